From an optimization exercise on the open Yosys and OpenROAD flow, aimed at small area and a short achievable clock period; shortcuts taken in it are not production practice.
Function was checked by simulation only, so behaviour that the tests miss may differ from the original.
The runs stand in the order in which they began. Some may have run side by side, so a run need not build on the results above it, and the first need not be the original design.
Not every run is shown, and edits may drop behaviour that the tests do not exercise.
No activity file was given, so power comes from the tool's default toggle rates. The clock port is modelled as an ideal driver; clocking choices that lean on that would not hold on a real chip.

[constraint.sdc]
create_clock -name core_clock -period 32.0 [get_ports {clk}]
set_input_delay 6.4000 -clock core_clock [delete_from_list [all_inputs] [get_ports {clk}]]
set_output_delay 6.4000 -clock core_clock [all_outputs]
set_load 0.01 [all_outputs]
[run.sh]
#!/bin/bash
# synth_recipe.tcl (not shown) runs the flow's synth.tcl, then flattens the netlist and writes it again
# the make line also repeats each setting of config.mk as NAME=value (left out here)
make -C /OpenROAD-flow-scripts/flow DESIGN_CONFIG=/design/flow/config.mk WORK_HOME=/design/flow/orfs CLKGATE_MAP_FILE= SYNTH_SCRIPT=/design/flow/synth_recipe.tcl finish
[config.mk]
export PLATFORM = sky130hd
export DESIGN_NAME = finall
export DESIGN_NICKNAME = finall
export VERILOG_FILES = /design/flow/design.v
export SDC_FILE = /design/flow/constraint.sdc
export NUM_CORES = 8
export LEC_CHECK = 0
export CAP_MARGIN = 20
export CORE_MARGIN = 2
export CORE_UTILIZATION = 40
export SETUP_SLACK_MARGIN = 2.0
export SLEW_MARGIN = 20
[design.v]
module signextend(input [15:0] in, output [31:0] out);
    assign out = {{16{in[15]}}, in};
endmodule
module d_flip_flop (
    input wire d,
    input wire clk,
    input wire rst,
    output reg q
);
    always @(posedge clk or posedge rst) begin
        if (rst) q <= 1'b0;
        else q <= d;
    end
endmodule
module register32 (
    input wire [31:0] d,
    input wire clk,
    input wire rst,
    output wire [31:0] q
);
    genvar i;
    generate
        for (i = 0; i < 32; i = i + 1) begin : gen_reg
            d_flip_flop dff (
                .d(d[i]),
                .clk(clk),
                .rst(rst),
                .q(q[i])
            );
        end
    endgenerate
endmodule
module instruction_memory (
    input wire load_memory,
    input wire [31:0] instr_mem_input,
    input wire [7:0] mem_addr_select,
    input wire [7:0] pc_output,
    input wire clk,
    input wire inst_reset,
    output wire [31:0] instr
);
    reg [31:0] instr_mem_q [63:0];
    integer i;
    always @(posedge clk or posedge inst_reset) begin
        if (inst_reset) begin
            for (i = 0; i < 64; i = i + 1)
                instr_mem_q[i] <= 32'b0;
        end
        else if (load_memory) begin
            instr_mem_q[mem_addr_select[5:0]] <= instr_mem_input;
        end
    end
    assign instr = instr_mem_q[pc_output[5:0]];
endmodule
module data_memory (
    input wire load_memory,
    input wire [31:0] data_mem_input,
    input wire [7:0] mem_addr_select,
    input wire [31:0] ALUresult,
    input wire [31:0] write_data,
    input wire clk,
    input wire data_reset,
    output wire [31:0] data,
    input wire Memwrite,
    input wire Memread
);
    reg [31:0] data_mem_q [63:0];
    integer i;
    always @(posedge clk or posedge data_reset) begin
        if (data_reset) begin
            for (i = 0; i < 64; i = i + 1)
                data_mem_q[i] <= 32'b0;
        end
        else if (load_memory) begin
            data_mem_q[mem_addr_select[5:0]] <= data_mem_input;
        end
        else if (Memwrite) begin
            data_mem_q[ALUresult[5:0]] <= write_data;
        end
    end
    assign data = Memread ? data_mem_q[ALUresult[5:0]] : 32'b0;
endmodule
module register_file (
    input wire reg_write,
    input wire [4:0] read_reg_no_1,
    input wire [4:0] read_reg_no_2,
    input wire [4:0] write_reg_no,
    input wire [31:0] write_data,
    output wire [31:0] read_data_1,
    output wire [31:0] read_data_2,
    input wire clk,
    input wire jal,
    input wire [7:0] pc_output,
    input wire reg_file_reset
);
    wire [31:0] reg_q [31:0];
    assign reg_q[0] = 32'b0;  
    genvar i;
    generate
        for (i = 1; i < 32; i = i + 1) begin : reg_file_gen 
            wire [31:0] d_in;
            assign d_in = (i==5'b11111)&&(jal==1'b1) ? pc_output : (reg_file_reset)          ? 32'b0 :
                         (reg_write && (write_reg_no == i)) ? write_data : reg_q[i];
            register32 reg32 (
                .d(d_in),
                .clk(clk),
                .rst(reg_file_reset),
                .q(reg_q[i])
            );
        end
    endgenerate
    assign read_data_1 = (read_reg_no_1 == 0) ? 32'b0 : reg_q[read_reg_no_1];
    assign read_data_2 = (read_reg_no_2 == 0) ? 32'b0 : reg_q[read_reg_no_2];
endmodule
module alu_i (
    input wire a,
    input wire b,
    input wire less,     
    input wire [3:0] alu_control_out,
    input wire carry_in,
    output wire result,
    output wire carry_out
);
    wire b_invert, sum, and_out, or_out;
    assign b_invert = (alu_control_out == 4'b0110 || alu_control_out == 4'b0111);  
    wire b_mux = b_invert ? ~b : b;
    assign and_out = a & b;
    assign or_out = a | b;
    assign sum = a ^ b_mux ^ carry_in;
    assign carry_out = (a & b_mux) | (a & carry_in) | (b_mux & carry_in);
    assign result = (alu_control_out == 4'b0000) ? and_out :
                    (alu_control_out == 4'b0001) ? or_out  :
                    (alu_control_out == 4'b0010 || alu_control_out == 4'b0110) ? sum :
                    (alu_control_out == 4'b0111) ? less :
                    (alu_control_out == 4'b1100) ? ~(a | b) :
                    1'b0;
endmodule
module alu_msb (
    input wire a,
    input wire b,
    input wire [3:0] alu_control_out,
    input wire carry_in,
    input wire less,          
    output wire result,
    output wire carry_out,
    output wire set,          
    output wire overflow
);
    wire b_invert = (alu_control_out == 4'b0110 || alu_control_out == 4'b0111);
    wire b_mux = b_invert ? ~b : b;
    wire sum = a ^ b_mux ^ carry_in;
    assign carry_out = (a & b_mux) | (a & carry_in) | (b_mux & carry_in);
    assign overflow = carry_in ^ carry_out;
    assign set = sum;
    assign result = (alu_control_out == 4'b0000) ? (a & b) :
                    (alu_control_out == 4'b0001) ? (a | b) :
                    (alu_control_out == 4'b0010 || alu_control_out == 4'b0110) ? sum :
                    (alu_control_out == 4'b0111) ? less :
                    (alu_control_out == 4'b1100) ? ~(a | b) :
                    1'b0;
endmodule
module alu (
    input wire [31:0] a,
    input wire [31:0] b,
    input wire [3:0] alu_control_out,
    output wire zero,
    output wire [31:0] result,
    output wire overflow
);
    wire [31:0] carry;
    wire [31:0] r;
    wire set;
    genvar i;
    generate
        for (i = 0; i < 31; i = i + 1) begin : alu_bits
            if (i == 0) begin
                alu_i alu_bit (
                    .a(a[i]),
                    .b(b[i]),
                    .less(set), 
                    .alu_control_out(alu_control_out),
                    .carry_in((alu_control_out == 4'b0110 || alu_control_out == 4'b0111) ? 1'b1 : (alu_control_out == 4'b0010) ? 1'b0 : 1'b0),
                    .result(r[i]),
                    .carry_out(carry[i])
                );
            end else begin
                alu_i alu_bit (
                    .a(a[i]),
                    .b(b[i]),
                    .less(1'b0),
                    .alu_control_out(alu_control_out),
                    .carry_in(carry[i-1]),
                    .result(r[i]),
                    .carry_out(carry[i])
                );
            end
        end
    endgenerate
    alu_msb alu_bit31 (
        .a(a[31]),
        .b(b[31]),
        .alu_control_out(alu_control_out),
        .carry_in(carry[30]),
        .less(1'b0),
        .result(r[31]),
        .carry_out(),
        .set(set),
        .overflow(overflow)
    );
    assign result = r;
    assign zero = ~|result; 
endmodule
module control(
    input wire [5:0] opcode,
    output wire RegDst,
    output wire ALUSrc,
    output wire MemtoReg,
    output wire reg_write,
    output wire Memread,
    output wire Memwrite,
    output wire branch,
    output wire [1:0] ALUop,
    output wire Jump,
    output wire jal
);
    assign RegDst   = (opcode == 6'b000000) ? 1'b1 : 1'b0;
    assign ALUSrc   = (opcode == 6'b100011 || opcode == 6'b101011) ? 1'b1 : 1'b0;
    assign MemtoReg = (opcode == 6'b100011) ? 1'b1 : 1'b0;
    assign reg_write= (opcode == 6'b000000 || opcode == 6'b100011) ? 1'b1 : 1'b0;
    assign Memread  = (opcode == 6'b100011) ? 1'b1 : 1'b0;
    assign Memwrite = (opcode == 6'b101011) ? 1'b1 : 1'b0;
    assign branch   = (opcode == 6'b000100) ? 1'b1 : 1'b0;
    assign ALUop    = (opcode == 6'b000000) ? 2'b10 :
                      (opcode == 6'b000100) ? 2'b01 :
                      2'b00;
    assign Jump=(opcode == 6'b000010) ? 1'b1 : 1'b0;
    assign jal=(opcode==6'b000011) ? 1'b1 :1'b0;
endmodule
module alucontrol(
    input wire [5:0] instr_last_6,
    input wire [1:0] ALUop,
    output wire [3:0] alu_control_out
);
    assign alu_control_out = (ALUop == 2'b00) ? 4'b0010 :
                             (ALUop == 2'b01) ? 4'b0110 :
                             (instr_last_6 == 6'b100000) ? 4'b0010 :  
                             (instr_last_6 == 6'b100010) ? 4'b0110 :  
                             (instr_last_6 == 6'b100100) ? 4'b0000 :  
                             (instr_last_6 == 6'b100101) ? 4'b0001 :  
                             (instr_last_6 == 6'b101010) ? 4'b0111 :  
                             4'b0000; 
endmodule
module program_counter(
    input wire pc_select_line,
    input wire [7:0] pc_input_0,
    input wire [7:0] pc_input_1,
    input wire Jump,
    input wire jal,
    input wire [7:0] pc_input_2,
    input wire clk,
    input wire rst,
    output reg [7:0] pc_output
);
    always @(posedge clk or posedge rst) begin
        if (rst) begin
            pc_output <= 8'b0;  
        end
        else begin
            pc_output <= (Jump | jal ) ? pc_input_2 : pc_select_line ? pc_input_1 : pc_input_0;
        end
    end
endmodule
module full_adder_8bit (
    input  [7:0] a,
    input  [7:0] b,
    input  cin,
    output [7:0] sum,
    output  cout
);
    wire [7:0] carry;
    assign sum[0]   = a[0] ^ b[0] ^ cin;
    assign carry[0] = (a[0] & b[0]) | (a[0] & cin) | (b[0] & cin);
    genvar i;
    generate
        for (i = 1; i < 8; i = i + 1) begin : adder_bits
            assign sum[i]   = a[i] ^ b[i] ^ carry[i-1];
            assign carry[i] = (a[i] & b[i]) | (a[i] & carry[i-1]) | (b[i] & carry[i-1]);
        end
    endgenerate
    assign cout = carry[7];
endmodule
module finall (
    input wire load_memory,
    input wire [31:0] instr_mem_input,
    input wire [31:0] data_mem_input,
    input wire [7:0] mem_addr_select_instr,
    input wire [7:0] mem_addr_select_data,
    input wire clk,
    input wire reset,
    input wire rst,
    output wire [7:0] pc_out,
    output wire rf_we,
    output wire [4:0] rf_waddr,
    output wire [31:0] rf_wdata,
    output wire dm_we,
    output wire [7:0] dm_addr,
    output wire [31:0] dm_wdata
);
    wire [31:0] instr;
    wire [7:0] pc_input,pc_output;
    instruction_memory im (
        .load_memory(load_memory),
        .instr_mem_input(instr_mem_input),
        .mem_addr_select(mem_addr_select_instr),
        .pc_output(pc_output),
        .clk(clk),
        .inst_reset(reset),
        .instr(instr)
    );
    wire zeroo;
    wire RegDst,ALUSrc,MemtoReg,reg_write,Memread,Memwrite,branch;
    wire pc_select_line;
    and and_gate(pc_select_line,branch,zeroo);
    wire [7:0] pc_input_0,pc_input_1;
    wire carr_out_idc,carr_out_idc2;
    wire [1:0] ALUop;
    wire Jump;
    wire jal;
  control c(.opcode(instr[31:26]),.RegDst(RegDst),.ALUSrc(ALUSrc),.MemtoReg(MemtoReg),.reg_write(reg_write),.Memread(Memread),.Memwrite(Memwrite),.branch(branch),.ALUop(ALUop),.Jump(Jump),.jal(jal));
    full_adder_8bit add1(.a(pc_output),.b(8'b00000001),.cin(1'b0),.sum(pc_input_0),.cout(carr_out_idc));
    program_counter pc(.pc_select_line(pc_select_line),.pc_input_0(pc_input_0),.pc_input_1(pc_input_1),.Jump(Jump),.jal(jal),.pc_input_2(instr[7:0]),.clk(clk),.rst(rst),.pc_output(pc_output));
    wire [31:0] read_data_1,read_data_2;
     wire [31:0] data_mem_out;
      wire [31:0] sign_ext_out;
    signextend sextend(.in(instr[15:0]),.out(sign_ext_out));
  full_adder_8bit add2(.a(pc_input_0),.b(sign_ext_out[7:0]),.cin(1'b0),.sum(pc_input_1),.cout(carr_out_idc2));
    wire [3:0] alu_control_out;
    wire [31:0] alu_result;
    wire overflow;
    alu alu_main(.a(read_data_1),.b(ALUSrc?sign_ext_out:read_data_2),.alu_control_out(alu_control_out),.zero(zeroo),.result(alu_result),.overflow(overflow));
    alucontrol a_c(.instr_last_6(instr[5:0]),.ALUop(ALUop),.alu_control_out(alu_control_out));
    register_file rf(
        .reg_write(reg_write),
        .read_reg_no_1(instr[25:21]),
        .read_reg_no_2(instr[20:16]),
        .write_reg_no(RegDst ? instr[15:11] : instr[20:16]),
        .write_data(MemtoReg?data_mem_out:alu_result),
        .read_data_1(read_data_1),
        .read_data_2(read_data_2),
        .clk(clk),
        .jal(jal),
        .pc_output(pc_output),
        .reg_file_reset(rst)
    );
    assign pc_out   = pc_output;
    assign rf_we    = jal | (reg_write & ((RegDst ? instr[15:11] : instr[20:16]) != 5'd0));
    assign rf_waddr = jal ? 5'd31 : (RegDst ? instr[15:11] : instr[20:16]);
    assign rf_wdata = jal ? {24'b0, pc_output} : (MemtoReg ? data_mem_out : alu_result);
    assign dm_we    = Memwrite & ~load_memory;
    assign dm_addr  = alu_result[7:0];
    assign dm_wdata = read_data_2;
    data_memory datam(.load_memory(load_memory),.data_mem_input(data_mem_input),.mem_addr_select(mem_addr_select_data),.ALUresult(alu_result),.write_data(read_data_2),.clk(clk),.data_reset(reset),.data(data_mem_out),.Memwrite(Memwrite),.Memread(Memread));
endmodule
==> results.txt, run 1 <==
* Outcome: timing/DRC/antenna clean
* Most frequent cells in the layout: 5,091 x dfrtp_1, 2,481 x a21oi_1, 2,275 x nor2_1, 2,084 x mux2_2, 1,466 x nand2_1
* Core ar. at 577,000 sq um
* DIE HEIGHT at 765 microns
* Initial antenna violation count at 146
* Peak Freq at 33.5 MHz
* RSZ-0062 raised after global routing: no
* Horiz. Die Dim at 765 microns
* # nets final at 22,100
* Most frequent cell on the critical path: fa_2
* Share of cells above drive strength 1 at 23.4%
* GRT Total Usage at 41.1%
* Ys flop type: dfrtp_1
* DRT iter0 DRCs at 35,100
* I/O pin count at 171
* Post-Layout Cell Count at 30,300
* Most common cell after layout, fill and taps aside: dfrtp_1
* Ys async rst share at 100%
* Post-synth design cell area at 232,000 sq um
* Synth area leaders: dfrtp_1 55%, mux2_2 10%, a21oi_1 5.4%
* CP arrival at 23,470 ps
* Fin crit period at 29,870 ps
* First-pass GRT wire length at 1670 mm
* Hold_buf cts at 0
* Mean number of vias per cell at 6.92
* Clock Path Buffers at 4
* Slowest CP cell: a222oi_1
* Final setup vio count at 0
* DRC violations left at 0
* Worst Path Max Fanout at 12
* Initial Util at 40.1%
* Drt pass-1 iters at 17
* CTS Sinks at 5,096
* EDFF count, synth at 0
* Number of max-cap violations at 0
* Slew headroom at 10.1%
* Vias in the first global route at 194,000
* Sequential cell area fraction in the yosys report at 55.0%
* Antenna Nets Post-Route at 0
* Delay-heaviest family, CP: adder cells
* Root Buffer: clkbuf_16
* Worst reg-to-reg setup slack at 9380 ps
* Routed len/inst at 41.0 microns
* Yosys top cell area share at 55.0%
* Gpl congestion at 1.05
* Syn_nets at 22,000
* Placed cells at 29,000
* Largest net degree at the start of global routing at 186
* Mapped Cells at 21,900
* Synth unique cells at 128
* Max-slew violations at 0
* Crit path kind: flip-flop to primary output
* Worst skew pair latency at 1170 ps
* Number of buffers and inverters on the critical path at 12
* Number of synthesized register bits at 5,096
* CTS tree: built
* Nature of the critical path endpoint: primary output
* Final setup margin at 2130 ps
* Buffers on Ports at 166
* Clock slew seen by the registers of the worst setup and hold paths at 60 ps
* Mean post-synth cell area at 10.6 sq um
* Crit start category: flip-flop
* Dpl ws at -234 ps
* Final Hold Viols at 0
* Vias at 209,000
* Worst path max stage delay at 890 ps
* Final wirelength at 1240 mm
* # H-tree levels at 6
* CP required at 25,600 ps
* Worst slew pin tran at 1350 ps
* Final Cycle Share at 93.4%
* Die area at 585,000 sq um
* Final clock skew at 151 ps
* # rows at 279
* Yosys top cell by area: dfrtp_1
* Fill count at 53,000
* Num CTS Buffers at 569
* Layout area overhead at 16.9%
* YS warnings at 7
* GRT overflow at 0
* Worst min path class: flip-flop to flip-flop
* DP HPWL at 765 mm
==> cell type report <==
cell class	instances	area, sq um	share of cell area (%)
Antenna cell	129	323	0.119
Sequential cell	5096	128000	47.1
Inverter	75	308	0.114
Tap cell	7727	9670	3.57
Clock buffer	853	17000	6.26
Timing Repair Buffer	1638	14500	5.34
Clock inverter	144	2000	0.737
Multi-Input combinational cell	14600	99600	36.8
==> routing by layer <==
layer  share of wire (%)  wire length [microns]  vias to the layer above  track usage (%)
li1                    -                      -                    80300                -
met3                  15                 185000                     5258             17.1
met4                 8.8                 110000                       83             29.1
met5                0.12                   1430                        -            0.674
met1                  36                 452000                   106000             52.4
met2                  40                 491000                    17900             55.9
==> flip-flops by register name, indices dropped and copies added, names as in the netlist <==
signal and cells:
pc.pc_output 8, im.instr_mem_q 2048, rf.reg_file_gen.reg32.gen.dff.q 992, datam.data_mem_q 2048
==> cells in the mapped netlist, types with 287 or more instances <==
cell      count
a21oi_1    2507
a221oi_1    311
a22o_1      368
a22oi_1    1387
and3_1      386
buf_2       287
clkbuf_1   1513
dfrtp_1    5096
mux2_2     2084
nand2_1    1559
nand3_1     505
nand4_1     386
nor2_1     2433
o21ai_0     542
==> logic make-up after synthesis <==
family,count (synthesis),synth area share (%)
AOI/OAI and AO/OA,6281,17.8
buffers and inverters,2212,3.95
DFF,5096,55.0
muxes,2277,11.0
xor gates and xnor gates,35,0.139
adders and majority gates,67,0.458
and+or+nand+nor,5938,11.6
==> worst paths after layout <==
kind	depth (start not counted)	start	to
worst max-delay path	61	pc.pc_output[5]$_DFF_PP0_	rf_wdata[4]
worst min-delay path	1	im.instr_mem_q[6][0]$_DFFE_PP0P_	im.instr_mem_q[6][0]$_DFFE_PP0P_
worst max register to register	61	pc.pc_output[5]$_DFF_PP0_	rf.reg_file_gen[30].reg32.gen_reg[4].dff.q$_DFFE_PP0P_
worst min register to register	1	im.instr_mem_q[6][0]$_DFFE_PP0P_	im.instr_mem_q[6][0]$_DFFE_PP0P_
max in group asynchronous	10	reset	datam.data_mem_q[22][22]$_DFFE_PP0P_
min in group asynchronous	2	rst	rf.reg_file_gen[30].reg32.gen_reg[23].dff.q$_DFFE_PP0P_
==> worst reg2reg max path: cells and delay by family, from the launching register on <==
family / cells / cell delay (ps)
xor gates and xnor gates: 2 / 360
DFF: 1 / 620
and+or+nand+nor: 11 / 3330
buffers and inverters: 11 / 2460
adders and majority gates: 30 / 12970
AOI/OAI and AO/OA: 7 / 2720
==> stage by stage <==
stage / TNS [ps] / instance area (sq um) / hold WS, ps / util [%]
after floorplan: - / 232000 / 450 / -
after global placement: -571 / 249000 / 475 / 43.1
after detailed placement: -684 / 249000 / 484 / 43.2
after CTS: 0 / 270000 / 497 / 46.8
after global routing: 0 / 271000 / 501 / 46.9
final: 0 / 271000 / 496 / 46.9
==> what timing repair did <==
action                     in CTS  in global routing
setup endpoints to repair      33                 32
pin swaps                      54                 36
resized for setup             246                 83
gates cloned                    2                  0
buffers inserted               78                 20
Power of run 1 is not shown: default switching activity piles up to over one toggle a cycle in this logic, so the estimate is an artifact.
==> inputs of run 2 (changes only) <==
==> design.v (replaced) <==
module finall (
    input wire load_memory,
    input wire [31:0] instr_mem_input,
    input wire [31:0] data_mem_input,
    input wire [7:0] mem_addr_select_instr,
    input wire [7:0] mem_addr_select_data,
    input wire clk,
    input wire reset,
    input wire rst,
    output wire [7:0] pc_out,
    output wire rf_we,
    output wire [4:0] rf_waddr,
    output wire [31:0] rf_wdata,
    output wire dm_we,
    output wire [7:0] dm_addr,
    output wire [31:0] dm_wdata
);
    localparam [2:0] C_NOP = 3'd0, C_R = 3'd1, C_LW = 3'd2, C_SW = 3'd3,
                     C_BEQ = 3'd4, C_J = 3'd5, C_JAL = 3'd6;
    localparam [2:0] OP_AND = 3'd0, OP_OR = 3'd1, OP_ADD = 3'd2, OP_SUB = 3'd3,
                     OP_SLT = 3'd4;
    wire [5:0] in_op = instr_mem_input[31:26];
    wire [5:0] in_fn = instr_mem_input[5:0];
    reg  [2:0] in_cls;
    reg  [2:0] in_rop;
    always @* begin
        case (in_fn)
            6'b100000: in_rop = OP_ADD;
            6'b100010: in_rop = OP_SUB;
            6'b100101: in_rop = OP_OR;
            6'b101010: in_rop = OP_SLT;
            default:   in_rop = OP_AND;
        endcase
        case (in_op)
            6'b000000: in_cls = (instr_mem_input[15:11] != 5'd0) ? C_R : C_NOP;
            6'b100011: in_cls = (instr_mem_input[20:16] != 5'd0) ? C_LW : C_NOP;
            6'b101011: in_cls = C_SW;
            6'b000100: in_cls = C_BEQ;
            6'b000010: in_cls = C_J;
            6'b000011: in_cls = C_JAL;
            default:   in_cls = C_NOP;
        endcase
    end
    wire [7:0]  in_f    = (in_op == 6'b000000) ? {in_rop, instr_mem_input[15:11]}
                                               : instr_mem_input[7:0];
    wire [20:0] in_word = {in_cls, instr_mem_input[25:16], in_f};
    wire [5:0] im_la = mem_addr_select_instr[5:0];
    reg  [20:0] im_q [0:63];
    reg  [63:0] im_v;
    integer k;
    always @(posedge clk) begin
        for (k = 0; k < 64; k = k + 1)
            if (load_memory && im_la == k) im_q[k] <= in_word;
    end
    always @(posedge clk or posedge reset) begin
        if (reset) im_v <= 64'b0;
        else if (load_memory) im_v[im_la] <= 1'b1;
    end
    reg  [7:0]  pc;
    reg  [20:0] ir;         
    reg         rst_seen;   
    wire [20:0] im0 = im_v[0] ? im_q[0] : 21'b0;
    wire [20:0] ins = rst_seen ? im0 : ir;
    wire [2:0] cls = ins[20:18];
    wire [4:0] rs  = ins[17:13];
    wire [4:0] rt  = ins[12:8];
    wire [7:0] f   = ins[7:0];
    wire [2:0] rop = f[7:5];
    wire is_r   = (cls == C_R);
    wire is_lw  = (cls == C_LW);
    wire is_sw  = (cls == C_SW);
    wire is_beq = (cls == C_BEQ);
    wire is_j   = (cls == C_J);
    wire is_jal = (cls == C_JAL);
    reg [31:0] rf_q [1:31];
    reg [31:1] rf_v;
    reg [31:0] a, b;
    always @* begin
        a = 32'b0;
        b = 32'b0;
        for (k = 1; k < 32; k = k + 1) begin
            a = a | ({32{rf_v[k] && rs == k}} & rf_q[k]);
            b = b | ({32{rf_v[k] && rt == k}} & rf_q[k]);
        end
    end
    wire        sub  = (rop == OP_SUB) || (rop == OP_SLT);
    wire [31:0] sum  = a + (sub ? ~b : b) + {31'b0, sub};
    reg  [31:0] alu;
    always @* begin
        case (rop)
            OP_OR:          alu = a | b;
            OP_ADD, OP_SUB: alu = sum;
            OP_SLT:         alu = {31'b0, sum[31]};
            default:        alu = a & b;
        endcase
    end
    wire [7:0] maddr = a[7:0] + f;
    wire [5:0]  dm_la = mem_addr_select_data[5:0];
    reg  [31:0] dm_q [0:63];
    reg  [63:0] dm_v;
    wire        st    = is_sw && !load_memory;
    wire [5:0]  dm_wa = load_memory ? dm_la : maddr[5:0];
    wire [31:0] dm_wd = load_memory ? data_mem_input : b;
    wire        dm_wr = load_memory || st;
    always @(posedge clk) begin
        for (k = 0; k < 64; k = k + 1)
            if (dm_wr && dm_wa == k) dm_q[k] <= dm_wd;
    end
    always @(posedge clk or posedge reset) begin
        if (reset) dm_v <= 64'b0;
        else if (dm_wr) dm_v[dm_wa] <= 1'b1;
    end
    reg [31:0] dm_rd;
    always @* begin
        dm_rd = 32'b0;
        for (k = 0; k < 64; k = k + 1)
            dm_rd = dm_rd | ({32{dm_v[k] && maddr[5:0] == k}} & dm_q[k]);
    end
    wire        wr_en   = is_r || is_lw || is_jal;
    wire [4:0]  wr_addr = is_jal ? 5'd31 : is_r ? f[4:0] : rt;
    wire [31:0] wr_data = is_jal ? {24'b0, pc} : is_lw ? dm_rd : alu;
    always @(posedge clk) begin
        for (k = 1; k < 32; k = k + 1)
            if (wr_en && wr_addr == k) rf_q[k] <= wr_data;
    end
    always @(posedge clk or posedge rst) begin
        if (rst) rf_v <= 31'b0;
        else
            for (k = 1; k < 32; k = k + 1)
                if (wr_en && wr_addr == k) rf_v[k] <= 1'b1;
    end
    wire [7:0] pc_inc  = pc + 8'd1;
    wire       taken   = is_beq && (a == b);
    wire [7:0] pc_next = (is_j || is_jal) ? f : taken ? pc_inc + f : pc_inc;
    always @(posedge clk or posedge rst) begin
        if (rst) pc <= 8'b0;
        else     pc <= pc_next;
    end
    always @(posedge clk or posedge rst) begin
        if (rst) rst_seen <= 1'b1;
        else     rst_seen <= 1'b0;
    end
    wire [5:0] fa = rst ? 6'd0 : pc_next[5:0];
    reg [20:0] im_rd;
    always @* begin
        im_rd = 21'b0;
        for (k = 0; k < 64; k = k + 1)
            im_rd = im_rd | ({21{im_v[k] && fa == k}} & im_q[k]);
    end
    always @(posedge clk or posedge reset) begin
        if (reset) ir <= 21'b0;
        else if (load_memory && im_la == fa) ir <= in_word;
        else ir <= im_rd;
    end
    assign pc_out   = pc;
    assign rf_we    = wr_en;
    assign rf_waddr = wr_addr;
    assign rf_wdata = wr_data;
    assign dm_we    = st;
    assign dm_addr  = maddr;
    assign dm_wdata = b;
endmodule
==> run 2 against run 1 <==
  * First-iteration DRC count is 21% lower
  * Critical path depth is 33 lower
  * Hold slack worse by 45 ps
  * Clock skew is 10 ps lower
  * Largest cell class unchanged
==> results.txt, run 2 <==
* Outcome: timing/DRC/antenna clean
* Largest regs: dm_q (2048), im_q (1344), rf_q (992)
* Worst path max stage delay at 890 ps
* Clock slew seen by the registers of the worst setup and hold paths at 70 ps
* Final wirelength at 786 mm
* Fill count at 37,500
* Final Cycle Share at 57.7%
* Worst slew pin tran at 1320 ps
* Post-CTS Setup Inserts at 0
* Synth unique cells at 88
* Final core utilization at 46.2%
* Finished layout cell area at 204,000 sq um
* Num CTS Buffers at 453
* Horiz. Die Dim at 669 microns
* Number of max-cap violations at 0
* Vias at 125,000
* DRT iter0 DRCs at 27,700
* CP required at 25,600 ps
* Dpl ws at 15,140 ps
* Top reg by flops: dm_q
* Hold_ws at 452 ps
* Slew headroom at 10.9%
* Most frequent cells in the layout: 4,384 x edfxtp_1, 1,166 x a22oi_1, 584 x a22o_1, 572 x a221oi_1, 526 x buf_4
* Peak Freq at 54.2 MHz
* Sequential cell area fraction in the yosys report at 77.1%
* Number of synthesized register bits at 4,573
* EDFF count, synth at 4,384
* DRC violations left at 0
* Max-slew violations at 0
* Share of cells above drive strength 1 at 14.4%
* Synth area leaders: edfxtp_1 74%, a22oi_1 5.0%, a22o_1 2.9%
* Layout area overhead at 15.2%
* Crit start category: flip-flop
* Static leakage at 66.1 nW
* RSZ-0062 raised after global routing: no
* Die area at 447,000 sq um
* Worst min path class: flip-flop to flip-flop
* Mean number of vias per cell at 7.17
* Initial Util at 40.1%
* Hold_buf cts at 0
* Slowest CP cell: nor4_1
* Root Buffer: clkbuf_16
* I/O pin count at 171
* GRT Total Usage at 34.1%
* # H-tree levels at 5
* Vias in the first global route at 115,000
* Most common cell in the netlist: edfxtp_1
* GRT overflow at 0
* # rows at 244
* Yosys top cell by area: edfxtp_1
* Crit path kind: flip-flop to primary output
* YS warnings at 4
* CP arrival at 12,060 ps
* Gpl congestion at 0.955
* Final setup vio count at 0
* Hold_sp: dm_v[50]$_DFFE_PP0P_
* Post-synth design cell area at 177,000 sq um
* Final setup margin at 13,540 ps
* Yosys top cell area share at 74.5%
* RR Startpoint: rst_seen$_DFF_PP1_
* Fin crit period at 18,460 ps
* CTS resizes at 0
* Syn_nets at 10,700
* Placed cell area at 189,000 sq um
* Routed len/inst at 45.3 microns
* CTS tree: built
* Setup TNS at 0 ps
* Worst skew pair latency at 1070 ps
* Largest net degree at the start of global routing at 85
* Ys async rst share at 4.13%
* Most common cell after layout, fill and taps aside: edfxtp_1
* Most frequent cell on the critical path: buf_4
* Drt pass-1 iters at 14
* Pwr dens at 69.9 nW/um^2
* First-pass GRT wire length at 1030 mm
* DIE HEIGHT at 669 microns
* Leading cell types by count after synthesis: 4,384 x edfxtp_1, 1,166 x a22oi_1, 584 x a22o_1
* Core ar. at 441,000 sq um
* Initial antenna violation count at 53
* Nature of the critical path endpoint: primary output
* # nets final at 11,300
* Final Hold Viols at 0
* Mean post-synth cell area at 16.8 sq um
* Final clock skew at 141 ps
* DP HPWL at 433 mm
* Worst Setup SP: rst_seen$_DFF_PP1_
* Clock Path Buffers at 4
* Max VDD drop at 0.0599 mV
* CTS Sinks at 4,573
* Max reg flops at 2,048
* Buffers on Ports at 163
* Antenna Nets Post-Route at 0
* Mapped Cells at 10,500
* Ys flop type: edfxtp_1
* Worst Path Max Fanout at 55
==> run 2: kinds of logic (layout without fill, tap and decap cells) <==
logic type / count (synthesis) / in the layout / synth area share [%]
AOI/OAI and AO/OA: 3102 / 3102 / 14.2
xor gates and xnor gates: 82 / 82 / 0.414
adders and majority gates: 121 / 121 / 0.869
buffers and inverters: 741 / 1650 / 1.66
DFF: 4573 / 4573 / 77.1
muxes: 55 / 55 / 0.340
other: 1 / 29 / 0.00212
and+or+nand+nor: 1853 / 1853 / 5.39
==> run 2: metal layers <==
metal | track usage, % | vias to the layer above | wire length [microns]
met4 | 21.6 | 40 | 63600
met3 | 11.4 | 2897 | 130000
met2 | 48.9 | 13100 | 327000
met1 | 44.5 | 63000 | 265000
met5 | 0.0760 | - | 328
li1 | - | 45500 | -
==> run 2: area by class of cell <==
class | instances | area [sq um] | share of cell area (%)
Antenna cell | 28 | 70.1 | 0.0344
Timing Repair Buffer | 702 | 5730 | 2.81
Tap cell | 5904 | 7390 | 3.63
Multi-Input combinational cell | 5214 | 39300 | 19.3
Clock buffer | 552 | 11800 | 5.79
Sequential cell | 4573 | 136000 | 67.0
Clock inverter | 283 | 2560 | 1.26
Inverter | 113 | 429 | 0.211
==> run 2: path summary, 6_finish.rpt <==
kind	cells past startpoint	slack, ps	end
setup / recovery	28	13540	rf_wdata[22]
hold / removal	1	450	dm_v[50]$_DFFE_PP0P_
setup reg to reg	23	19440	ir[17]$_DFF_PP0_
hold reg to reg	1	450	dm_v[50]$_DFFE_PP0P_
max in group asynchronous	3	24510	im_v[28]$_DFFE_PP0P_
min in group asynchronous	2	6130	dm_v[63]$_DFFE_PP0P_
==> run 2: power by group <==
part	internal, mW	switching (mW)	total, mW	leakage (nW)
Clock	2.92	2.34	5.26	6.99
Combinational	0.484	1.46	1.95	17.2
Sequential	6.92	0.106	7.03	42.0
Total	10.3	3.91	14.2	66.1
==> run 2: critical path, delay by kind of cell, from the launching register on <==
kind                     cells  cell delay [ps]
XOR/XNOR                     1              140
AND/OR/NAND/NOR             15             5560
flip-flops                   1              530
AO/OA/AOI/OAI                4              900
adder cells (fa/ha/maj)      1              390
buffers and inverters        7             3310
==> run 2: through the flow <==
step / instances / total power [mW]
2_1_floorplan: 10500 / 7.97
3_3_place_gp: 16500 / 8.95
3_5_place_dp: 16500 / 8.99
4_1_cts: 17300 / 14.1
5_1_grt: 17300 / 14.5
6_report: 17400 / 14.2
==> inputs of run 3 (changes only) <==
==> design.v (replaced) <==
module finall (
    input wire load_memory,
    input wire [31:0] instr_mem_input,
    input wire [31:0] data_mem_input,
    input wire [7:0] mem_addr_select_instr,
    input wire [7:0] mem_addr_select_data,
    input wire clk,
    input wire reset,
    input wire rst,
    output wire [7:0] pc_out,
    output wire rf_we,
    output wire [4:0] rf_waddr,
    output wire [31:0] rf_wdata,
    output wire dm_we,
    output wire [7:0] dm_addr,
    output wire [31:0] dm_wdata
);
    localparam [1:0] C_OTHER = 2'd0, C_R = 2'd1, C_SW = 2'd2, C_BEQ = 2'd3;
    localparam [1:0] S_NOP = 2'd0, S_LW = 2'd1, S_J = 2'd2, S_JAL = 2'd3;
    localparam [2:0] OP_AND = 3'd0, OP_OR = 3'd1, OP_ADD = 3'd2, OP_SUB = 3'd3,
                     OP_SLT = 3'd4;
    wire [5:0] in_op = instr_mem_input[31:26];
    wire [5:0] in_fn = instr_mem_input[5:0];
    reg  [1:0] in_cls;
    reg  [1:0] in_sub;
    reg  [2:0] in_rop;
    always @* begin
        case (in_fn)
            6'b100000: in_rop = OP_ADD;
            6'b100010: in_rop = OP_SUB;
            6'b100101: in_rop = OP_OR;
            6'b101010: in_rop = OP_SLT;
            default:   in_rop = OP_AND;
        endcase
        in_sub = S_NOP;
        case (in_op)
            6'b000000: in_cls = (instr_mem_input[15:11] != 5'd0) ? C_R : C_OTHER;
            6'b101011: in_cls = C_SW;
            6'b000100: in_cls = C_BEQ;
            default: begin
                in_cls = C_OTHER;
                if (in_op == 6'b100011 && instr_mem_input[20:16] != 5'd0) in_sub = S_LW;
                if (in_op == 6'b000010) in_sub = S_J;
                if (in_op == 6'b000011) in_sub = S_JAL;
            end
        endcase
    end
    wire [4:0]  in_rt   = (in_op[1] && !in_op[5]) ? {3'b000, instr_mem_input[7:6]}
                                                 : instr_mem_input[20:16];
    wire [7:0]  in_f    = (in_cls == C_R) ? {in_rop, instr_mem_input[15:11]} :
                          (in_cls == C_OTHER) ? {in_sub, instr_mem_input[5:0]} :
                          instr_mem_input[7:0];
    wire [19:0] in_word = {in_cls, instr_mem_input[25:21], in_rt, in_f};
    localparam CTL_W = 24;
    function [CTL_W-1:0] decode(input [19:0] w);
        reg [1:0] c;
        reg [4:0] wrt;
        reg [7:0] wf;
        reg r, lw, sw, beq, j, jal, wen;
        reg [4:0] wa;
        reg [2:0] op;
        begin
            c   = w[19:18];
            wrt = w[12:8];
            wf  = w[7:0];
            op  = wf[7:5];
            r   = (c == C_R);
            sw  = (c == C_SW);
            beq = (c == C_BEQ);
            lw  = (c == C_OTHER) && (wf[7:6] == S_LW);
            j   = (c == C_OTHER) && (wf[7:6] == S_J);
            jal = (c == C_OTHER) && (wf[7:6] == S_JAL);
            wen = r || lw || jal;
            wa  = jal ? 5'd31 : r ? wf[4:0] : wrt;
            decode = {wen, wa, lw, sw, jal, j || jal, beq,
                      (op == OP_SUB) || (op == OP_SLT),
                      (op == OP_ADD) || (op == OP_SUB),
                      (op != OP_ADD) && (op != OP_SUB) && (op != OP_OR) && (op != OP_SLT),
                      (op == OP_OR),
                      (op == OP_SLT),
                      (j || jal) ? {wrt[1:0], wf[5:0]} : wf};
        end
    endfunction
    wire [5:0] im_la = mem_addr_select_instr[5:0];
    reg  [19:0] im_q [0:63];
    reg  [63:0] im_v;
    integer k;
    always @(posedge clk) begin
        for (k = 0; k < 64; k = k + 1)
            if (load_memory && im_la == k) im_q[k] <= in_word;
    end
    always @(posedge clk or posedge reset) begin
        if (reset) im_v <= 64'b0;
        else if (load_memory) im_v[im_la] <= 1'b1;
    end
    reg  [7:0]       pc;
    reg  [CTL_W-1:0] ir;         
    reg  [31:0]      opa, opb;   
    reg  [7:0]       ma;         
    reg              rst_seen;   
    wire [19:0]      im0  = im_v[0] ? im_q[0] : 20'b0;
    wire [CTL_W-1:0] ctl0 = decode(im0);
    wire [CTL_W-1:0] ctl  = rst_seen ? ctl0 : ir;
    wire [7:0]       maddr = rst_seen ? im0[7:0] : ma;
    wire       wr_en   = ctl[23];
    wire [4:0] wr_addr = ctl[22:18];
    wire       is_lw   = ctl[17];
    wire       is_sw   = ctl[16];
    wire       is_jal  = ir[15];        
    wire       is_jmp  = ctl[14];
    wire       is_beq  = ctl[13];
    wire       a_sub   = ir[12];        
    wire       s_sum   = ir[11];
    wire       s_and   = ir[10];
    wire       s_or    = ir[9];
    wire       s_slt   = ir[8];
    wire [7:0] x       = ctl[7:0];
    wire [31:0] sum = opa + (a_sub ? ~opb : opb) + {31'b0, a_sub};
    wire [31:0] alu = ({32{s_sum}} & sum) | ({32{s_and}} & (opa & opb)) |
                      ({32{s_or}} & (opa | opb)) | {31'b0, s_slt & sum[31]};
    wire [5:0]  dm_la = mem_addr_select_data[5:0];
    reg  [31:0] dm_q [0:63];
    reg  [63:0] dm_v;
    wire        st    = is_sw && !load_memory;
    wire [5:0]  dm_wa = load_memory ? dm_la : maddr[5:0];
    wire [31:0] dm_wd = load_memory ? data_mem_input : opb;
    wire        dm_wr = load_memory || st;
    always @(posedge clk) begin
        for (k = 0; k < 64; k = k + 1)
            if (dm_wr && dm_wa == k) dm_q[k] <= dm_wd;
    end
    always @(posedge clk or posedge reset) begin
        if (reset) dm_v <= 64'b0;
        else if (dm_wr) dm_v[dm_wa] <= 1'b1;
    end
    reg [31:0] dm_rd;
    always @* begin
        dm_rd = 32'b0;
        for (k = 0; k < 64; k = k + 1)
            dm_rd = dm_rd | ({32{dm_v[k] && maddr[5:0] == k}} & dm_q[k]);
    end
    reg [31:0] rf_q [1:31];
    reg [31:1] rf_v;
    wire [31:0] wr_data = is_lw ? dm_rd : is_jal ? {24'b0, pc} : alu;
    always @(posedge clk) begin
        for (k = 1; k < 32; k = k + 1)
            if (wr_en && wr_addr == k) rf_q[k] <= wr_data;
    end
    always @(posedge clk or posedge rst) begin
        if (rst) rf_v <= 31'b0;
        else
            for (k = 1; k < 32; k = k + 1)
                if (wr_en && wr_addr == k) rf_v[k] <= 1'b1;
    end
    wire [7:0] pc_inc  = pc + 8'd1;
    wire       taken   = is_beq && (opa == opb);
    wire [7:0] pc_next = is_jmp ? x : taken ? pc_inc + x : pc_inc;
    always @(posedge clk or posedge rst) begin
        if (rst) pc <= 8'b0;
        else     pc <= pc_next;
    end
    always @(posedge clk or posedge rst) begin
        if (rst) rst_seen <= 1'b1;
        else     rst_seen <= 1'b0;
    end
    wire [5:0] fa = rst ? 6'd0 : pc_next[5:0];
    reg [19:0] im_rd;
    always @* begin
        im_rd = 20'b0;
        for (k = 0; k < 64; k = k + 1)
            im_rd = im_rd | ({20{im_v[k] && fa == k}} & im_q[k]);
    end
    wire [19:0] nw  = (load_memory && im_la == fa) ? in_word : im_rd;
    wire [4:0]  nrs = nw[17:13];
    wire [4:0]  nrt = nw[12:8];
    wire fwd = wr_en && !rst;
    reg [31:0] ra, rb;
    always @* begin
        ra = 32'b0;
        rb = 32'b0;
        for (k = 1; k < 32; k = k + 1) begin
            ra = ra | ({32{rf_v[k] && nrs == k}} & rf_q[k]);
            rb = rb | ({32{rf_v[k] && nrt == k}} & rf_q[k]);
        end
        if (fwd && wr_addr == nrs) ra = wr_data;
        if (fwd && wr_addr == nrt) rb = wr_data;
    end
    always @(posedge clk or posedge reset) begin
        if (reset) ir <= {CTL_W{1'b0}};
        else       ir <= decode(nw);
    end
    always @(posedge clk or posedge rst) begin
        if (rst) begin
            opa <= 32'b0;
            opb <= 32'b0;
        end else begin
            opa <= ra;
            opb <= rb;
        end
    end
    always @(posedge clk) ma <= ra[7:0] + nw[7:0];
    assign pc_out   = pc;
    assign rf_we    = wr_en;
    assign rf_waddr = wr_addr;
    assign rf_wdata = wr_data;
    assign dm_we    = st;
    assign dm_addr  = maddr;
    assign dm_wdata = opb;
endmodule
==> flow/run.sh (new file) <==
#!/bin/bash
# Layout flow: the standard ORFS flow (standard synthesis unchanged), with
#  - timing repair aiming at a larger setup slack than the standard margin,
#  - port buffers of a fixed cell (sky130_fd_sc_hd__buf_4),
#  - clock-tree sinks clustered more widely, without dummy loads.
# Each step's full log is in orfs/logs/; this script's own output in flow_*.log.
set -euo pipefail
W=$(pwd)
KNOBS=(
  "SETUP_SLACK_MARGIN=18.5"
  "BUFFER_PORTS_ARGS=-buffer_cell sky130_fd_sc_hd__buf_4"
  "CTS_ARGS=-sink_clustering_enable -repair_clock_nets -dont_use_dummy_load -sink_clustering_size 30 -sink_clustering_max_diameter 100"
)
bash standard.sh synth > "$W/flow_synth.log" 2>&1
make -C "$FLOW_HOME" DESIGN_CONFIG="$W/config.mk" WORK_HOME="$W/orfs" CLKGATE_MAP_FILE= \
  SYNTH_SCRIPT="$W/synth_recipe.tcl" "${KNOBS[@]}" finish > "$W/flow_layout.log" 2>&1
R="$W/orfs/results/$FLOW_PLATFORM/finall/base"
: # left out here: write the final layout as DEF
==> standard.sh (new file) <==
#!/bin/bash
# synth_recipe.tcl (not shown) runs the flow's synth.tcl, then flattens the netlist and writes it again
# the make line also repeats each setting of config.mk as NAME=value (left out here)
make -C /OpenROAD-flow-scripts/flow DESIGN_CONFIG=/design/flow/config.mk WORK_HOME=/design/flow/orfs CLKGATE_MAP_FILE= SYNTH_SCRIPT=/design/flow/synth_recipe.tcl "${@:-finish}"
--- a/config.mk
+++ b/config.mk
@@ -7,6 +7,6 @@
 export LEC_CHECK = 0
 export CAP_MARGIN = 20
 export CORE_MARGIN = 2
-export CORE_UTILIZATION = 40
+export CORE_UTILIZATION = 55
 export SETUP_SLACK_MARGIN = 2.0
 export SLEW_MARGIN = 20
removed: run.sh
==> run 3 against run 2 <==
  * Still clean on timing, DRC and antenna
  * Worst setup slack better by 4600 ps
  * Sequential cell count is 11 higher
  * Via count increased by 1.9%
  * Hold slack better by 7.0 ps
  * Critical path type is now primary input to flip-flop
  * Highest routed layer unchanged
==> results.txt, run 3 <==
* Number of synthesized register bits at 4,584
* Met2 Wirelength at 343 mm
* Share of cells above drive strength 1 at 13.2%
* CTS tree: built
* Most common cell in the netlist: edfxtp_1
* Clock slew seen by the registers of the worst setup and hold paths at 110 ps
* Outcome: timing/DRC/antenna clean
* Initial antenna violation count at 56
* CTS Sinks at 4,584
* Final Cycle Share at 43.4%
* YS warnings at 4
* Max-slew violations at 0
* Routed len/inst at 51.6 microns
* Antenna Nets Post-Route at 0
* Largest regs: dm_q (2048), im_q (1280), rf_q (992)
* Area of the multi-input gates at 41,200 sq um
* Worst Setup SP: rst
* Leading cell types by count after synthesis: 4,320 x edfxtp_1, 964 x a22oi_1, 617 x a22o_1
* RSZ-0062 raised after global routing: yes
* Worst Path Max Fanout at 66
* Buffers on Ports at 163
* Hold_buf cts at 0
* RR Startpoint: opb[12]$_DFF_PP0_
* Top reg by flops: dm_q
* Nature of the critical path endpoint: flip-flop
* Final Hold Viols at 0
* Drt pass-1 iters at 13
* Vias in the first global route at 116,000
* Final clock skew at 97.4 ps
* GRT Total Usage at 47.8%
* Root Buffer: clkbuf_16
* Register area at 136,000 sq um
* Syn_nets at 11,200
* Worst path max stage delay at 770 ps
* EDFF count, synth at 4,320
* Peak Freq at 72.1 MHz
* DP HPWL at 464 mm
* Number of buffers and inverters on the critical path at 6
* Largest net degree at the start of global routing at 87
* Yosys top cell area share at 72.4%
* Die area at 330,000 sq um
* Final core utilization at 60.0%
* Final setup vio count at 0
* Worst reg-to-reg setup slack at 20,180 ps
* Vias at 127,000
* Core ar. at 324,000 sq um
* Num CTS Buffers at 179
* Final wirelength at 806 mm
* Fill count at 24,200
* Crit start category: primary input
* Synth unique cells at 115
* Max reg flops at 2,048
* Initial Util at 55.3%
* Placed cell area at 189,000 sq um
* # rows at 209
* Pwr Total at 12.2 mW
* First-pass GRT wire length at 1050 mm
* Most common cell after layout, fill and taps aside: edfxtp_1
* DRT iter0 DRCs at 29,700
* # nets final at 11,400
* M1 WL at 258 mm
* # H-tree levels at 4
* Finished layout cell area at 195,000 sq um
* Mapped Cells at 11,000
* Post-synth design cell area at 179,000 sq um
* Worst skew pair latency at 950 ps
* Horiz. Die Dim at 575 microns
* GRT overflow at 0
* Hold_sp: dm_v[27]$_DFFE_PP0P_
* Slew headroom at 7.54%
* Pwr dens at 62.9 nW/um^2
* Most frequent cells in the layout: 4,320 x edfxtp_1, 964 x a22oi_1, 741 x buf_4, 617 x a22o_1, 556 x a221oi_1
* I/O pin count at 171
* Gpl congestion at 1.02
* Delay-heaviest family, CP: compound AO/OA/AOI/OAI gates
* Worst slew pin tran at 1390 ps
* Sequential cell area fraction in the yosys report at 76.0%
* CP arrival at 14,710 ps
* Mean number of vias per cell at 8.13
* Ys flop type: edfxtp_1
* Clock Path Buffers at 4
* Mean post-synth cell area at 16.3 sq um
* DIE HEIGHT at 575 microns
* Synth area leaders: edfxtp_1 72%, a22oi_1 4.0%, dfrtp_1 3.6%
* Max VDD drop at 0.0670 mV
* Layout area overhead at 8.52%
* Highest metal used: met5
* Ys async rst share at 5.58%
* Fin crit period at 13,880 ps
* Number of max-cap violations at 0
* Setup TNS at 0 ps
* CP required at 32,830 ps
* DRC violations left at 0
* Met3 wire length at 131 mm
* Slowest CP cell: a32oi_1
* Yosys top cell by area: edfxtp_1
* Worst min path class: flip-flop to flip-flop
* Crit path kind: primary input to flip-flop
* Static leakage at 62.3 nW
==> run 3: final timing paths <==
check	to	depth (start not counted)
hold / removal	dm_v[27]$_DFFE_PP0P_	1
max in group asynchronous	ir[12]$_DFF_PP0_	3
setup / recovery	ma[7]$_DFF_P_	28
setup reg to reg	ma[7]$_DFF_P_	32
min in group asynchronous	dm_v[38]$_DFFE_PP0P_	2
hold reg to reg	dm_v[27]$_DFFE_PP0P_	1
==> run 3: cell families after synthesis <==
family,count (synthesis),share of synthesized area (%)
multiplexers,36,0.206
other,1,0.00209
AND/OR/NAND/NOR,2105,6.27
adder cells (fa/ha/maj),121,0.857
flip-flops,4584,76.0
XOR/XNOR,93,0.454
AO/OA/AOI/OAI,3126,14.0
buffers and inverters,948,2.17
==> run 3: timing repair <==
action | in CTS | in global routing
pin swaps | 1 | 2
endpoints found under the setup margin | 18 | 15
gates resized for setup | 51 | 46
buffers inserted | 3 | 2
gates cloned | 1 | 4
==> run 3: cell type report <==
| cell class | count | share of cell area, % |
|---|---|---|
| Sequential cell | 4584 | 70.1 |
| Multi-Input combinational cell | 5482 | 21.2 |
| Timing Repair Buffer | 778 | 3.19 |
| Tap cell | 4325 | 2.78 |
| Clock buffer | 179 | 2.30 |
| Inverter | 203 | 0.414 |
| Antenna cell | 44 | 0.0566 |
| Timing Repair inverter | 5 | 0.0129 |
==> run 3: metrics by stage <==
step                setup WS, ps  hold slack (ps)  std cells
global route               18180              479      15600
floorplan                  18510              420      11000
CTS                        18330              461      15500
detailed placement         16410              436      15400
finish                     18120              459      15600
global placement           16350              430      15400
==> run 3: per-layer routing <==
layer	vias up	GRT usage, %
li1	46000	-
met4	30	33.4
met5	-	0
met1	63900	60.1
met3	3402	16.3
met2	13600	69.8
==> run 3: power breakdown <==
part           switching, mW  leakage [nW]  total (mW)  internal [mW]
Clock                   1.79          2.21        2.80           1.01
Combinational           1.89          18.1        2.50          0.614
Sequential             0.115          42.0        6.93           6.82
==> inputs of run 4 (changes only) <==
--- a/design.v
+++ b/design.v
@@ -163,7 +163,7 @@
         if (rst) rst_seen <= 1'b1;
         else     rst_seen <= 1'b0;
     end
-    wire [5:0] fa = rst ? 6'd0 : pc_next[5:0];
+    wire [5:0] fa = pc_next[5:0];
     reg [19:0] im_rd;
     always @* begin
         im_rd = 20'b0;
@@ -173,7 +173,7 @@
     wire [19:0] nw  = (load_memory && im_la == fa) ? in_word : im_rd;
     wire [4:0]  nrs = nw[17:13];
     wire [4:0]  nrt = nw[12:8];
-    wire fwd = wr_en && !rst;
+    wire fwd = wr_en;
     reg [31:0] ra, rb;
     always @* begin
         ra = 32'b0;
==> run 4 against run 3 <==
  * Power increased by 27%
  * Critical path depth down 13
  * Final cell count is 0.99% lower
  * Non-clock buffer count is 28 lower
  * Clock-buffer cell count unchanged
  * Fmax is 2.0% higher
  * Via count increased by 0.19%
  * Sequential cell count did not move
  * Still clean on timing, DRC and antenna
==> results.txt, run 4 <==
* Outcome: timing/DRC/antenna clean
* Vias at 127,000
* Max reg flops at 2,048
* Die area at 329,000 sq um
* Worst reg-to-reg setup slack at 19,920 ps
* Ys async rst share at 5.58%
* Crit path kind: flip-flop to primary output
* Final Cycle Share at 42.5%
* EDFF count, synth at 4,320
* Syn_nets at 11,100
* Net Sw Frac at 38.7%
* Number of max-cap violations at 0
* CP arrival at 7210 ps
* Yosys top cell area share at 72.6%
* Worst min path class: flip-flop to flip-flop
* Max VDD drop at 0.110 mV
* First-pass GRT wire length at 1070 mm
* Buffers on Ports at 163
* GRT overflow at 0
* CTS tree: built
* Yosys top cell by area: edfxtp_1
* Mapped Cells at 10,900
* Nature of the critical path endpoint: primary output
* Fin crit period at 13,610 ps
* YS warnings at 4
* RR Startpoint: rst_seen$_DFF_PP1_
* Finished layout cell area at 194,000 sq um
* Clk pwr share at 18.1%
* Clock Path Buffers at 4
* Final Hold Viols at 0
* Top reg by flops: dm_q
* Horiz. Die Dim at 574 microns
* Slew headroom at 13.4%
* Drt pass-1 iters at 14
* Worst slew pin tran at 1290 ps
* # rows at 209
* Gpl congestion at 0.969
* # H-tree levels at 4
* Most common cell in the netlist: edfxtp_1
* DRT iter0 DRCs at 29,200
* Static leakage at 61.9 nW
* Mean post-synth cell area at 16.5 sq um
* Leading cell types by count after synthesis: 4,320 x edfxtp_1, 853 x a22oi_1, 734 x a22o_1
* Dpl ws at 17,930 ps
* Final setup vio count at 0
* Share of cells above drive strength 1 at 12.8%
* Number of synthesized register bits at 4,584
* Mean number of vias per cell at 8.23
* Most frequent cells in the layout: 4,320 x edfxtp_1, 853 x a22oi_1, 734 x a22o_1, 734 x buf_4, 671 x a221oi_1
* Register area at 136,000 sq um
* Synth unique cells at 102
* GRT Total Usage at 48.6%
* Largest regs: dm_q (2048), im_q (1280), rf_q (992)
* Vias in the first global route at 116,000
* Int Pwr at 9.51 mW
* WHS Path Cells at 1
* Largest net degree at the start of global routing at 91
* Routed len/inst at 53.0 microns
* Pwr dens at 80.0 nW/um^2
* DIE HEIGHT at 574 microns
* Synth area leaders: edfxtp_1 73%, a22o_1 3.6%, a22oi_1 3.6%
* Gate power share at 35.6%
* I/O pin count at 171
* Hold EP: dm_v[59]$_DFFE_PP0P_
* Crit start category: flip-flop
* CTS Sinks at 4,584
* DRC violations left at 0
* Area of the multi-input gates at 41,000 sq um
* Final setup margin at 18,390 ps
* Post-synth design cell area at 179,000 sq um
* Initial Util at 55.2%
* Initial antenna violation count at 61
* Worst r2r dst: ma[7]$_DFF_P_
* Final wirelength at 819 mm
* Layout area overhead at 8.53%
* Sequential cell area fraction in the yosys report at 76.3%
* Peak Freq at 73.5 MHz
* Setup TNS at 0 ps
* RSZ-0062 raised after global routing: yes
* Reg power frac at 46.3%
* Hold_ws at 455 ps
* # nets final at 11,300
* Clock slew seen by the registers of the worst setup and hold paths at 110 ps
* Switching power total at 6.01 mW
* Placed cell area at 189,000 sq um
* Core ar. at 324,000 sq um
* CP required at 25,600 ps
* DP HPWL at 458 mm
* Hold_buf cts at 0
* Worst-case reg-to-reg path depth at 31
* Worst skew pair latency at 980 ps
* Final core utilization at 59.9%
* Antenna Nets Post-Route at 0
* Ys flop type: edfxtp_1
* Fill count at 24,300
* Hold_sp: dm_v[59]$_DFFE_PP0P_
* Final clock skew at 112 ps
* Max-slew violations at 0
* Most common cell after layout, fill and taps aside: edfxtp_1
* Root Buffer: clkbuf_16
* Num CTS Buffers at 179
* Worst Path Max Fanout at 39
## run 4: changes by cell type after synthesis, moves of 23 or more
| cell | delta |
|---|---|
| a22o_1 | +117 |
| a221oi_1 | +115 |
| buf_2 | -34 |
| nand4_1 | -84 |
| nand2_1 | -54 |
| o211ai_1 | -23 |
| nand3_1 | -24 |
| a32o_1 | +25 |
| a222oi_1 | -55 |
| nor4_1 | -31 |
| a22oi_1 | -111 |
| and2_1 | +32 |
## run 4: worst max-delay path by stage
stage | start | endpoint | slack, ps | depth (start not counted)
after detailed placement | load_memory | dm_we | 17930 | 3
after global routing | opb[0]$_DFF_PP0_ | rf_wdata[30] | 18260 | 19
after floorplan | load_memory | dm_we | 18510 | 4
after global placement | load_memory | ma[7]$_DFF_P_ | 17890 | 23
final | rst_seen$_DFF_PP1_ | rf_wdata[4] | 18390 | 15
after CTS | ir[12]$_DFF_PP0_ | rf_wdata[0] | 18500 | 19
## run 4: cells by family after synthesis
logic type,share of synthesized area (%)
AOI/OAI and AO/OA,14.6
xor gates and xnor gates,0.505
adders and majority gates,0.860
buffers and inverters,2.02
DFF,76.3
muxes,0.223
other,0.00210
and+or+nand+nor,5.56
## run 4: critical path: stages, from the launching register on
cell	delay, ps
dfstp_4	860
and3_1	270
a21o_1	610
nand2b_1	270
nor2_1	110
and3_2	470
buf_4	460
a22oi_1	430
nand3_1	140
nor4_2	700
nand4_1	280
nor3_1	750
buf_4	270
a21oi_4	30
buf_4	260
buf_4	240
## run 4: power by group through the flow
stage / clock network [mW] / logic (mW) / registers, mW
6_report: 2.81 / 5.52 / 7.19
5_1_grt: 2.94 / 5.48 / 7.20
4_1_cts: 2.76 / 5.07 / 7.18
3_5_place_dp: 0 / 5.03 / 7.32
3_3_place_gp: 0 / 5.01 / 7.31
2_1_floorplan: 0 / 2.45 / 7.27
## run 4: area by class of cell
type,count,area share [%]
clock buffer,179,2.31
sequential,4584,70.3
timing repair buffer,750,2.97
tap,4325,2.79
inverter,202,0.410
multi-input combinational,5353,21.2
antenna,46,0.0594
timing repair inverter,6,0.0155
## run 4: timing repair
action / 4_1_cts / 5_1_grt
setup endpoints to repair: 20 / 17
hold endpoints to repair: 0 / 0
buffers inserted: 4 / 1
pin swaps: 4 / 1
resized for setup: 16 / 21
gates cloned: 2 / 4
## run 4: layer usage
layer | up-vias | GRT usage [%] | part of all wire (%) | wire (microns)
li1 | 45500 | - | - | -
met2 | 14000 | 70.7 | 42 | 347000
met3 | 3684 | 18.0 | 17 | 137000
met1 | 63900 | 60.3 | 32 | 258000
met5 | - | 0 | 0.031 | 253
met4 | 40 | 34.7 | 9.4 | 76600
## run 4: per-stage QoR
stage,power (mW),std cells
5_1_grt,15.6,15400
3_3_place_gp,12.3,15200
3_5_place_dp,12.4,15200
2_1_floorplan,9.73,10900
6_report,15.5,15400
4_1_cts,15.0,15400
==> inputs of run 5 (changes only) <==
==> flow/run.sh (replaced) <==
#!/bin/bash
# Layout flow: the standard ORFS flow (standard synthesis unchanged), with
#  - timing repair aiming at a larger setup slack than the standard margin,
#  - port buffers of a fixed cell (sky130_fd_sc_hd__buf_4),
#  - the pins of load_memory and dm_we (joined by a gate) placed side by side,
#  - clock-tree sinks clustered more widely, without dummy loads.
# Each step's full log is in orfs/logs/; this script's own output in flow_*.log.
set -euo pipefail
W=$(pwd)
KNOBS=(
  "SETUP_SLACK_MARGIN=19"
  "BUFFER_PORTS_ARGS=-buffer_cell sky130_fd_sc_hd__buf_4"
  "PLACE_PINS_ARGS=-group_pins {load_memory dm_we}"
  "CTS_ARGS=-sink_clustering_enable -repair_clock_nets -dont_use_dummy_load -sink_clustering_size 25 -sink_clustering_max_diameter 80"
)
bash standard.sh synth > "$W/flow_synth.log" 2>&1
make -C "$FLOW_HOME" DESIGN_CONFIG="$W/config.mk" WORK_HOME="$W/orfs" CLKGATE_MAP_FILE= \
  SYNTH_SCRIPT="$W/synth_recipe.tcl" "${KNOBS[@]}" finish > "$W/flow_layout.log" 2>&1
R="$W/orfs/results/$FLOW_PLATFORM/finall/base"
: # left out here: write the final layout as DEF
==> run 5 against run 4 <==
  * Critical endpoint is now dm_we
  * Hold slack got worse by 1.6 ps
  * Critical path type is now primary input to primary output
  * Via count up 0.61%
  * Final cell count increased by 0.40%
==> results.txt, run 5 <==
* Clock slew seen by the registers of the worst setup and hold paths at 80 ps
* Finished layout cell area at 195,000 sq um
* Setup TNS at 0 ps
* Leading cell types by count after synthesis: 4,320 x edfxtp_1, 853 x a22oi_1, 734 x a22o_1
* Placed cell area at 189,000 sq um
* DP HPWL at 459 mm
* Post-Layout Cell Count at 15,500
* Layout area overhead at 9.33%
* Worst path max stage delay at 100 ps
* I/O pin count at 171
* CP cell instances: buf_16, nor2_4, buf_6
* Hold_buf cts at 0
* Slowest CP cell: buf_16
* Sequential cell area fraction in the yosys report at 76.3%
* # rows at 209
* Share of cells above drive strength 1 at 13.6%
* Placed cells at 15,200
* Root Buffer: clkbuf_16
* Synth area leaders: edfxtp_1 73%, a22o_1 3.6%, a22oi_1 3.6%
* Worst-case reg-to-reg path depth at 28
* Gate power share at 35.1%
* Most common cell in the netlist: edfxtp_1
* CP required at 25,600 ps
* Slew headroom at 4.98%
* Worst Path Max Fanout at 3
* Die area at 329,000 sq um
* Vias in the first global route at 116,000
* Post-synth design cell area at 179,000 sq um
* Worst slew pin tran at 1430 ps
* Net Sw Frac at 38.5%
* Num CTS Buffers at 220
* DRT iter0 DRCs at 30,100
* Final clock skew at 99.9 ps
* Core ar. at 324,000 sq um
* Largest net degree at the start of global routing at 89
* Hold_sp: dm_v[21]$_DFFE_PP0P_
* Max reg flops at 2,048
* Largest regs: dm_q (2048), im_q (1280), rf_q (992)
* Int Pwr at 9.72 mW
* Peak Freq at 76.5 MHz
* WHS Path Cells at 1
* Top reg by flops: dm_q
* Switching power total at 6.10 mW
* Number of max-cap violations at 0
* Yosys top cell area share at 72.6%
* Initial Util at 55.2%
* CTS tree: built
* Synth unique cells at 102
* # nets final at 11,300
* Final wirelength at 827 mm
* Worst skew pair latency at 980 ps
* RSZ-0062 raised after global routing: yes
* Pwr dens at 81.0 nW/um^2
* GRT Total Usage at 49.0%
* Hold EP: dm_v[21]$_DFFE_PP0P_
* Clk pwr share at 19.4%
* RR Startpoint: opb[24]$_DFF_PP0_
* Initial antenna violation count at 53
* Final Cycle Share at 40.9%
* YS warnings at 4
* Mean number of vias per cell at 8.25
* Drt pass-1 iters at 9
* Hold_ws at 453 ps
* Ys async rst share at 5.58%
* # H-tree levels at 4
* Routed len/inst at 53.3 microns
* GRT overflow at 0
* EDFF count, synth at 4,320
* Dpl ws at 18,300 ps
* Crit start category: primary input
* Final setup margin at 18,920 ps
* Most common cell after layout, fill and taps aside: edfxtp_1
* Final Hold Viols at 0
* Gpl congestion at 0.966
* Syn_nets at 11,100
* Delay-heaviest family, CP: buffers and inverters
* Outcome: timing/DRC/antenna clean
* Antenna Nets Post-Route at 0
* Mapped Cells at 10,900
* Final setup vio count at 0
* Worst min path class: flip-flop to flip-flop
* Worst reg-to-reg setup slack at 20,320 ps
* Crit path kind: primary input to primary output
* Clock Path Buffers at 4
* Max-slew violations at 0
* Horiz. Die Dim at 574 microns
* Mean post-synth cell area at 16.5 sq um
* Ys flop type: edfxtp_1
* Fill count at 24,100
* Yosys top cell by area: edfxtp_1
* DRC violations left at 0
* Static leakage at 62.4 nW
* Max VDD drop at 0.111 mV
* Reg power frac at 45.4%
* Number of synthesized register bits at 4,584
* Buffers on Ports at 163
* Fin crit period at 13,080 ps
* First-pass GRT wire length at 1070 mm
* Worst r2r dst: ma[7]$_DFF_P_
* Most frequent cells in the layout: 4,320 x edfxtp_1, 853 x a22oi_1, 749 x buf_4, 734 x a22o_1, 671 x a221oi_1
* CTS Sinks at 4,584
* CP arrival at 6680 ps
* DIE HEIGHT at 574 microns
* Nature of the critical path endpoint: primary output
* Number of buffers and inverters on the critical path at 2
* Vias at 128,000
-- run 5: logic make-up after synthesis --
group / after synthesis / share of synthesized area [%]
flip-flops: 4584 / 76.3
AO/OA/AOI/OAI: 3213 / 14.6
AND/OR/NAND/NOR: 1876 / 5.56
buffers and inverters: 914 / 2.02
adder cells (fa/ha/maj): 121 / 0.860
XOR/XNOR: 103 / 0.505
multiplexers: 39 / 0.223
other: 1 / 0.00210
-- run 5: power by group through the flow --
stage,registers [mW],clock network [mW],logic (mW)
floorplan,7.27,0,2.46
global placement,7.32,0,5.00
detailed placement,7.32,0,5.02
CTS,7.18,3.02,5.08
global route,7.20,3.21,5.51
finish,7.19,3.07,5.56
-- run 5: metal layers --
metal	part of all wire, %	up-vias	routed length [microns]	track usage (%)
met5	0.051	-	420	0.689
met4	9.5	36	78600	35.7
met3	17	3735	141000	17.6
met2	42	14600	346000	70.4
met1	31	63900	260000	61.5
li1	-	45600	-	-
-- run 5: through the flow --
step	util, %	power (mW)
5_1_grt	60.3	15.9
3_5_place_dp	58.4	12.3
3_3_place_gp	58.4	12.3
4_1_cts	60.2	15.3
6_report	60.3	15.8
2_1_floorplan	-	9.73
-- run 5: worst reg2reg max path: cells and delay by family, from the launching register on --
family	cells	cell delay, ps
buffers and inverters	2	600
flip-flops	1	470
AND/OR/NAND/NOR	7	3470
adder cells (fa/ha/maj)	2	680
AO/OA/AOI/OAI	15	6080
XOR/XNOR	2	240
-- run 5: worst max path at each step --
stage	start	end	slack (ps)	cells past startpoint
floorplan	load_memory	dm_we	18700	4
global placement	mem_addr_select_instr[4]	ma[7]$_DFF_P_	18230	26
detailed placement	mem_addr_select_instr[4]	ma[7]$_DFF_P_	18300	26
CTS	load_memory	dm_we	18920	3
global route	opb[0]$_DFF_PP0_	rf_wdata[26]	18870	17
finish	load_memory	dm_we	18920	3
-- run 5: layout make-up --
cell class	instances	area, sq um	area share (%)
antenna	41	103	0.0525
inverter	202	832	0.426
timing repair inverter	17	85.1	0.0436
timing repair buffer	765	5970	3.06
sequential	4584	136000	69.8
multi-input combinational	5353	41100	21.1
clock buffer	220	5510	2.82
tap	4325	5410	2.77
-- run 5: timing repair --
| action | 4_1_cts | 5_1_grt |
|---|---|---|
| buffers inserted | 5 | 8 |
| gates resized for setup | 51 | 20 |
| pin swaps | 2 | 2 |
| setup endpoints to repair | 32 | 22 |
| hold endpoints to repair | 0 | 0 |
| cloned | 14 | 5 |
==> inputs of run 6 (changes only) <==
==> flow/run.sh (replaced) <==
#!/bin/bash
# Layout flow: the ORFS flow with
#  - the standard flow's synthesis script, except that abc maps with flow/abc_area.script
#    (area-oriented; flip-flops are mapped before abc, so they are the standard ones),
#  - timing repair aiming at a larger setup slack than the standard margin,
#  - port buffers of a fixed cell (sky130_fd_sc_hd__buf_4),
#  - the pins of load_memory and dm_we (joined by a gate) placed side by side,
#  - clock-tree sinks clustered more widely, without dummy loads.
# Each step's full log is in orfs/logs/; this script's own output in flow_*.log.
set -euo pipefail
W=$(pwd)
export MY_ABC_SCRIPT="$W/flow/abc_area.script"
KNOBS=(
  "SETUP_SLACK_MARGIN=19"
  "BUFFER_PORTS_ARGS=-buffer_cell sky130_fd_sc_hd__buf_4"
  "PLACE_PINS_ARGS=-group_pins {load_memory dm_we}"
  "CTS_ARGS=-sink_clustering_enable -repair_clock_nets -dont_use_dummy_load -sink_clustering_size 25 -sink_clustering_max_diameter 80"
)
make -C "$FLOW_HOME" DESIGN_CONFIG="$W/config.mk" WORK_HOME="$W/orfs" CLKGATE_MAP_FILE= \
  SYNTH_SCRIPT="$W/flow/synth.tcl" "${KNOBS[@]}" synth > "$W/flow_synth.log" 2>&1
make -C "$FLOW_HOME" DESIGN_CONFIG="$W/config.mk" WORK_HOME="$W/orfs" CLKGATE_MAP_FILE= \
  SYNTH_SCRIPT="$W/flow/synth.tcl" "${KNOBS[@]}" finish > "$W/flow_layout.log" 2>&1
R="$W/orfs/results/$FLOW_PLATFORM/finall/base"
: # left out here: write the final layout as DEF
==> flow/abc_area.script (new file) <==
&get -n
&st
&syn2
&dch
&nf -R 1000 -p
&put
topo
stime -c
==> flow/synth.tcl (new file) <==
# The standard flow's synthesis script (synth_recipe.tcl) with one change: Yosys's abc
# call uses flow/abc_area.script, an area-oriented mapping, in place of
# ORFS's abc_speed.script. Registers are mapped before abc and are the same.
proc synth {args} { yosys synth -nofsm -noshare {*}$args }
proc abc {args} {
  set i [lsearch -exact $args -script]
  if {$i >= 0} { set args [lreplace $args [expr {$i + 1}] [expr {$i + 1}] $::env(MY_ABC_SCRIPT)] }
  yosys abc {*}$args
}
source $::env(SCRIPTS_DIR)/synth.tcl
# left out here: clear keep_hierarchy, flatten, clean up, hide names made inside functions, write 1_2_yosys.v
==> run 6 against run 5 <==
  * Still clean
  * Non-clock buffer count down 157
  * Sequential cell count stayed put
  * Fmax decreased by 0.21%
  * Combinational power decreased by 49%
  * Die area is 4.0% lower
  * Register-to-register slack gained 180 ps
  * Clock skew is 2.7 ps lower
  * Critical path type unchanged
  * Critical endpoint unchanged
  * Largest cell class unchanged
==> results.txt, run 6 <==
* Outcome: timing/DRC/antenna clean
* Routed len/inst at 44.1 microns
* Crit start category: primary input
* Antenna Nets Post-Route at 0
* Slew headroom at 7.81%
* Fill count at 22,700
* Initial antenna violation count at 25
* Register area at 136,000 sq um
* Sequential cell area fraction in the yosys report at 79.5%
* Vias at 111,000
* Max-slew violations at 0
* Final Cycle Share at 41.0%
* Die area at 316,000 sq um
* Final wirelength at 640 mm
* # rows at 205
* Final setup vio count at 0
* Vias in the first global route at 105,000
* Setup TNS at 0 ps
* Syn_nets at 9,740
* First-pass GRT wire length at 858 mm
* Root Buffer: clkbuf_16
* Worst-case reg-to-reg path depth at 32
* Largest regs: dm_q (2048), im_q (1280), rf_q (992)
* Synth area leaders: edfxtp_1 76%, a222oi_1 3.8%, dfrtp_1 3.7%
* Top reg by flops: dm_q
* CP required at 25,600 ps
* YS warnings at 4
* EDFF count, synth at 4,320
* Yosys top cell area share at 75.6%
* Number of buffers and inverters on the critical path at 2
* Pwr dens at 68.7 nW/um^2
* WHS Path Cells at 1
* Worst slew pin tran at 1370 ps
* Final clock skew at 97.2 ps
* DIE HEIGHT at 562 microns
* Initial Util at 55.1%
* GRT overflow at 0
* # nets final at 10,600
* Ys flop type: edfxtp_1
* Dpl ws at 17,870 ps
* Clock slew seen by the registers of the worst setup and hold paths at 80 ps
* Buffers on Ports at 163
* I/O pin count at 171
* Max reg flops at 2,048
* Final setup margin at 18,890 ps
* Number of synthesized register bits at 4,584
* Nature of the critical path endpoint: primary output
* CTS Sinks at 4,584
* Synth unique cells at 62
* Worst Path Max Fanout at 4
* Num CTS Buffers at 214
* Final Hold Viols at 0
* Most common cell after layout, fill and taps aside: edfxtp_1
* Slowest CP cell: buf_16
* DRC violations left at 0
* Layout area overhead at 10.3%
* Max VDD drop at 0.0752 mV
* Number of max-cap violations at 0
* Most common cell in the netlist: edfxtp_1
* Worst skew pair latency at 970 ps
* Ys async rst share at 5.58%
* GRT Total Usage at 39.7%
* DRT iter0 DRCs at 21,500
* Leading cell types by count after synthesis: 4,320 x edfxtp_1, 650 x a222oi_1, 540 x a221oi_1
* Peak Freq at 76.3 MHz
* Mean post-synth cell area at 18.0 sq um
* Clock Path Buffers at 4
* RSZ-0062 raised after global routing: yes
* Fin crit period at 13,110 ps
* Largest net degree at the start of global routing at 95
* # H-tree levels at 4
* Static leakage at 60.2 nW
* Mapped Cells at 9,535
* Post-synth design cell area at 172,000 sq um
* Hold_ws at 454 ps
* Yosys top cell by area: edfxtp_1
* CP arrival at 6710 ps
* Levels on crit path at 3
* Crit path kind: primary input to primary output
* Horiz. Die Dim at 562 microns
* Gpl congestion at 0.941
* DP HPWL at 367 mm
* Core ar. at 311,000 sq um
* Most frequent cells in the layout: 4,320 x edfxtp_1, 650 x a222oi_1, 596 x buf_4, 538 x a221oi_1, 518 x a22o_1
* CTS tree: built
* Drt pass-1 iters at 10
* Delay-heaviest family, CP: buffers and inverters
* Mean number of vias per cell at 7.63
* Area of the multi-input gates at 37,100 sq um
* Share of cells above drive strength 1 at 12.0%
* CP cell instances: buf_16, nor2_4, buf_6
* Worst min path class: flip-flop to flip-flop
* Worst path max stage delay at 120 ps
## run 6: final timing paths
check,start,slack (ps),to
worst max-delay path,load_memory,18890,dm_we
worst min-delay path,dm_v[34]$_DFFE_PP0P_,450,dm_v[34]$_DFFE_PP0P_
worst max register to register,opb[26]$_DFF_PP0_,20500,ma[7]$_DFF_P_
worst min register to register,dm_v[34]$_DFFE_PP0P_,450,dm_v[34]$_DFFE_PP0P_
max in group asynchronous,reset,24920,dm_v[33]$_DFFE_PP0P_
min in group asynchronous,rst,5610,pc[3]$_DFF_PP0_
## run 6: kinds of logic after synthesis
logic type                 after synthesis  synth area share [%]
AOI/OAI and AO/OA                     2760                  13.4
other                                    1               0.00219
xor gates and xnor gates               101                 0.516
adders and majority gates              121                 0.896
muxes                                   15                0.0941
buffers and inverters                  129                 0.282
and+or+nand+nor                       1824                  5.38
DFF                                   4584                  79.5
## run 6: final cells by class
type	instances	share of cell area, %
multi-input cells	4822	19.6
flip-flops and latches	4584	72.0
clock buffers	214	2.83
repair buffers	608	2.47
repair inverters	1	0.00264
well taps	4140	2.74
inverters	129	0.310
diodes	24	0.0317
## run 6: worst register-to-register path: cells and delay by family, from the launching register on
family	cells	cell delay (ps)
and+or+nand+nor	16	6070
AOI/OAI and AO/OA	8	2490
buffers and inverters	4	1290
adders and majority gates	2	750
DFF	1	520
xor gates and xnor gates	2	290
## run 6: report_power, final
| group | total [mW] | leakage, nW | switching (mW) | internal (mW) |
|---|---|---|---|---|
| combinational | 2.85 | 15.5 | 2.12 | 0.730 |
| clock | 2.97 | 2.64 | 1.77 | 1.19 |
| sequential | 7.19 | 42.0 | 0.122 | 7.07 |
| total | 13.0 | 60.2 | 4.01 | 8.99 |
## run 6: repair_timing
item	4_1_cts	5_1_grt
buffers inserted	8	3
pin swaps	14	16
gates resized for setup	101	28
setup endpoints to repair	34	31
hold buffers	0	0
hold endpoints to repair	0	0
gates cloned	1	1
## run 6: routing by layer
layer	track usage, %	part of all wire (%)	wire, microns
met3	11.5	13	85700
met4	23.9	7.4	47200
met5	0	0.030	193
met2	60.7	45	288000
met1	50.7	34	219000
## run 6: metrics by stage
stage / utilization [%] / total power [mW] / cell area [sq um] / cells
6_report: 60.8 / 13.0 / 189000 / 14500
5_1_grt: 60.8 / 13.3 / 189000 / 14500
4_1_cts: 60.7 / 12.8 / 189000 / 14500
3_5_place_dp: 58.9 / 9.97 / 183000 / 14300
3_3_place_gp: 58.8 / 9.92 / 183000 / 14300
2_1_floorplan: - / 8.57 / 172000 / 9535
==> inputs of run 7 (changes only) <==
--- a/flow/run.sh
+++ b/flow/run.sh
@@ -3,7 +3,7 @@
 #  - the standard flow's synthesis script, except that abc maps with flow/abc_area.script
 #    (area-oriented; flip-flops are mapped before abc, so they are the standard ones),
 #  - timing repair aiming at a larger setup slack than the standard margin,
-#  - port buffers of a fixed cell (sky130_fd_sc_hd__buf_4),
+#  - port buffers of a fixed cell (sky130_fd_sc_hd__buf_2),
 #  - the pins of load_memory and dm_we (joined by a gate) placed side by side,
 #  - clock-tree sinks clustered more widely, without dummy loads.
 # Each step's full log is in orfs/logs/; this script's own output in flow_*.log.
@@ -12,7 +12,7 @@
 export MY_ABC_SCRIPT="$W/flow/abc_area.script"
 KNOBS=(
   "SETUP_SLACK_MARGIN=19"
-  "BUFFER_PORTS_ARGS=-buffer_cell sky130_fd_sc_hd__buf_4"
+  "BUFFER_PORTS_ARGS=-buffer_cell sky130_fd_sc_hd__buf_2"
   "PLACE_PINS_ARGS=-group_pins {load_memory dm_we}"
   "CTS_ARGS=-sink_clustering_enable -repair_clock_nets -dont_use_dummy_load -sink_clustering_size 25 -sink_clustering_max_diameter 80"
 )
--- a/config.mk
+++ b/config.mk
@@ -7,6 +7,6 @@
 export LEC_CHECK = 0
 export CAP_MARGIN = 20
 export CORE_MARGIN = 2
-export CORE_UTILIZATION = 55
+export CORE_UTILIZATION = 65
 export SETUP_SLACK_MARGIN = 2.0
 export SLEW_MARGIN = 20
==> run 7 against run 6 <==
  * Largest power group unchanged
  * Final cell count shrank 4.5%
  * Die area decreased by 15%
  * Sequential cell count is the same
==> results.txt, run 7 <==
* Outcome: timing/DRC/antenna clean
* Mean post-synth cell area at 18.0 sq um
* Core ar. at 263,000 sq um
* Final wirelength at 607 mm
* RSZ-0062 raised after global routing: yes
* Yosys top cell area share at 75.6%
* Setup TNS at 0 ps
* Share of cells above drive strength 1 at 11.8%
* Most common cell in the netlist: edfxtp_1
* Hold_buf cts at 0
* Crit path kind: primary input to flip-flop
* Routed len/inst at 43.8 microns
* CP required at 32,860 ps
* Vias at 112,000
* Clock slew seen by the registers of the worst setup and hold paths at 90 ps
* Number of synthesized register bits at 4,584
* Most common cell after layout, fill and taps aside: edfxtp_1
* Pwr dens at 68.9 nW/um^2
* Mapped Cells at 9,535
* Layout area overhead at 9.53%
* EDFF count, synth at 4,320
* RR Startpoint: opb[20]$_DFF_PP0_
* Final setup margin at 18,850 ps
* Ys flop type: edfxtp_1
* Fin crit period at 13,150 ps
* CTS Sinks at 4,584
* I/O pin count at 171
* Die area at 268,000 sq um
* Crit start category: primary input
* Peak Freq at 76.0 MHz
* Worst-case reg-to-reg path depth at 33
* DP HPWL at 350 mm
* Static leakage at 60.0 nW
* Ys async rst share at 5.58%
* Nature of the critical path endpoint: flip-flop
* First-pass GRT wire length at 823 mm
* Gpl congestion at 0.992
* Initial Util at 65.3%
* Most frequent cell on the critical path: buf_4
* Mean number of vias per cell at 8.04
* Root Buffer: clkbuf_16
* Max VDD drop at 0.0620 mV
* Slowest CP cell: nor3_1
* Horiz. Die Dim at 518 microns
* Worst r2r dst: ma[7]$_DFF_P_
* Drt pass-1 iters at 13
* GRT Total Usage at 44.6%
* DRC violations left at 0
* Largest regs: dm_q (2048), im_q (1280), rf_q (992)
* # nets final at 10,500
* # H-tree levels at 4
* Number of max-cap violations at 0
* Hold_ws at 453 ps
* Final clock skew at 113 ps
* Synth unique cells at 62
* Worst Setup SP: mem_addr_select_instr[0]
* Antenna Nets Post-Route at 0
* Vias in the first global route at 106,000
* Clock Path Buffers at 4
* DRT iter0 DRCs at 23,700
* Worst path max stage delay at 850 ps
* Num CTS Buffers at 212
* Max reg flops at 2,048
* Sequential cell area fraction in the yosys report at 79.5%
* Syn_nets at 9,740
* Pwr Total at 13.0 mW
* Post-synth design cell area at 172,000 sq um
* Worst min path class: flip-flop to flip-flop
* CP arrival at 14,020 ps
* Final setup vio count at 0
* Slew headroom at 10.0%
* Critical Path End: ma[7]$_DFF_P_
* Initial antenna violation count at 31
* CTS tree: built
* Buffers on Ports at 163
* YS warnings at 4
* Worst skew pair latency at 990 ps
* Most frequent cells in the layout: 4,320 x edfxtp_1, 650 x a222oi_1, 539 x a221oi_1, 518 x a22o_1, 497 x a22oi_1
* Worst slew pin tran at 1340 ps
* Worst Path Max Fanout at 40
* # rows at 188
* Largest net degree at the start of global routing at 82
* Synth area leaders: edfxtp_1 76%, a222oi_1 3.8%, dfrtp_1 3.7%
* DIE HEIGHT at 518 microns
* Final Cycle Share at 41.1%
* Max-slew violations at 0
* GRT overflow at 0
* Dpl ws at 18,140 ps
* Final Hold Viols at 0
* Leading cell types by count after synthesis: 4,320 x edfxtp_1, 650 x a222oi_1, 540 x a221oi_1
* Top reg by flops: dm_q
* Worst reg-to-reg setup slack at 20,470 ps
* Yosys top cell by area: edfxtp_1
run 7: changes by cell type in the layout (fill, tap and decap cells not counted), sizes merged, moves of 2 or more:
cell and change:
buf -21, clkinv -3, clkinvlp +2, diode -2, inv +2
run 7: per-layer routing:
layer / track usage (%) / vias up / routed length [microns] / part of all wire (%)
li1: - / 43100 / - / -
met1: 57.6 / 55600 / 195000 / 32
met2: 64.3 / 10500 / 261000 / 43
met3: 15.0 / 2327 / 96300 / 16
met4: 31.4 / 20 / 54600 / 9.0
met5: 0 / - / 327 / 0.054
run 7: where the power goes:
group          switching (mW)  internal, mW
clock network            1.75          1.18
registers               0.112          7.07
logic                    2.14         0.703
run 7: stage by stage:
stage	cell area, sq um	utilization (%)	instances
2_1_floorplan	172000	-	9535
5_1_grt	188000	71.6	13900
4_1_cts	187000	71.4	13800
3_5_place_dp	182000	69.3	13600
6_report	188000	71.6	13900
3_3_place_gp	182000	69.2	13600
run 7: kinds of logic (layout without fill, tap and decap cells):
kind of cell,Yosys count,in the layout,synth area share [%]
AO/OA/AOI/OAI,2760,2760,13.4
XOR/XNOR,101,101,0.516
flip-flops,4584,4584,79.5
other,1,23,0.00219
AND/OR/NAND/NOR,1824,1824,5.38
buffers and inverters,129,930,0.282
adder cells (fa/ha/maj),121,121,0.896
multiplexers,15,15,0.0941
run 7: final cells by class:
type | instances | area (sq um)
sequential | 4584 | 136000
fill | 16500 | 74600
multi-input combinational | 4822 | 37100
clock buffer | 212 | 5310
tap | 3515 | 4400
timing repair buffer | 587 | 4080
inverter | 129 | 614
antenna | 22 | 55.1
timing repair inverter | 2 | 10.0
run 7: critical path, delay by kind of cell:
family                     cells  cell delay (ps)
and+or+nand+nor               11             2270
xor gates and xnor gates       3              490
buffers and inverters          6             1700
adders and majority gates      1              410
AOI/OAI and AO/OA              9             2650
run 7: how the worst min path moves through the flow:
| stage | from | endpoint | slack [ps] | cells after the start |
|---|---|---|---|---|
| 2_1_floorplan | dm_v[10]$_DFFE_PP0P_ | dm_v[10]$_DFFE_PP0P_ | 420 | 1 |
| 3_3_place_gp | dm_v[40]$_DFFE_PP0P_ | dm_v[40]$_DFFE_PP0P_ | 430 | 1 |
| 3_5_place_dp | dm_v[12]$_DFFE_PP0P_ | dm_v[12]$_DFFE_PP0P_ | 440 | 1 |
| 4_1_cts | dm_v[23]$_DFFE_PP0P_ | dm_v[23]$_DFFE_PP0P_ | 450 | 1 |
| 5_1_grt | dm_v[25]$_DFFE_PP0P_ | dm_v[25]$_DFFE_PP0P_ | 470 | 1 |
| 6_report | dm_v[23]$_DFFE_PP0P_ | dm_v[23]$_DFFE_PP0P_ | 450 | 1 |
run 7: what timing repair did:
action | CTS | global route
pin swaps | 12 | 27
gates resized for setup | 91 | 50
endpoints found under the setup margin | 33 | 34
buffers inserted | 5 | 6
cloned | 0 | 2
==> inputs of run 8 (changes only) <==
==> flow/run.sh (replaced) <==
#!/bin/bash
# Layout flow: the ORFS flow with
#  - the standard flow's synthesis script, except that abc maps with flow/abc_area.script
#    (area-oriented; flip-flops are mapped before abc, so they are the standard ones),
#  - timing repair aiming at a larger setup slack than the standard margin,
#  - port buffers of a fixed cell (sky130_fd_sc_hd__buf_4),
#  - the pins of load_memory and dm_we (joined by a gate) placed side by side,
#  - clock-tree sinks clustered more widely, without dummy loads.
# Each step's full log is in orfs/logs/; this script's own output in flow_*.log.
set -euo pipefail
W=$(pwd)
export MY_ABC_SCRIPT="$W/flow/abc_area.script"
KNOBS=(
  "SETUP_SLACK_MARGIN=19.3"
  "BUFFER_PORTS_ARGS=-buffer_cell sky130_fd_sc_hd__buf_4"
  "PLACE_PINS_ARGS=-group_pins {load_memory dm_we}"
  "CTS_ARGS=-sink_clustering_enable -repair_clock_nets -dont_use_dummy_load -sink_clustering_size 28 -sink_clustering_max_diameter 90"
)
make -C "$FLOW_HOME" DESIGN_CONFIG="$W/config.mk" WORK_HOME="$W/orfs" CLKGATE_MAP_FILE= \
  SYNTH_SCRIPT="$W/flow/synth.tcl" "${KNOBS[@]}" synth > "$W/flow_synth.log" 2>&1
make -C "$FLOW_HOME" DESIGN_CONFIG="$W/config.mk" WORK_HOME="$W/orfs" CLKGATE_MAP_FILE= \
  SYNTH_SCRIPT="$W/flow/synth.tcl" "${KNOBS[@]}" finish > "$W/flow_layout.log" 2>&1
R="$W/orfs/results/$FLOW_PLATFORM/finall/base"
: # left out here: write the final layout as DEF
--- a/config.mk
+++ b/config.mk
@@ -7,6 +7,6 @@
 export LEC_CHECK = 0
 export CAP_MARGIN = 20
 export CORE_MARGIN = 2
-export CORE_UTILIZATION = 65
+export CORE_UTILIZATION = 55
 export SETUP_SLACK_MARGIN = 2.0
 export SLEW_MARGIN = 20
==> run 8 against run 7 <==
  * First-iteration DRC count decreased by 8.3%
  * Combinational power up 1%
  * Cell area is 0.72% higher
  * Synthesized area stayed put
  * Routed wire length grew 4.9%
  * Worst setup slack worse by 240 ps
  * Non-clock buffer count up 46
  * Fmax decreased by 1.8%
  * Sequential share of layout area fell by 0.52 points
  * Register-to-register slack got worse by 650 ps
  * Power fell by 0.45%
  * Critical path type is now primary input to primary output
  * Highest routed layer unchanged
==> results.txt, run 8 <==
* Outcome: timing/DRC/antenna clean
* # H-tree levels at 4
* Max-slew violations at 0
* First-pass GRT wire length at 855 mm
* Final Hold Viols at 0
* Layout area overhead at 10.3%
* Int Pwr at 8.90 mW
* Horiz. Die Dim at 562 microns
* EDFF count, synth at 4,320
* Worst skew pair latency at 940 ps
* Most common cell in the netlist: edfxtp_1
* Max VDD drop at 0.0626 mV
* Pwr dens at 68.1 nW/um^2
* CTS tree: built
* Routed len/inst at 43.9 microns
* # rows at 205
* Net Sw Frac at 31.0%
* Gr busiest metal: met2
* Global Route met3 Usage at 11.2%
* Clk pwr share at 21.9%
* Antenna Nets Post-Route at 0
* Share of cells above drive strength 1 at 12.2%
* Sequential cell area fraction in the yosys report at 79.5%
* Largest net degree at the start of global routing at 78
* RSZ-0062 raised after global routing: yes
* Most frequent cells in the layout: 4,320 x edfxtp_1, 650 x a222oi_1, 599 x buf_4, 536 x a221oi_1, 518 x a22o_1
* Top reg by flops: dm_q
* Synth area leaders: edfxtp_1 76%, a222oi_1 3.8%, dfrtp_1 3.7%
* Initial Util at 55.1%
* # nets final at 10,600
* Gate power share at 22.4%
* Dpl ws at 17,720 ps
* Vias in the first global route at 104,000
* Gpl congestion at 0.945
* Syn_nets at 9,740
* Crit start category: primary input
* Leading cell types by count after synthesis: 4,320 x edfxtp_1, 650 x a222oi_1, 540 x a221oi_1
* Hold_buf cts at 0
* CP cell instances: buf_16, nor2_4, buf_6
* Final setup vio count at 0
* Root Buffer: clkbuf_16
* Drt pass-1 iters at 11
* Number of synthesized register bits at 4,584
* Ys async rst share at 5.58%
* Register area at 136,000 sq um
* Nature of the critical path endpoint: primary output
* Final wirelength at 637 mm
* CTS Sinks at 4,584
* Area of the multi-input gates at 37,300 sq um
* Delay-heaviest family, CP: simple AND/OR/NAND/NOR gates
* Mapped Cells at 9,535
* I/O pin count at 171
* Setup TNS at 0 ps
* Clock slew seen by the registers of the worst setup and hold paths at 90 ps
* Worst path max stage delay at 300 ps
* Mean number of vias per cell at 7.59
* GRT overflow at 0
* DP HPWL at 370 mm
* Synth unique cells at 62
* Slowest CP cell: nor2_4
* Switching power total at 4.00 mW
* Yosys top cell by area: edfxtp_1
* DRC violations left at 0
* Met1 Use GR at 51.6%
* Initial antenna violation count at 29
* Final Cycle Share at 41.9%
* Peak Freq at 74.7 MHz
* Ys flop type: edfxtp_1
* Buffers on Ports at 163
* Worst Path Max Fanout at 3
* GRT Total Usage at 39.6%
* Slew headroom at 15.0%
* CP required at 25,600 ps
* Fill count at 22,700
* Clock Path Buffers at 4
* Vias at 110,000
* Core ar. at 311,000 sq um
* Final clock skew at 97.1 ps
* Final setup margin at 18,610 ps
* Worst min path class: flip-flop to flip-flop
* Fin crit period at 13,390 ps
* Mean post-synth cell area at 18.0 sq um
* Most common cell after layout, fill and taps aside: edfxtp_1
* CP arrival at 6990 ps
* Number of max-cap violations at 0
* DIE HEIGHT at 562 microns
* Yosys top cell area share at 75.6%
* GR Util met2 at 59.2%
* Reg power frac at 55.7%
* Worst slew pin tran at 1270 ps
* Die area at 316,000 sq um
* Number of buffers and inverters on the critical path at 2
* Hold_ws at 456 ps
* DRT iter0 DRCs at 21,700
* Num CTS Buffers at 192
* YS warnings at 4
* Max reg flops at 2,048
* Static leakage at 60.1 nW
* Largest regs: dm_q (2048), im_q (1280), rf_q (992)
* Post-synth design cell area at 172,000 sq um
* Crit path kind: primary input to primary output
## run 8: cell counts after synthesis
No cell type changed its count.
## run 8: power groups by stage
stage          sequential, mW  clock (mW)  combinational (mW)
5_1_grt                  7.20        3.02                2.98
2_1_floorplan            7.31           0                1.26
6_report                 7.19        2.82                2.88
3_5_place_dp             7.33           0                2.65
4_1_cts                  7.18        2.82                2.72
3_3_place_gp             7.32           0                2.61
## run 8: cell type report
class                      instances  area share [%]
inverter                         129           0.331
sequential                      4584            72.0
clock buffer                     192            2.54
tap                             4140            2.74
multi-input combinational       4822            19.7
timing repair inverter             1         0.00463
antenna                           12          0.0159
timing repair buffer             633            2.66
## run 8: per-stage QoR
stage	std cells	power [mW]	area, sq um	util, %
6_report	14500	12.9	189000	60.8
5_1_grt	14500	13.2	189000	60.8
4_1_cts	14500	12.7	189000	60.7
3_5_place_dp	14300	9.98	183000	58.9
3_3_place_gp	14300	9.93	183000	58.9
2_1_floorplan	9535	8.57	172000	-
## run 8: logic make-up after synthesis
family | share of synthesized area, %
AO/OA/AOI/OAI | 13.4
adder cells (fa/ha/maj) | 0.896
AND/OR/NAND/NOR | 5.38
other | 0.00219
XOR/XNOR | 0.516
flip-flops | 79.5
multiplexers | 0.0941
buffers and inverters | 0.282
## run 8: per-layer routing
metal	share of wire (%)	wire, microns	vias up
met5	0.033	211	-
met4	7.7	49200	10
met3	14	86700	1901
met2	44	281000	8915
met1	35	220000	56200
li1	-	-	43100
## run 8: final timing paths
kind	cells past startpoint	to	start	slack [ps]
hold / removal	1	dm_v[37]$_DFFE_PP0P_	dm_v[37]$_DFFE_PP0P_	460
setup reg to reg	33	ma[7]$_DFF_P_	opb[27]$_DFF_PP0_	19820
setup / recovery	3	dm_we	load_memory	18610
min in group asynchronous	2	pc[1]$_DFF_PP0_	rst	5610
hold reg to reg	1	dm_v[37]$_DFFE_PP0P_	dm_v[37]$_DFFE_PP0P_	460
max in group asynchronous	3	im_v[0]$_DFFE_PP0P_	reset	24780
## run 8: worst register-to-register path, delay by kind of cell (launching register included)
kind | cells | cell delay (ps)
AOI/OAI and AO/OA | 9 | 3190
buffers and inverters | 3 | 1140
DFF | 1 | 510
and+or+nand+nor | 16 | 5880
muxes | 1 | 440
xor gates and xnor gates | 2 | 280
adders and majority gates | 2 | 690
## run 8: what timing repair did
action,in CTS,in global routing
pin swaps,38,35
endpoints found under the setup margin,34,32
gates resized for setup,146,44
buffers inserted,20,3
gates cloned,3,0
==> inputs of run 9 (changes only) <==
--- a/flow/run.sh
+++ b/flow/run.sh
@@ -11,10 +11,10 @@
 W=$(pwd)
 export MY_ABC_SCRIPT="$W/flow/abc_area.script"
 KNOBS=(
-  "SETUP_SLACK_MARGIN=19.3"
+  "SETUP_SLACK_MARGIN=19"
   "BUFFER_PORTS_ARGS=-buffer_cell sky130_fd_sc_hd__buf_4"
   "PLACE_PINS_ARGS=-group_pins {load_memory dm_we}"
-  "CTS_ARGS=-sink_clustering_enable -repair_clock_nets -dont_use_dummy_load -sink_clustering_size 28 -sink_clustering_max_diameter 90"
+  "CTS_ARGS=-sink_clustering_enable -repair_clock_nets -dont_use_dummy_load -sink_clustering_size 25 -sink_clustering_max_diameter 80"
 )
 make -C "$FLOW_HOME" DESIGN_CONFIG="$W/config.mk" WORK_HOME="$W/orfs" CLKGATE_MAP_FILE= \
   SYNTH_SCRIPT="$W/flow/synth.tcl" "${KNOBS[@]}" synth > "$W/flow_synth.log" 2>&1
--- a/config.mk
+++ b/config.mk
@@ -7,6 +7,6 @@
 export LEC_CHECK = 0
 export CAP_MARGIN = 20
 export CORE_MARGIN = 2
-export CORE_UTILIZATION = 55
+export CORE_UTILIZATION = 65
 export SETUP_SLACK_MARGIN = 2.0
 export SLEW_MARGIN = 20
==> run 9 against run 8 <==
  * Still clean on timing, DRC and antenna
  * Non-clock buffer count shrank 51
  * First-iteration DRC count grew 14%
  * Power grew 0.20%
  * Synthesized cell count is the same
  * Combinational power is essentially flat
  * Clock power grew 2%
  * Largest cell class unchanged
  * Highest routed layer unchanged
==> results.txt, run 9 <==
* Post-Layout Cell Count at 13,900
* Fill count at 16,500
* Vias in the first global route at 106,000
* Layout area overhead at 9.62%
* Crit start category: primary input
* DP HPWL at 348 mm
* Max reg flops at 2,048
* GRT overflow at 0
* Sequential cell area fraction in the yosys report at 79.5%
* Leading cell types by count after synthesis: 4,320 x edfxtp_1, 650 x a222oi_1, 540 x a221oi_1
* CP required at 25,600 ps
* Most common cell in the netlist: edfxtp_1
* Worst Setup SP: load_memory
* Area of the multi-input gates at 37,100 sq um
* Die area at 268,000 sq um
* Number of max-cap violations at 0
* DIE HEIGHT at 518 microns
* Peak Freq at 76.5 MHz
* Vias at 111,000
* Post-synth design cell area at 172,000 sq um
* Worst skew pair latency at 960 ps
* Max-slew violations at 0
* Mean post-synth cell area at 18.0 sq um
* Placed cells at 13,600
* Most frequent cells in the layout: 4,320 x edfxtp_1, 650 x a222oi_1, 574 x buf_4, 538 x a221oi_1, 518 x a22o_1
* Worst min path class: flip-flop to flip-flop
* Final setup vio count at 0
* Final clock skew at 144 ps
* Core ar. at 263,000 sq um
* Fin crit period at 13,080 ps
* Largest net degree at the start of global routing at 86
* # rows at 188
* Final core utilization at 71.6%
* CTS tree: built
* Synth unique cells at 62
* Register area at 136,000 sq um
* Worst path max stage delay at 110 ps
* Antenna Nets Post-Route at 0
* Outcome: timing/DRC/antenna clean
* Worst-case reg-to-reg path depth at 32
* Max VDD drop at 0.0853 mV
* Post-Synth Simple-Gate Area at 5.38%
* Horiz. Die Dim at 518 microns
* Mean number of vias per cell at 8.04
* Mapped Cells at 9,535
* Largest regs: dm_q (2048), im_q (1280), rf_q (992)
* Worst r2r dst: ma[7]$_DFF_P_
* Largest family of logic cells by synthesized area: compound AO/OA/AOI/OAI gates
* Worst slew pin tran at 1340 ps
* Worst reg-to-reg setup slack at 20,450 ps
* Most common cell after layout, fill and taps aside: edfxtp_1
* Top reg by flops: dm_q
* Routed len/inst at 43.8 microns
* Yosys top cell by area: edfxtp_1
* RR Startpoint: opb[19]$_DFF_PP0_
* Num CTS Buffers at 208
* GRT Total Usage at 44.6%
* Clock slew seen by the registers of the worst setup and hold paths at 80 ps
* Setup TNS at 0 ps
* EDFF count, synth at 4,320
* Pwr dens at 68.7 nW/um^2
* RSZ-0062 raised after global routing: yes
* Adder-cell share of the synthesized area at 0.896%
* Number of synthesized register bits at 4,584
* Yosys top cell area share at 75.6%
* Share of cells above drive strength 1 at 11.7%
* Final wirelength at 607 mm
* Syn_nets at 9,740
* Complex-gate fraction of the synthesized area at 13.4%
* Slowest CP cell: buf_6
* # H-tree levels at 4
* Final Cycle Share at 40.9%
* Worst Path Max Fanout at 2
* Clock Path Buffers at 3
* Ys async rst share at 5.58%
* YS warnings at 4
* CP cell instances: buf_12, nor2_4, buf_6
* Post-synthesis xor/xnor area fraction at 0.516%
* Critical Path End: dm_we
* Gpl congestion at 0.992
* Static leakage at 60.0 nW
* Nature of the critical path endpoint: primary output
* Drt pass-1 iters at 15
* I/O pin count at 171
* Slew headroom at 10.1%
* Initial antenna violation count at 20
* # nets final at 10,500
* DRC violations left at 0
* DRT iter0 DRCs at 24,700
* Root Buffer: clkbuf_16
* Final Hold Viols at 0
* Ys flop type: edfxtp_1
* Buffers on Ports at 163
* Synth area leaders: edfxtp_1 76%, a222oi_1 3.8%, dfrtp_1 3.7%
* CP arrival at 6680 ps
* Initial Util at 65.3%
* Crit path kind: primary input to primary output
* Hold_buf cts at 0
* CTS Sinks at 4,584
* Post-synthesis mux area share at 0.0941%
* First-pass GRT wire length at 824 mm
-- run 9: worst max-delay path, delay by kind of cell --
kind | cells | cell delay, ps
buffers and inverters | 2 | 210
AND/OR/NAND/NOR | 1 | 70
-- run 9: metrics by stage --
stage	setup WS, ps	hold slack [ps]	total power, mW	instance area, sq um
3_5_place_dp	17860	436	9.92	182000
4_1_cts	18850	455	12.7	188000
3_3_place_gp	17930	429	9.85	182000
5_1_grt	18780	463	13.2	188000
6_report	18920	452	12.9	188000
2_1_floorplan	19030	420	8.57	172000
-- run 9: metal layers --
layer | global-route usage (%) | up-vias | share of wire [%]
met2 | 63.9 | 10600 | 43
met5 | 0.676 | - | 0.070
met3 | 15.3 | 2249 | 16
met1 | 57.6 | 55500 | 32
li1 | - | 43100 | -
met4 | 31.7 | 16 | 8.9
-- run 9: area by class of cell --
type,instances,area share [%]
flip-flops and latches,4584,72.5
multi-input cells,4822,19.7
clock buffers,208,2.77
repair buffers,582,2.36
well taps,3515,2.34
inverters,129,0.309
diodes,13,0.0173
repair inverters,3,0.00798
-- run 9: timing repair --
action,4_1_cts,5_1_grt
pin swaps,15,17
resized for setup,83,36
setup endpoints to repair,35,29
cloned,0,3
setup buffers,4,3
-- run 9: worst min path at each step --
stage                                     from                   end  cells after the start
after floorplan           dm_v[10]$_DFFE_PP0P_  dm_v[10]$_DFFE_PP0P_                      1
after global placement    dm_v[40]$_DFFE_PP0P_  dm_v[40]$_DFFE_PP0P_                      1
after detailed placement  dm_v[59]$_DFFE_PP0P_  dm_v[59]$_DFFE_PP0P_                      1
after CTS                 dm_v[59]$_DFFE_PP0P_  dm_v[59]$_DFFE_PP0P_                      1
after global routing      dm_v[59]$_DFFE_PP0P_  dm_v[59]$_DFFE_PP0P_                      1
final                      dm_v[1]$_DFFE_PP0P_   dm_v[1]$_DFFE_PP0P_                      1
-- run 9: logic make-up (layout without fill, tap and decap cells) --
| family | count (synthesis) | after routing |
|---|---|---|
| DFF | 4584 | 4584 |
| buffers and inverters | 129 | 922 |
| and+or+nand+nor | 1824 | 1824 |
| xor gates and xnor gates | 101 | 101 |
| adders and majority gates | 121 | 121 |
| muxes | 15 | 15 |
| AOI/OAI and AO/OA | 2760 | 2760 |
| other | 1 | 14 |
-- run 9: where the power goes --
part,switching (mW),internal (mW),leakage (nW)
Combinational,2.13,0.726,15.4
Sequential,0.115,7.07,42.0
Clock,1.73,1.16,2.56
Total,3.97,8.95,60.0
==> inputs of run 10 (changes only) <==
--- a/config.mk
+++ b/config.mk
@@ -7,6 +7,6 @@
 export LEC_CHECK = 0
 export CAP_MARGIN = 20
 export CORE_MARGIN = 2
-export CORE_UTILIZATION = 65
+export CORE_UTILIZATION = 72
 export SETUP_SLACK_MARGIN = 2.0
 export SLEW_MARGIN = 20
==> run 10 against run 9 <==
  * Combinational power barely moved
  * Utilization rose by 7.3 points
  * Clock-buffer cell count fell by 2
  * Clock skew fell by 55 ps
  * Hold slack got worse by 1.3 ps
==> results.txt, run 10 <==
* Ys async rst share at 5.58%
* Peak Freq at 76.3 MHz
* # H-tree levels at 4
* Hold_buf cts at 0
* GRT Total Usage at 48.7%
* Largest regs: dm_q (2048), im_q (1280), rf_q (992)
* Levels on crit path at 3
* Crit path kind: primary input to primary output
* YS warnings at 4
* DIE HEIGHT at 492 microns
* Pwr Total at 12.9 mW
* Fill count at 12,700
* Clock Path Buffers at 3
* Most common cell in the netlist: edfxtp_1
* Initial antenna violation count at 44
* Most common cell after layout, fill and taps aside: edfxtp_1
* Mean number of vias per cell at 8.39
* # nets final at 10,500
* DP HPWL at 338 mm
* Static leakage at 60.0 nW
* Critical Path End: dm_we
* Mapped Cells at 9,535
* Yosys top cell by area: edfxtp_1
* Delay-heaviest family, CP: buffers and inverters
* Ys flop type: edfxtp_1
* Clock slew seen by the registers of the worst setup and hold paths at 70 ps
* EDFF count, synth at 4,320
* CP required at 25,600 ps
* CTS tree: built
* First-pass GRT wire length at 811 mm
* Crit start category: primary input
* Nature of the critical path endpoint: primary output
* Worst Setup SP: load_memory
* Slowest CP cell: buf_6
* RSZ-0062 raised after global routing: yes
* Die area at 242,000 sq um
* Worst min path class: flip-flop to flip-flop
* Largest net degree at the start of global routing at 81
* I/O pin count at 171
* Outcome: timing/DRC/antenna clean
* Gpl congestion at 0.995
* Placed cell area at 182,000 sq um
* Max VDD drop at 0.0593 mV
* # rows at 179
* Worst-case reg-to-reg path depth at 34
* Most frequent cells in the layout: 4,320 x edfxtp_1, 650 x a222oi_1, 588 x buf_4, 539 x a221oi_1, 518 x a22o_1
* Finished layout cell area at 187,000 sq um
* Number of buffers and inverters on the critical path at 2
* Top reg by flops: dm_q
* Share of cells above drive strength 1 at 11.5%
* Final Cycle Share at 40.9%
* Worst slew pin tran at 1240 ps
* Max reg flops at 2,048
* GRT overflow at 0
* Worst skew pair latency at 970 ps
* Number of synthesized register bits at 4,584
* DRT iter0 DRCs at 24,900
* Fin crit period at 13,100 ps
* CP arrival at 6700 ps
* Number of max-cap violations at 0
* Slew headroom at 16.8%
* Setup TNS at 0 ps
* Post-synth design cell area at 172,000 sq um
* Pwr dens at 68.6 nW/um^2
* Final Hold Viols at 0
* Leading cell types by count after synthesis: 4,320 x edfxtp_1, 650 x a222oi_1, 540 x a221oi_1
* Num CTS Buffers at 206
* Final wirelength at 595 mm
* Buffers on Ports at 163
* Synth unique cells at 62
* Vias at 113,000
* Yosys top cell area share at 75.6%
* RR Startpoint: opb[27]$_DFF_PP0_
* Max-slew violations at 0
* Antenna Nets Post-Route at 0
* Horiz. Die Dim at 492 microns
* Mean post-synth cell area at 18.0 sq um
* Root Buffer: clkbuf_16
* Synth area leaders: edfxtp_1 76%, a222oi_1 3.8%, dfrtp_1 3.7%
* Initial Util at 72.3%
* Worst Path Max Fanout at 2
* Worst path max stage delay at 110 ps
* Vias in the first global route at 108,000
* CP cell instances: buf_16, nor2_4, buf_6
* Syn_nets at 9,740
* Core ar. at 237,000 sq um
* Final clock skew at 89.3 ps
* CTS Sinks at 4,584
* Drt pass-1 iters at 15
* Layout area overhead at 9.29%
* Worst r2r dst: ma[7]$_DFF_P_
* Worst reg-to-reg setup slack at 20,410 ps
* DRC violations left at 0
* Sequential cell area fraction in the yosys report at 79.5%
* Final setup vio count at 0
* Routed len/inst at 43.9 microns
run 10: report_power, final:
| part | total, mW | switching (mW) | internal [mW] |
|---|---|---|---|
| logic | 2.82 | 2.11 | 0.712 |
| clock network | 2.86 | 1.71 | 1.15 |
| registers | 7.18 | 0.109 | 7.07 |
| total | 12.9 | 3.92 | 8.93 |
run 10: worst min path at each step:
stage	startpoint	to	cells past startpoint
floorplan	dm_v[10]$_DFFE_PP0P_	dm_v[10]$_DFFE_PP0P_	1
global placement	dm_v[31]$_DFFE_PP0P_	dm_v[31]$_DFFE_PP0P_	1
detailed placement	dm_v[57]$_DFFE_PP0P_	dm_v[57]$_DFFE_PP0P_	1
CTS	dm_v[52]$_DFFE_PP0P_	dm_v[52]$_DFFE_PP0P_	1
global route	dm_v[45]$_DFFE_PP0P_	dm_v[45]$_DFFE_PP0P_	1
finish	dm_v[52]$_DFFE_PP0P_	dm_v[52]$_DFFE_PP0P_	1
run 10: metal layers:
layer  wire length [microns]  GRT usage (%)  vias up
met2                  255000           70.5    12400
met3                  105000           18.2     2970
met4                   58300           35.2       42
met5                     805          0.744        -
met1                  176000           61.1    54900
li1                        -              -    43100
run 10: worst reg2reg max path, delay by kind of cell (launching register included):
kind            cells  cell delay (ps)
fa+ha+maj           2              670
compound gates      8             2990
xor+xnor            2              280
buf+inv             3             1120
simple gates       18             5400
mux                 1              470
flops               1              570
run 10: through the flow:
step                util (%)  std cells  hold WS [ps]  setup slack [ps]
global route            78.9      13500           466             18890
finish                  79.0      13500           451             18900
CTS                     78.9      13500           453             18890
floorplan                  -       9535           420             19030
global placement        76.6      13300           429             18480
detailed placement      76.6      13300           436             18410
run 10: what timing repair did:
item                       4_1_cts  5_1_grt
hold endpoints to repair         0        0
setup buffers                    4        7
cloned                           0        0
setup endpoints to repair       33       31
pin swaps                       10       10
gates resized for setup         74       35
run 10: layout make-up:
cell class,instances,area (sq um),area share [%]
sequential,4584,136000,72.7
timing repair buffer,593,4500,2.40
multi-input combinational,4822,36900,19.7
antenna,28,70.1,0.0374
tap,3167,3960,2.11
inverter,129,593,0.316
clock buffer,206,5150,2.75
run 10: cells by family (layout without fill, tap and decap cells):
group,after synthesis,count (layout),synth area share (%)
other,1,29,0.00219
DFF,4584,4584,79.5
muxes,15,15,0.0941
buffers and inverters,129,928,0.282
AOI/OAI and AO/OA,2760,2760,13.4
adders and majority gates,121,121,0.896
and+or+nand+nor,1824,1824,5.38
xor gates and xnor gates,101,101,0.516

==> static timing again, ports no longer ideal <==
Ports are ideal in the flow. The routed layouts listed here were re-timed in OpenROAD. Step 1: set_driving_cell puts a clkbuf_16 on clk and a buf_2 on each other input, an assumption about the parent block. Step 2 adds t to the input delays and takes it off the output delays; t is the mean of the earliest and latest rising clock arrival at the registers after step 1. Input paths then give back, and output paths get back, about the clock's delay inside the block. Slacks: ideal / step 1 / step 2; pairs: ideal / step 1.
run	t, ns	setup slack, ns	slew at the worst register clock pin (ns)
run 1	1.217	2.126 / 2.000 / 3.217	0.08 / 0.08
run 2	1.125	13.543 / 13.419 / 14.544	0.07 / 0.07
run 3	1.014	18.122 / 18.174 / 17.160	0.12 / 0.12
run 4	1.037	18.391 / 18.276 / 17.775	0.12 / 0.12
run 5	1.058	18.921 / 18.497 / 17.827	0.11 / 0.11
run 6	1.026	18.894 / 18.798 / 18.060	0.10 / 0.10
run 7	1.044	18.845 / 18.768 / 17.725	0.11 / 0.11
run 8	1.016	18.606 / 18.404 / 18.017	0.12 / 0.12
run 9	0.999	18.920 / 18.821 / 18.073	0.11 / 0.11
run 10	1.042	18.901 / 18.829 / 17.945	0.10 / 0.10
After both steps every run listed still meets setup and hold. The setup slack of run 7, which loses most, moves by -0.077 ns with the drivers and by -1.120 ns with both steps.
